What follows belongs to an exercise in optimizing a design on an open flow for small area; a production flow would make more cautious choices.
Function was checked by simulation only, so behaviour that the tests miss may differ from the original.
Order is by start time. A run may have started before the one above it ended, and the first run may already hold edits.
The series may have gaps, and a smaller design here may also do less where the tests do not look.
In runs 6 to 11 the design's own scripts or RTL, not TritonCTS, make the clock network.
The clock input has no modelled driver; a real chip could not lean on it and would need a root buffer or a full tree.
Power figures rest on the tool's default switching activity, not on a simulated workload.

## flow/run.sh

```bash
#!/bin/bash
# synth_recipe.tcl (not shown) runs the flow's synth.tcl, then flattens the netlist and writes it again
# the make line also repeats each setting of config.mk as NAME=value (left out here)
make -C /OpenROAD-flow-scripts/flow DESIGN_CONFIG=/design/flow/config.mk WORK_HOME=/design/flow/orfs CLKGATE_MAP_FILE= SYNTH_SCRIPT=/design/flow/synth_recipe.tcl finish
```

## flow/config.mk

```make
export PLATFORM = sky130hd
export DESIGN_NAME = top_module
export DESIGN_NICKNAME = top_module
export VERILOG_FILES = /design/flow/design.v
export SDC_FILE = /design/flow/constraint.sdc
export NUM_CORES = 4
export LEC_CHECK = 0
export CAP_MARGIN = 20
export CORE_MARGIN = 2
export CORE_UTILIZATION = 40
export SLEW_MARGIN = 20
```

## flow/constraint.sdc

```tcl
create_clock -name core_clock -period 14.0 [get_ports {clk}]
set_input_delay 2.8000 -clock core_clock [delete_from_list [all_inputs] [get_ports {clk}]]
set_output_delay 2.8000 -clock core_clock [all_outputs]
set_load 0.01 [all_outputs]
```

## flow/design.v

```verilog
module input_manager (
    input logic clk,
    input logic reset,
    input logic [3:0] dip_switch,
    input logic input_ready,
    output logic [11:0] number_out,
    output logic ready
);
    logic [3:0] units;
    logic [3:0] tens;
    logic [3:0] hundreds;
    logic [1:0] state;
    always_ff @(posedge clk or posedge reset) begin
        if (reset) begin
            units <= 4'b0;
            tens <= 4'b0;
            hundreds <= 4'b0;
            state <= 2'b00;
            ready <= 1'b0;  
        end else begin
            case (state)
                2'b00: begin
                    if (input_ready) begin
                        hundreds <= dip_switch;  
                        state <= 2'b01;  
                    end
                end
                2'b01: begin
                    if (input_ready) begin
                        tens <= dip_switch;  
                        state <= 2'b10;  
                    end
                end
                2'b10: begin
                    if (input_ready) begin
                        units <= dip_switch;  
                        state <= 2'b00;  
                        ready <= 1'b1;  
                    end
                end
            endcase
        end
    end
    assign number_out = (hundreds * 100) + (tens * 10) + units;  
endmodule
module adder_submodule (
    input logic clk,              
    input logic reset,           
    input logic [11 : 0] number1,         
    input logic [11 : 0] number2,         
    input logic enable,                   
    output logic [11 : 0] sum_result,     
    output logic sum_state                
);
    logic [11 : 0] sum_reg;           
    logic sum_ready;                     
    always_ff @(posedge clk or posedge reset) begin
        if (reset) begin
            sum_reg <= 12'b0;          
            sum_ready <= 1'b0;         
        end else if (enable) begin
            sum_reg <= number1 + number2;
            sum_ready <= 1'b1; 
        end
    end
    assign sum_result = sum_reg;
    assign sum_state = sum_ready;  
endmodule
module display_multiplexer(
    input logic clk,
    input logic reset,
    input logic [11:0] sum_result,                     
    output logic [6:0] segments,                       
    output logic [3:0] display_select                  
);
    logic [3:0] units, tens, hundreds, thousands;      
    logic [1:0] current_display;                
    logic [19:0] refresh_counter;              
    always_comb begin
        thousands = sum_result / 1000;                 
        hundreds = (sum_result % 1000) / 100;          
        tens = (sum_result % 100) / 10;                
        units = sum_result % 10;                       
    end
    always_ff @(posedge clk or posedge reset) begin    
        if (reset) begin
            refresh_counter <= 0;
            current_display <= 0;
        end else begin
            refresh_counter <= refresh_counter + 1;
            if (refresh_counter == 10000) begin
                refresh_counter <= 0;
                current_display <= current_display + 1;
            end
        end
    end
    always_comb begin
        case(current_display)
            2'b00: display_select = 4'b1110;           
            2'b01: display_select = 4'b1101;           
            2'b10: display_select = 4'b1011;           
            2'b11: display_select = 4'b0111;           
            default: display_select = 4'b1111; 
        endcase
    end
    always_comb begin                                  
        segments = 7'b0000000;
        case(display_select)
            4'b1110: segments = display_to_segments(units);
            4'b1101: segments = display_to_segments(tens);
            4'b1011: segments = display_to_segments(hundreds);
            4'b0111: segments = display_to_segments(thousands);
            default: segments = 7'b0000000;
        endcase
    end
    function [6:0] display_to_segments(input logic [3:0] digit);
        case(digit)
            4'd0: display_to_segments = 7'b1111110;
            4'd1: display_to_segments = 7'b0110000;
            4'd2: display_to_segments = 7'b1101101; 
            4'd3: display_to_segments = 7'b1111001;
            4'd4: display_to_segments = 7'b0110011; 
            4'd5: display_to_segments = 7'b1011011;
            4'd6: display_to_segments = 7'b1011111; 
            4'd7: display_to_segments = 7'b1110000;
            4'd8: display_to_segments = 7'b1111111; 
            4'd9: display_to_segments = 7'b1110011; 
            default: display_to_segments = 7'b0000000;
        endcase
    endfunction
endmodule
module top_module (
    input logic clk,
    input logic reset,
    input logic [3:0] dip_switch,       
    input logic input_ready1,           
    input logic input_ready2,           
    output logic [6:0] segments,        
    output logic [3:0] display_select   
);
    logic [11:0] number1, number2, sum_result;
    logic ready1, ready2, enable_adder,sum_ready;
    logic [1:0] state;
    typedef enum logic [1:0] {
        IM = 2'b00,    
        ADD = 2'b01,     
        DISPLAY = 2'b10  
    } state_t;
    state_t current_state, next_state;
    input_manager input_manager1 (
        .clk(clk),
        .reset(reset),
        .dip_switch(dip_switch),
        .input_ready(input_ready1),
        .number_out(number1),
        .ready(ready1)
    );
    input_manager input_manager2 (
        .clk(clk),
        .reset(reset),
        .dip_switch(dip_switch),
        .input_ready(input_ready2),
        .number_out(number2),
        .ready(ready2)
    );
    adder_submodule adder (
        .clk(clk),
        .reset(reset),
        .number1(number1),
        .number2(number2),
        .enable(enable_adder), 
        .sum_result(sum_result),
        .sum_state(sum_ready)
    );
    display_multiplexer display (
        .clk(clk),
        .reset(reset),
        .sum_result(sum_result),
        .segments(segments),
        .display_select(display_select)
    );
    always_ff @(posedge clk or posedge reset) begin
        if (reset) begin
            current_state <= IM;
        end else begin
            current_state <= next_state;
        end
    end
    always_comb begin
        enable_adder = 1'b0;
        next_state = current_state; 
        case (current_state)
            IM: begin
                if (ready1 & ready2) begin
                    next_state = ADD;
                end
            end
            ADD: begin
                enable_adder = 1'b1;
                if (sum_ready) begin
                    next_state = DISPLAY;
                end
            end
            DISPLAY: begin
                next_state = DISPLAY; 
            end
            default: next_state = IM;
        endcase
    end
endmodule
```

==> results.yml, run 1 <==
timing:
  slew_viol_final: 0
  worst_pin_slew_ns: 0.935
  tns_ns: 0
  setup-violations-final: 0
  fin_crit_sh_pct: 94.6
  post-route-min-period_ns: 13.24
  rsz0062_at_grt: "no"
  fmax_ghz: 0.0755
  report.final.hold_viol_count: 0
  relSlewSlack_pct: 37.4
  skew_ns: 0.00527
worst_setup_path:
  critPathLaunchType: "flip-flop"
  worstPathMaxFanout: 14
  crit_type: "flip-flop to primary output"
  cp.required_ns: 11.20
  reg2regPathDepth: 16
  critPathSlowestCell: "or4b_1"
  arrival_ns: 10.44
  reg2reg_to: "adder.sum_reg[11]"
  r2r_start: "input_manager1.tens[1]"
  path_buf_inv: 2
  critPathCaptureType: "primary output"
  cpPeakStageDelay_ns: 0.76
  cp_top_family: "compound AO/OA/AOI/OAI gates"
  worst-path-stages: 32
  rrSetupSlack_ns: 9.44
floorplanning:
  die_area_um2: 27300
  die_y_um: 165
  start_util_pct: 40.3
  boundaryPins: 19
  row_count: 59
  core-area_um2: 25800
  die_w_um: 165
clock_network:
  insertion_delay_ns: 0.32
  cts_root_buf: "clkbuf_16"
  cts_hold_buf: 0
  cts_num_sinks: 67
  clockBufferDepth: 2
  clk_pin_slew_ns: 0.06
  cts_made_buffers: 9
  cts_tree: "done"
  h-tree-depth: 3
final_layout:
  largest_reg_flops: 20
  drive_above_1_share_pct: 9.19
  regArea_um2: 1680
  fillers: 2606
  n_antenna_cell: 0
  multi_input_area_um2: 8160
  design_area_um2: 11100
  fin_cells: 1619
  post-route-util_pct: 43.1
  area_delta_synth_final_pct: 6.93
  final_nets: 1404
outcome:
  status: "timing/DRC/antenna clean"
placed_design:
  dp_hpwl_mm: 19.8
  place_congestion: 0.887
  place_area_um2: 10800
  port_buffers: 18
  placed_cells: 1603
synthesis:
  yosys_register_bits: 67
  syn_nets: 1424
  synthCells: 1299
  async_reset_ff_share_pct: 100
  synth_area_leaders: "dfrtp_1 16%, ha_1 11%, xnor2_1 4.8%"
  ys_types: 106
  synth_edf_count: 0
  yosys_most_used_dff: "dfrtp_1"
  yosysMostFrequentCell: "nand2_1"
  ys_warn_count: 4
  ys_seq_area_share_pct: 16.1
  syn_area_um2: 10400
  syn_avg_cell_area_um2: 8.02
  synthDominantCellAreaShare_pct: 16.1
  synth_commonest_cells: "117 x nand2_1, 93 x ha_1, 92 x nor2_1"
  yosysTopAreaCell: "dfrtp_1"
hold_path:
  min_to: "input_manager1.ready"
  hold_class: "flip-flop to flip-flop"
  hold_depth: 1
  hold_start: "input_manager1.ready"
routing:
  ant_nets: 0
  vias_per_cell: 5.96
  drc: 0
  routed_wirelength_mm: 26.2
  wl_per_cell_um: 16.2
  drt_iter0_markers: 880
  vias: 9643
  drt_pass1_iterations: 6
job:
  cap_viol_max_count: 0
grt:
  antenna_found_initial: 0
  grt_pass1_wl_mm: 43.9
  grt_pass1_vias: 8966
  overflow: 0
  grt_max_degree: 68
  grtUsageTotal_pct: 19.1
-- metrics by stage --
stage	setup WS [ns]	hold WS, ns
4_1_cts	0.808	0.473
3_3_place_gp	1.41	0.454
6_report	0.759	0.470
5_1_grt	0.0823	0.493
2_1_floorplan	2.66	0.435
3_5_place_dp	1.19	0.459
-- layout by cell type, fill, tap and decap left out, types with 18 or more instances in the layout --
| master | count |
|---|---|
| inv_1 | 68 |
| ha_1 | 93 |
| nor4_1 | 18 |
| nand2_1 | 117 |
| nor2_1 | 91 |
| fa_1 | 24 |
| o21ai_0 | 82 |
| a21o_1 | 21 |
| mux2_2 | 32 |
| clkdlybuf4s50_1 | 18 |
| a21oi_1 | 57 |
| mux2i_1 | 18 |
| o21a_1 | 18 |
| dfrtp_1 | 67 |
| nor3_1 | 36 |
| xnor2_1 | 57 |
| nand3_1 | 41 |
| a31oi_1 | 20 |
| xor2_1 | 21 |
-- per-layer routing --
layer / global-route usage (%) / vias to the layer above / routed length (µm)
met5: 0 / - / 0
met4: 3.76 / 0 / 323
met3: 1.75 / 39 / 1100
met2: 32.3 / 257 / 12300
met1: 26.8 / 4582 / 12400
li1: - / 4765 / -
-- cell families (layout without fill, tap and decap cells) --
family	Yosys count	after routing	synth area share [%]
simple gates	447	447	22.3
compound gates	390	390	27.0
buf+inv	139	124	5.62
fa+ha+maj	124	124	16.5
xor+xnor	79	79	6.72
flops	67	67	16.1
mux	53	53	5.77
-- timing repair --
action | 4_1_cts | 5_1_grt
buffers inserted | 0 | 0
setup endpoints to repair | 0 | 3
gates resized for setup | 0 | 1
-- worst reg2reg max path: cells and delay by family (launching register included) --
family                     cells  cell delay, ns
adders and majority gates      7            2.69
DFF                            1            0.42
AOI/OAI and AO/OA              6            0.88
xor gates and xnor gates       1            0.17
and+or+nand+nor                2            0.24
-- final cells by class --
type	count	share of cell area (%)
clock buffer	10	2.15
multi-input combinational	1093	73.3
timing repair buffer	34	2.70
clock inverter	6	0.573
inverter	74	2.49
tap	335	3.76
sequential	67	15.1
-- how the worst max path moves through the flow --
stage,startpoint,slack [ns],to
6_report,adder.sum_reg[9],0.76,segments[0]
5_1_grt,adder.sum_reg[11],0.08,segments[0]
3_5_place_dp,adder.sum_reg[9],1.19,segments[0]
4_1_cts,adder.sum_reg[9],0.81,segments[0]
2_1_floorplan,adder.sum_reg[7],2.66,segments[0]
3_3_place_gp,adder.sum_reg[9],1.41,segments[0]
Power of run 1 is not shown: default switching activity piles up to over one toggle a cycle in this logic, so the estimate is an artifact.
==> inputs of run 2 (changes only) <==
==> flow/design.v (replaced) <==
module input_manager (
    input  logic       clk,
    input  logic       reset,
    input  logic [3:0] dip_switch,
    input  logic       input_ready,
    input  logic       freeze,           
    output logic [3:0] hundreds,
    output logic [3:0] tens,
    output logic [3:0] units,
    output logic       ready
);
    logic [1:0] pos;
    logic take;
    assign take = input_ready & ~freeze;
    always_ff @(posedge clk or posedge reset) begin
        if (reset) begin
            pos   <= 2'b00;
            ready <= 1'b0;
        end else if (input_ready) begin
            pos   <= {pos[0] & ~pos[1], ~pos[1]};
            if (pos[1]) ready <= 1'b1;
        end
    end
    always_ff @(posedge clk) begin
        if (take & ~pos[0])          hundreds <= dip_switch;
        if (take & pos[0] & ~pos[1]) tens     <= dip_switch;
        if (take & pos[1])           units    <= dip_switch;
    end
endmodule
module adder_submodule (
    input  logic [3:0] h1, t1, u1,
    input  logic [3:0] h2, t2, u2,
    input  logic [1:0] sel,
    output logic [3:0] digit
);
    function automatic logic [5:0] add3(input logic [3:0] a, input logic [3:0] b,
                                        input logic [1:0] c);
        logic [4:0] s;
        logic [5:0] r;
        logic       k;
        k = c[0];
        for (int i = 0; i < 4; i++) begin
            s[i] = a[i] ^ b[i] ^ k;
            k    = (a[i] & b[i]) | (k & (a[i] ^ b[i]));
        end
        s[4] = k;
        r[0] = s[0];
        k    = c[1];
        for (int i = 1; i < 5; i++) begin
            r[i] = s[i] ^ k;
            k    = s[i] & k;
        end
        r[5] = k;
        add3 = r;
    endfunction
    function automatic logic [1:0] dcarry(input logic [5:0] s);
        case (s)
            6'd0, 6'd1, 6'd2, 6'd3, 6'd4, 6'd5, 6'd6, 6'd7, 6'd8, 6'd9: dcarry = 2'd0;
            6'd10, 6'd11, 6'd12, 6'd13, 6'd14, 6'd15, 6'd16, 6'd17, 6'd18, 6'd19: dcarry = 2'd1;
            6'd20, 6'd21, 6'd22, 6'd23, 6'd24, 6'd25, 6'd26, 6'd27, 6'd28, 6'd29: dcarry = 2'd2;
            default: dcarry = 2'd3;
        endcase
    endfunction
    function automatic logic [3:0] dmod(input logic [5:0] s);
        case (s)
            6'd0, 6'd10, 6'd20, 6'd30: dmod = 4'd0;
            6'd1, 6'd11, 6'd21, 6'd31: dmod = 4'd1;
            6'd2, 6'd12, 6'd22, 6'd32: dmod = 4'd2;
            6'd3, 6'd13, 6'd23, 6'd33: dmod = 4'd3;
            6'd4, 6'd14, 6'd24: dmod = 4'd4;
            6'd5, 6'd15, 6'd25: dmod = 4'd5;
            6'd6, 6'd16, 6'd26: dmod = 4'd6;
            6'd7, 6'd17, 6'd27: dmod = 4'd7;
            6'd8, 6'd18, 6'd28: dmod = 4'd8;
            default: dmod = 4'd9;
        endcase
    endfunction
    logic [5:0] su, st, sh, s;
    assign su = add3(u1, u2, 2'd0);
    assign st = add3(t1, t2, dcarry(su));
    assign sh = add3(h1, h2, dcarry(st));
    always_comb begin
        case (sel)
            2'd0: s = su;
            2'd1: s = st;
            2'd2: s = sh;
            default: s = {4'b0000, dcarry(sh)};
        endcase
    end
    assign digit = dmod(s);
endmodule
module display_multiplexer (
    input  logic       clk,
    input  logic       reset,
    input  logic       load,             
    input  logic [3:0] digit,            
    output logic [1:0] next_display,
    output logic [6:0] segments,
    output logic [3:0] display_select
);
    localparam logic [13:0] START = 14'd2188;
    localparam logic [13:0] WRAP  = 14'd9286;
    localparam logic [13:0] WMASK = 14'b01101111111111;
    logic [13:0] refresh;
    logic [1:0]  current_display;
    logic [3:0]  shown;                  
    logic        wrap;
    assign wrap = ((refresh ^ WRAP) & WMASK) == 14'd0;
    assign next_display = {current_display[1] ^ (current_display[0] & wrap),
                           current_display[0] ^ wrap};
    always_ff @(posedge clk or posedge reset) begin
        if (reset) begin
            refresh         <= START;
            current_display <= 2'd0;
            shown           <= 4'd0;
        end else begin
            refresh         <= {refresh[12:0], refresh[13] ^ refresh[12] ^ wrap};
            current_display <= next_display;
            shown           <= load ? digit : 4'd0;
        end
    end
    always_comb begin
        case (current_display)
            2'd0: display_select = 4'b1110;
            2'd1: display_select = 4'b1101;
            2'd2: display_select = 4'b1011;
            default: display_select = 4'b0111;
        endcase
    end
    always_comb begin
        case (shown)
            4'd0: segments = 7'b1111110;
            4'd1: segments = 7'b0110000;
            4'd2: segments = 7'b1101101;
            4'd3: segments = 7'b1111001;
            4'd4: segments = 7'b0110011;
            4'd5: segments = 7'b1011011;
            4'd6: segments = 7'b1011111;
            4'd7: segments = 7'b1110000;
            4'd8: segments = 7'b1111111;
            4'd9: segments = 7'b1110011;
            default: segments = 7'bxxxxxxx;
        endcase
    end
endmodule
module top_module (
    input  logic       clk,
    input  logic       reset,
    input  logic [3:0] dip_switch,
    input  logic       input_ready1,
    input  logic       input_ready2,
    output logic [6:0] segments,
    output logic [3:0] display_select
);
    logic [3:0] h1, t1, u1, h2, t2, u2;
    logic       ready1, ready2;
    logic [1:0] state;                   
    logic [1:0] next_display;
    logic [3:0] digit;
    input_manager input_manager1 (
        .clk(clk), .reset(reset), .dip_switch(dip_switch),
        .input_ready(input_ready1), .freeze(state[1]),
        .hundreds(h1), .tens(t1), .units(u1), .ready(ready1)
    );
    input_manager input_manager2 (
        .clk(clk), .reset(reset), .dip_switch(dip_switch),
        .input_ready(input_ready2), .freeze(state[1]),
        .hundreds(h2), .tens(t2), .units(u2), .ready(ready2)
    );
    adder_submodule adder (
        .h1(h1), .t1(t1), .u1(u1), .h2(h2), .t2(t2), .u2(u2),
        .sel(next_display), .digit(digit)
    );
    display_multiplexer display (
        .clk(clk), .reset(reset), .load(state[0] | state[1]), .digit(digit),
        .next_display(next_display), .segments(segments),
        .display_select(display_select)
    );
    always_ff @(posedge clk or posedge reset) begin
        if (reset) state <= 2'b00;
        else       state <= {state[0] | state[1], ~state[1] & (state[0] | (ready1 & ready2))};
    end
endmodule
--- a/flow/config.mk
+++ b/flow/config.mk
@@ -7,5 +7,6 @@
 export LEC_CHECK = 0
+export ABC_AREA = 1
 export CAP_MARGIN = 20
 export CORE_MARGIN = 2
-export CORE_UTILIZATION = 40
+export CORE_UTILIZATION = 60
 export SLEW_MARGIN = 20
==> run 2 against run 1 <==
Clock skew grew 0.0014 ns. First-iteration DRC count shrank 92%. Routed wire length shrank 83%. Maximum frequency grew 59%. Die area shrank 81%. Global-route usage grew 0.73 points. Design area shrank 72%. Sequential cell count shrank 15. Register-to-register slack lost 3.8 ns. Non-clock buffer count shrank 16. Critical endpoint is now display.shown[3]. Largest cell class is now sequential cells. Highest routed layer unchanged.
==> results.yml, run 2 <==
outcome:
  status: "timing/DRC/antenna clean"
worst_setup_path:
  worstPathMaxFanout: 4
  cpPeakStageDelay_ns: 0.55
  critPathLaunch: "input_manager1.units[0]"
  cp.required_ns: 14.18
  critPathLaunchType: "flip-flop"
  crit_type: "flip-flop to flip-flop"
  arrival_ns: 8.50
  critPathSlowestCell: "fa_1"
  crit_end: "display.shown[3]"
  reg2reg_to: "display.shown[3]"
  rrSetupSlack_ns: 5.69
  reg2regPathDepth: 32
  cpMostUsedCell: "fa_1"
  critPathCaptureType: "flip-flop"
  r2r_start: "input_manager1.units[0]"
synthesis:
  ys_warn_count: 4
  synthCells: 256
  synth_area_leaders: "edfxtp_1 26%, dfrtp_1 22%, fa_1 8.0%"
  yosysMostFrequentCell: "inv_1"
  async_reset_ff_share_pct: 53.8
  yosys_most_used_dff: "edfxtp_1"
  yosysTopAreaCell: "edfxtp_1"
  syn_avg_cell_area_um2: 10.7
  synth_edf_count: 24
  ys_seq_area_share_pct: 52.0
  synth_commonest_cells: "48 x inv_1, 32 x nand2_1, 24 x dfrtp_1, 24 x edfxtp_1, 20 x nand3_1"
  ys_types: 33
  synthDominantCellAreaShare_pct: 26.3
  syn_nets: 292
  syn_area_um2: 2740
  yosys_register_bits: 52
grt:
  grt_max_degree: 29
  grt_pass1_vias: 1703
  overflow: 0
  grtUsageTotal_pct: 19.9
  grt_pass1_wl_mm: 7.69
  antenna_found_initial: 0
final_layout:
  largest_reg_flops: 14
  final_nets: 316
  n_antenna_cell: 0
  fin_cells: 333
  final_cell_mix: "47 x inv_1, 32 x nand2_1, 24 x dfrtp_1, 24 x edfxtp_1, 20 x nand3_1"
  drive_above_1_share_pct: 12.8
  area_delta_synth_final_pct: 12.2
  top_register: "display.refresh"
  layout_commonest_cell: "inv_1"
  fillers: 327
timing:
  slew_viol_final: 0
  rsz0062_at_grt: "no"
  setup-violations-final: 0
  tns_ns: 0
  worst_pin_slew_ns: 0.648
  skew_ns: 0.00669
  finalWorstSetupSlack_ns: 5.69
  post-route-min-period_ns: 8.31
  fmax_ghz: 0.120
  relSlewSlack_pct: 56.5
  report.final.hold_viol_count: 0
  fin_crit_sh_pct: 59.4
clock_network:
  clk_pin_slew_ns: 0.08
  clockBufferDepth: 2
  cts_tree: "done"
  insertion_delay_ns: 0.30
  cts_num_sinks: 52
  cts_made_buffers: 5
  cts_root_buf: "clkbuf_8"
  h-tree-depth: 2
  cts_resized: 0
  cts_hold_buf: 0
  post-cts-setup-buffers: 0
routing:
  drt_iter0_markers: 74
  routed_wirelength_mm: 4.43
  vias_per_cell: 5.28
  ant_nets: 0
  wl_per_cell_um: 13.3
  drt_pass1_iterations: 4
  drc: 0
  vias: 1757
floorplanning:
  core-area_um2: 4380
  start_util_pct: 62.6
  die_area_um2: 5130
  row_count: 24
  boundaryPins: 19
  die_y_um: 71.6
  die_w_um: 71.6
power_and_ir_drop:
  p_per_area_nw_per_um2: 114
  fin_total_pwr_uw: 350
  p_leak_nw: 1.39
  ir_drop_mv: 0.0905
placed_design:
  place_congestion: 0.847
  placed_cells: 325
  dp_hpwl_mm: 3.46
  pre_cts_ws_ns: 5.67
  port_buffers: 18
job:
  cap_viol_max_count: 0
hold_path:
  hold_class: "flip-flop to flip-flop"
## run 2: changes by cell type after synthesis, sizes merged, moves of 21 or more
cell and delta:
xnor2 -57, ha -76, a21oi -48, nor2 -75, o21ai -81, nand2 -78
mux2 -33, clkbuf -44, inv -23, edfxtp +24, nor3 -39, dfrtp -43
a21o -21
## run 2: cell families after synthesis
group,Yosys count,share of synthesized area [%]
compound gates,30,6.75
simple gates,94,18.0
xor+xnor,2,0.639
flops,52,52.0
fa+ha+maj,28,15.8
buf+inv,50,6.84
## run 2: metrics by stage
step | area, µm² | utilization, % | hold WS (ns)
floorplan | 2740 | - | 0.333
global placement | 2990 | 68.1 | 0.335
detailed placement | 2990 | 68.1 | 0.338
CTS | 3080 | 70.2 | 0.368
global route | 3080 | 70.2 | 0.375
finish | 3080 | 70.2 | 0.362
## run 2: worst min path at each step
| stage | startpoint | end | cells past startpoint |
|---|---|---|---|
| 3_5_place_dp | display.refresh[10] | display.refresh[11] | 0 |
| 3_3_place_gp | display.refresh[10] | display.refresh[11] | 0 |
| 4_1_cts | display.refresh[10] | display.refresh[11] | 0 |
| 2_1_floorplan | display.refresh[10] | display.refresh[11] | 0 |
| 6_report | display.refresh[10] | display.refresh[11] | 0 |
| 5_1_grt | display.refresh[2] | display.refresh[3] | 0 |
## run 2: cell type report
class	instances	area, µm²	area share (%)
multi-input combinational	154	1130	36.7
timing repair buffer	18	180	5.85
tap	52	65.1	2.11
clock buffer	6	82.6	2.68
inverter	49	184	5.98
sequential	52	1430	46.3
clock inverter	2	10.0	0.325
## run 2: where the power goes
group	internal (mW)	switching [mW]	leakage [nW]
clock	0.0394	0.0446	0.0510
sequential	0.170	0.00751	0.560
combinational	0.0395	0.0492	0.776
## run 2: metal layers
layer	share of wire [%]	GRT usage [%]	routed length [µm]	up-vias
li1	-	-	-	895
met1	47	27.2	2100	795
met2	45	31.4	2000	55
met3	5.5	4.64	244	12
met4	2.1	7.34	95	0
met5	0	0	0	-
## run 2: critical path, delay by kind of cell, from the launching register on
kind            cells  cell delay, ns
fa+ha+maj          16            6.18
simple gates        8            0.79
compound gates      5            0.69
flops               1            0.39
buf+inv             3            0.19
==> inputs of run 3 (changes only) <==
--- a/flow/config.mk
+++ b/flow/config.mk
@@ -10,3 +10,3 @@
 export CORE_MARGIN = 2
-export CORE_UTILIZATION = 60
+export CORE_UTILIZATION = 85
 export SLEW_MARGIN = 20
==> run 3 against run 2 <==
Area after synthesis unchanged. Synthesized cell count unchanged. The flow now stops in 3_3_place_gp.
==> results.yml, run 3 <==
outcome:
  status: "stopped before the end"
  lastStage: "3_3_place_gp"
  firstError: "[ERROR GPL-0301] Utilization 100.747 % exceeds 100%."
synthesis:
  yosys_most_used_dff: "edfxtp_1"
  synthDominantCellAreaShare_pct: 26.3
  yosysMostFrequentCell: "inv_1"
  synth_commonest_cells: "48 x inv_1, 32 x nand2_1, 24 x dfrtp_1, 24 x edfxtp_1, 20 x nand3_1"
  synth_area_leaders: "edfxtp_1 26%, dfrtp_1 22%, fa_1 8.0%"
  syn_avg_cell_area_um2: 10.7
  yosys_register_bits: 52
  yosysTopAreaCell: "edfxtp_1"
  ys_types: 33
  async_reset_ff_share_pct: 53.8
  ys_warn_count: 4
  synthCells: 256
  ys_seq_area_share_pct: 52.0
  syn_nets: 292
  syn_area_um2: 2740
  synth_edf_count: 24
floorplanning:
  die_w_um: 60.8
  boundaryPins: 19
  die_y_um: 60.8
  start_util_pct: 89.9
  row_count: 20
placed_design:
  port_buffers: 18
-- run 3: cell counts after synthesis --
No cell type changed its count.
-- run 3: logic make-up after synthesis --
group,share of synthesized area [%]
adders and majority gates,15.8
buffers and inverters,6.84
DFF,52.0
xor gates and xnor gates,0.639
and+or+nand+nor,18.0
AOI/OAI and AO/OA,6.75
==> inputs of run 4 (changes only) <==
--- a/flow/design.v
+++ b/flow/design.v
@@ -9,3 +9,3 @@
     output logic [3:0] units,
-    output logic       ready
+    output logic       done              
 );
@@ -14,10 +14,6 @@
     assign take = input_ready & ~freeze;
+    assign done = input_ready & pos[1];
     always_ff @(posedge clk or posedge reset) begin
-        if (reset) begin
-            pos   <= 2'b00;
-            ready <= 1'b0;
-        end else if (input_ready) begin
-            pos   <= {pos[0] & ~pos[1], ~pos[1]};
-            if (pos[1]) ready <= 1'b1;
-        end
+        if (reset)            pos <= 2'b00;
+        else if (input_ready) pos <= {pos[0] & ~pos[1], ~pos[1]};
     end
@@ -155,4 +151,5 @@
     logic [3:0] h1, t1, u1, h2, t2, u2;
-    logic       ready1, ready2;
-    logic [1:0] state;                   
+    logic       done1, done2;
+    logic       ready1, ready2, add;
+    logic       freeze, load;
     logic [1:0] next_display;
@@ -161,4 +158,4 @@
         .clk(clk), .reset(reset), .dip_switch(dip_switch),
-        .input_ready(input_ready1), .freeze(state[1]),
-        .hundreds(h1), .tens(t1), .units(u1), .ready(ready1)
+        .input_ready(input_ready1), .freeze(freeze),
+        .hundreds(h1), .tens(t1), .units(u1), .done(done1)
     );
@@ -166,4 +163,4 @@
         .clk(clk), .reset(reset), .dip_switch(dip_switch),
-        .input_ready(input_ready2), .freeze(state[1]),
-        .hundreds(h2), .tens(t2), .units(u2), .ready(ready2)
+        .input_ready(input_ready2), .freeze(freeze),
+        .hundreds(h2), .tens(t2), .units(u2), .done(done2)
     );
@@ -174,3 +171,3 @@
     display_multiplexer display (
-        .clk(clk), .reset(reset), .load(state[0] | state[1]), .digit(digit),
+        .clk(clk), .reset(reset), .load(load), .digit(digit),
         .next_display(next_display), .segments(segments),
@@ -178,5 +175,14 @@
     );
+    assign load   = add;               
+    assign freeze = add & ~ready1;     
     always_ff @(posedge clk or posedge reset) begin
-        if (reset) state <= 2'b00;
-        else       state <= {state[0] | state[1], ~state[1] & (state[0] | (ready1 & ready2))};
+        if (reset) begin
+            ready1 <= 1'b0;
+            ready2 <= 1'b0;
+            add    <= 1'b0;
+        end else begin
+            ready1 <= ~add & (ready1 | done1);
+            ready2 <= add ? (ready1 & ready2) : (ready2 | done2);
+            add    <= add | (ready1 & ready2);
+        end
     end
==> flow/flow/run.sh (new file) <==
#!/bin/bash
# Standard synthesis, then the combinational logic re-mapped with a stronger
# ABC script (registers untouched), then the standard layout.
set -euo pipefail
W=$PWD
R=$W/orfs/results/$FLOW_PLATFORM/top_module/base
YOSYS=$FLOW_HOME/../tools/install/yosys/bin/yosys
[[ -x $YOSYS ]] || YOSYS=yosys

bash standard.sh synth > $W/synth.log 2>&1

cp $R/1_2_yosys.v $W/std_1_2_yosys.v
export REOPT_LIB=$FLOW_HOME/platforms/$FLOW_PLATFORM/lib/sky130_fd_sc_hd__tt_025C_1v80.lib
export REOPT_IN=$W/std_1_2_yosys.v
export REOPT_OUT=$W/reopt_1_2_yosys.v
export REOPT_TOP=$FLOW_TOP
export REOPT_DIR=$W
export REOPT_SCRIPT=$W/flow/reopt.abc
export REOPT_DONT_USE="$(grep -o -- '-dont_use [A-Za-z0-9_]*' $W/orfs/logs/$FLOW_PLATFORM/top_module/base/1_2_yosys.log | awk '{print $2}' | sort -u | tr '\n' ' ')"
$YOSYS -c $W/flow/reopt.tcl > $W/reopt.log 2>&1

cp $REOPT_OUT $R/1_2_yosys.v
rm -f $R/1_synth.odb $R/1_synth.sdc
# extra make variables for the layout, one per line
EXTRA=()
[[ -f $W/flow/make.args ]] && mapfile -t EXTRA < <(grep -v '^#' $W/flow/make.args | grep -v '^$')
bash standard.sh finish "${EXTRA[@]}" > $W/layout.log 2>&1
==> flow/flow/make.args (new file) <==
# port buffers: the smallest buffer
BUFFER_PORTS_ARGS=-buffer_cell sky130_fd_sc_hd__buf_1
# clock tree: clkbuf_8 only, no dummy loads
CTS_ARGS=-sink_clustering_enable -repair_clock_nets -dont_use_dummy_load -buf_list sky130_fd_sc_hd__clkbuf_8 -root_buf sky130_fd_sc_hd__clkbuf_8
==> flow/flow/reopt.abc (new file) <==
strash
&get -n
&deepsyn -J 20 -T 300
&put
&get -n
&dch -f
&nf -R 1000
&put
topo
==> flow/flow/reopt.tcl (new file) <==
# Re-map the combinational logic of the standard synthesis netlist with a
# stronger ABC script.  Flip-flops (and tie cells) are kept as they are:
# same instances, names and cell types.
set lib $::env(REOPT_LIB)
yosys read_liberty -ignore_miss_func $lib
yosys blackbox sky130_fd_sc_hd__df* sky130_fd_sc_hd__edf* sky130_fd_sc_hd__sdf* sky130_fd_sc_hd__sedf* sky130_fd_sc_hd__dl* sky130_fd_sc_hd__conb*
yosys read_verilog $::env(REOPT_IN)
yosys hierarchy -top $::env(REOPT_TOP)
yosys flatten
yosys rename -hide w:_*_.*
yosys opt_clean -purge
yosys tee -o $::env(REOPT_DIR)/reopt_before.stat stat -liberty $lib
set du {}
foreach c [split $::env(REOPT_DONT_USE)] { if {$c ne ""} { lappend du -dont_use $c } }
yosys abc -liberty $lib -script $::env(REOPT_SCRIPT) {*}$du
yosys setundef -zero
yosys splitnets
yosys opt_clean -purge
yosys hilomap -singleton -hicell sky130_fd_sc_hd__conb_1 HI -locell sky130_fd_sc_hd__conb_1 LO
yosys insbuf -buf sky130_fd_sc_hd__buf_4 A X
yosys tee -o $::env(REOPT_DIR)/reopt_after.stat stat -liberty $lib
yosys read_liberty -lib -ignore_redef $lib
yosys hierarchy -top $::env(REOPT_TOP)
yosys check -assert
yosys write_verilog -noattr -nohex -nodec $::env(REOPT_OUT)
==> flow/standard.sh (new file) <==
#!/bin/bash
# synth_recipe.tcl (not shown) runs the flow's synth.tcl, then flattens the netlist and writes it again
# the make line also repeats each setting of config.mk as NAME=value (left out here)
make -C /OpenROAD-flow-scripts/flow DESIGN_CONFIG=/design/flow/config.mk WORK_HOME=/design/flow/orfs CLKGATE_MAP_FILE= SYNTH_SCRIPT=/design/flow/synth_recipe.tcl "${@:-finish}"
--- a/flow/config.mk
+++ b/flow/config.mk
@@ -10,3 +10,3 @@
 export CORE_MARGIN = 2
-export CORE_UTILIZATION = 85
+export CORE_UTILIZATION = 60
 export SLEW_MARGIN = 20
removed: flow/run.sh
==> run 4 against run 3 <==
Now clean on timing, DRC and antenna. Synthesized cell count shrank 13%. Area after synthesis decreased by 12%.
==> results.yml, run 4 <==
timing:
  finalWorstSetupSlack_ns: 7.53
  skew_ns: 0.0201
  setup-violations-final: 0
  tns_ns: 0
  rsz0062_at_grt: "no"
  worst_pin_slew_ns: 0.904
  fin_crit_sh_pct: 46.2
  report.final.hold_viol_count: 0
  whs_ns: 0.374
  relSlewSlack_pct: 39.4
  slew_viol_final: 0
  fmax_ghz: 0.154
  post-route-min-period_ns: 6.47
synthesis:
  synthCells: 224
  syn_avg_cell_area_um2: 10.8
  syn_area_um2: 2420
  ys_warn_count: 4
  syn_nets: 232
floorplanning:
  core-area_um2: 3940
  row_count: 23
  die_w_um: 67.5
  boundaryPins: 19
  start_util_pct: 61.3
  die_area_um2: 4550
  die_y_um: 67.5
clock_network:
  cts_num_sinks: 51
  clockBufferDepth: 2
  h-tree-depth: 2
  cts_hold_buf: 0
  clk_pin_slew_ns: 0.09
  cts_resized: 0
  insertion_delay_ns: 0.30
  cts_tree: "done"
  cts_root_buf: "clkbuf_8"
  cts_made_buffers: 5
  post-cts-setup-buffers: 0
final_layout:
  design_area_um2: 2620
  top_register: "display.refresh"
  post-route-util_pct: 66.3
  drive_above_1_share_pct: 3.64
  final_cell_mix: "28 x nand2_1, 25 x nor2_1, 24 x edfxtp_1"
  final_nets: 257
  layout_commonest_cell: "nand2_1"
  area_delta_synth_final_pct: 8.23
  largest_reg_flops: 14
  fin_cells: 297
  n_antenna_cell: 0
grt:
  grtUsageTotal_pct: 21.9
  overflow: 0
  grt_max_degree: 28
  grt_pass1_wl_mm: 7.16
  grt_pass1_vias: 1678
  antenna_found_initial: 0
worst_setup_path:
  critPathSlowestCell: "o21ai_0"
  arrival_ns: 6.71
  worstPathMaxFanout: 5
  critPathLaunchType: "flip-flop"
  cpPeakStageDelay_ns: 0.51
  cp.required_ns: 14.23
  reg2regPathDepth: 29
  critPathCaptureType: "flip-flop"
  crit_type: "flip-flop to flip-flop"
  cpMostUsedCell: "nor2_1"
routing:
  vias: 1689
  routed_wirelength_mm: 4.31
  drc: 0
  wl_per_cell_um: 14.5
  vias_per_cell: 5.69
  ant_nets: 0
  drt_iter0_markers: 104
  drt_pass1_iterations: 4
outcome:
  status: "timing/DRC/antenna clean"
power_and_ir_drop:
  fin_total_pwr_uw: 351
  power_switching_uw: 109
  ir_drop_mv: 0.0897
  clock_power_share_pct: 20.9
  power_frac_seq_pct: 52.5
  switching_share_pct: 31.1
  p_leak_nw: 0.986
  p_per_area_nw_per_um2: 134
  pwr-share-comb_pct: 26.7
  p_int_uw: 242
placed_design:
  placed_cells: 292
  place_area_um2: 2550
  port_buffers: 18
  pre_cts_ws_ns: 7.63
  dp_hpwl_mm: 3.34
  place_congestion: 0.943
hold_path:
  hold_class: "flip-flop to flip-flop"
  hold_depth: 0
job:
  cap_viol_max_count: 0
-- run 4: final cells by class --
cell class                      count  area, µm²
Sequential cell                    51       1400
Fill cell                         327       1330
Multi-Input combinational cell    166        988
Clock buffer                        5       68.8
Timing Repair Buffer               18       67.6
Tap cell                           50       62.6
Inverter                            7       26.3
-- run 4: layer usage --
layer  vias to the layer above  global-route usage, %  part of all wire, %  wire, µm
met5                         -                      0                    0         0
li1                        837                      -                    -         -
met4                         0                   10.5                  2.4       104
met1                       801                   24.3                   42      1800
met2                        43                   39.2                   51      2180
met3                         8                   5.67                  5.2       225
-- run 4: final timing paths --
check	start	endpoint	slack, ns
min reg2reg	display.refresh[2]	display.refresh[3]	0.37
min in group asynchronous	reset	display.refresh[13]	2.54
max in group asynchronous	reset	display.refresh[0]	11.03
max reg2reg	input_manager1.units[1]	display.shown[1]	7.53
min	display.refresh[2]	display.refresh[3]	0.37
max	input_manager1.units[1]	display.shown[1]	7.53
-- run 4: power by group through the flow --
| stage | logic (mW) | registers (mW) | clock network, mW |
|---|---|---|---|
| after floorplan | 0.0718 | 0.184 | 0 |
| after global placement | 0.0889 | 0.186 | 0 |
| after detailed placement | 0.0932 | 0.187 | 0 |
| after CTS | 0.0936 | 0.184 | 0.0750 |
| after global routing | 0.106 | 0.187 | 0.0792 |
| final | 0.0937 | 0.184 | 0.0733 |
-- run 4: critical path: cells and delay by family, from the launching register on --
family,cells,cell delay [ns]
adder cells (fa/ha/maj),3,1.23
AND/OR/NAND/NOR,10,1.25
AO/OA/AOI/OAI,15,3.13
flip-flops,1,0.43
XOR/XNOR,1,0.37
==> inputs of run 5 (changes only) <==
--- a/flow/flow/run.sh
+++ b/flow/flow/run.sh
@@ -18,7 +18,14 @@
 export REOPT_SCRIPT=$W/flow/reopt.abc
+export REOPT_FA=-fa
+export REOPT_ADDER_MAP=$FLOW_HOME/platforms/$FLOW_PLATFORM/cells_adders_hd.v
 export REOPT_DONT_USE="$(grep -o -- '-dont_use [A-Za-z0-9_]*' $W/orfs/logs/$FLOW_PLATFORM/top_module/base/1_2_yosys.log | awk '{print $2}' | sort -u | tr '\n' ' ')"
-$YOSYS -c $W/flow/reopt.tcl > $W/reopt.log 2>&1
+$YOSYS -c $W/flow/reopt.tcl > $W/reopt.log 2>&1 || true
 
-cp $REOPT_OUT $R/1_2_yosys.v
-rm -f $R/1_synth.odb $R/1_synth.sdc
+# Use the re-mapped netlist only if it is proven equivalent to the standard one.
+sed -e "s|@LIB@|$REOPT_LIB|" -e "s|@GOLD@|$REOPT_IN|" -e "s|@GATE@|$REOPT_OUT|" -e "s|@TOP@|$FLOW_TOP|g" \
+    $W/flow/equiv.ys.in > $W/equiv.ys
+if $YOSYS -s $W/equiv.ys > $W/equiv.log 2>&1; then
+  cp $REOPT_OUT $R/1_2_yosys.v
+  rm -f $R/1_synth.odb $R/1_synth.sdc
+fi
 # extra make variables for the layout, one per line
==> flow/flow/equiv.ys.in (new file) <==
read_liberty -ignore_miss_func @LIB@
read_verilog @GOLD@
rename @TOP@ gold
read_verilog @GATE@
rename @TOP@ gate
hierarchy -check
flatten gold gate
opt_clean
async2sync
rename -hide w:_*
opt_clean
equiv_make gold gate equiv
hierarchy -top equiv
equiv_simple
equiv_status -assert
--- a/flow/flow/reopt.tcl
+++ b/flow/flow/reopt.tcl
@@ -2,3 +2,4 @@
 # stronger ABC script.  Flip-flops (and tie cells) are kept as they are:
-# same instances, names and cell types.
+# same instances, names and cell types.  Full adders are extracted first and
+# mapped to the full-adder cell, which ABC cannot use itself.
 set lib $::env(REOPT_LIB)
@@ -11,2 +12,8 @@
 yosys opt_clean -purge
+yosys techmap
+yosys opt -fast
+yosys extract_fa $::env(REOPT_FA)
+yosys techmap -map $::env(REOPT_ADDER_MAP)
+yosys techmap
+yosys opt -fast -purge
 yosys tee -o $::env(REOPT_DIR)/reopt_before.stat stat -liberty $lib
==> run 5 against run 4 <==
Still clean on timing, DRC and antenna. Sequential cell count stayed put. Clock skew is 0.00081 ns lower. Sequential share of layout area is 1.7 points higher.
==> results.yml, run 5 <==
clock_network:
  cts_resized: 0
  cts_root_buf: "clkbuf_8"
  cts_tree: "done"
  h-tree-depth: 2
  cts_num_sinks: 51
  cts_made_buffers: 5
  clockBufferDepth: 2
  insertion_delay_ns: 0.29
  clk_pin_slew_ns: 0.09
  post-cts-setup-buffers: 0
  cts_hold_buf: 0
routing:
  wl_per_cell_um: 14.4
  vias: 1501
  drt_pass1_iterations: 4
  drt_iter0_markers: 134
  routed_wirelength_mm: 3.82
  vias_per_cell: 5.66
  drc: 0
  ant_nets: 0
grt:
  grt_max_degree: 28
  overflow: 0
  grt_pass1_wl_mm: 6.69
  grt_pass1_vias: 1524
  grtUsageTotal_pct: 20.8
  antenna_found_initial: 0
placed_design:
  dp_hpwl_mm: 3.04
  place_congestion: 0.902
  port_buffers: 18
timing:
  report.final.hold_viol_count: 0
  fmax_ghz: 0.129
  relSlewSlack_pct: 39.8
  slew_viol_final: 0
  setup-violations-final: 0
  tns_ns: 0
  post-route-min-period_ns: 7.77
  whs_ns: 0.364
  worst_pin_slew_ns: 0.898
  skew_ns: 0.0192
  fin_crit_sh_pct: 55.5
  rsz0062_at_grt: "no"
synthesis:
  ys_warn_count: 4
  synthCells: 194
  syn_avg_cell_area_um2: 12.0
  syn_area_um2: 2340
  syn_nets: 213
final_layout:
  final_cell_mix: "24 x edfxtp_1, 23 x dfrtp_1, 21 x clkinv_1"
  largest_reg_flops: 14
  fillers: 289
  regArea_um2: 1400
  multi_input_area_um2: 857
  drive_above_1_share_pct: 4.15
  final_nets: 238
  n_antenna_cell: 0
  layout_commonest_cell: "edfxtp_1"
  top_register: "display.refresh"
  area_delta_synth_final_pct: 8.40
worst_setup_path:
  reg2reg_to: "display.shown[1]"
  critPathLaunchType: "flip-flop"
  critPathCaptureType: "flip-flop"
  crit_type: "flip-flop to flip-flop"
  cp.required_ns: 14.22
  worstPathMaxFanout: 5
  rrSetupSlack_ns: 6.23
  reg2regPathDepth: 25
  critPathLaunch: "input_manager2.units[0]"
  r2r_start: "input_manager2.units[0]"
  crit_end: "display.shown[1]"
  arrival_ns: 7.99
power_and_ir_drop:
  ir_drop_mv: 0.105
  fin_total_pwr_uw: 349
  p_per_area_nw_per_um2: 138
  p_leak_nw: 0.943
floorplanning:
  core-area_um2: 3720
  row_count: 22
  die_area_um2: 4410
  die_y_um: 66.4
  die_w_um: 66.4
  start_util_pct: 62.9
  boundaryPins: 19
hold_path:
  hold_class: "flip-flop to flip-flop"
  hold_depth: 0
outcome:
  status: "timing/DRC/antenna clean"
job:
  cap_viol_max_count: 0
==> run 5: cell type report <==
| cell class | instances | share of cell area [%] |
|---|---|---|
| Clock buffer | 5 | 2.72 |
| Sequential cell | 51 | 55.3 |
| Multi-Input combinational cell | 122 | 33.8 |
| Inverter | 21 | 3.11 |
| Tap cell | 48 | 2.37 |
| Timing Repair Buffer | 18 | 2.67 |
==> run 5: power breakdown <==
group / switching [mW] / leakage, nW / internal [mW]
Sequential: 0.0113 / 0.560 / 0.173
Combinational: 0.0563 / 0.347 / 0.0373
Clock: 0.0394 / 0.0359 / 0.0322
==> run 5: worst min-delay path by stage <==
stage / startpoint / endpoint / slack (ns)
floorplan: display.refresh[10] / display.refresh[11] / 0.33
global placement: display.refresh[10] / display.refresh[11] / 0.35
detailed placement: display.refresh[10] / display.refresh[11] / 0.35
CTS: display.refresh[2] / display.refresh[3] / 0.37
global route: display.refresh[2] / display.refresh[3] / 0.37
finish: display.refresh[10] / display.refresh[11] / 0.36
==> run 5: worst max-delay path, cell delays in order, from the launching register on <==
cell and delay (ns):
edfxtp_1 0.39, and2_0 0.21, fa_1 0.46, fa_1 0.47
fa_1 0.50, nor2b_1 0.15, o211ai_1 0.10, o21a_1 0.13
fa_1 0.46, fa_1 0.50, fa_1 0.48, fa_1 0.56
nor3_1 0.21, a31oi_1 0.08, fa_1 0.47, fa_1 0.43
clkinv_1 0.07, fa_1 0.20, fa_1 0.45, or3_1 0.42
a221o_1 0.31, nand2_1 0.07, and2_0 0.20, nand3_1 0.13
o211ai_1 0.10, and2_0 0.15
==> run 5: routing by layer <==
layer	vias to the layer above	GRT usage [%]	part of all wire (%)
li1	725	-	-
met1	725	28.2	45
met2	44	33.9	49
met3	7	4.26	4.2
met4	0	6.63	1.5
met5	-	0	0
==> run 5: metrics by stage <==
stage	utilization [%]	cell area [µm²]	cells	worst slack, ns
4_1_cts	68.2	2530	265	6.23
6_report	68.2	2530	265	6.23
3_5_place_dp	66.3	2460	260	6.24
5_1_grt	68.2	2530	265	5.91
2_1_floorplan	-	2340	194	6.72
3_3_place_gp	66.3	2460	260	6.43
==> inputs of run 6 (changes only) <==
--- a/flow/flow/run.sh
+++ b/flow/flow/run.sh
@@ -33,2 +33,4 @@
 [[ -f $W/flow/make.args ]] && mapfile -t EXTRA < <(grep -v '^#' $W/flow/make.args | grep -v '^$')
+# clock distribution: one buffer (flow/pre_cts.tcl)
+EXTRA+=("PRE_CTS_TCL=$W/flow/pre_cts.tcl" "ROOT_CLK_PORT=clk")
 bash standard.sh finish "${EXTRA[@]}" > $W/layout.log 2>&1
==> flow/flow/make.args (replaced) <==
# port buffers: the smallest buffer
BUFFER_PORTS_ARGS=-buffer_cell sky130_fd_sc_hd__buf_1
ROOT_CLK_NBUF=4
ROOT_CLK_BUF=sky130_fd_sc_hd__clkbuf_4
==> flow/flow/pre_cts.tcl (new file) <==
# Clock distribution for a small design: the clock port drives a few clock
# buffers directly (ROOT_CLK_NBUF of them), each placed at the centre of a
# balanced cluster of nearby flip-flops and driving that cluster.  This replaces the
# H-tree that clock_tree_synthesis would build; every register is one buffer
# from the clock port.
set nbuf $::env(ROOT_CLK_NBUF)
set block [ord::get_db_block]
set db [ord::get_db]
set clk_net [[$block findBTerm $::env(ROOT_CLK_PORT)] getNet]
set master [$db findMaster $::env(ROOT_CLK_BUF)]
$clk_net setSigType CLOCK

# sinks and their locations (pin centres)
set sinks {}
foreach it [$clk_net getITerms] {
  set bb [[$it getInst] getBBox]
  lappend sinks [list $it [expr {([$bb xMin] + [$bb xMax]) / 2.0}] [expr {([$bb yMin] + [$bb yMax]) / 2.0}]]
}

# balanced clusters by recursive bisection: split the larger coordinate span
# at the median (sizes in proportion to the buffers each side gets)
proc bisect {sinks nbuf} {
  if {$nbuf <= 1} { return [list $sinks] }
  set xs [lmap s $sinks {lindex $s 1}]
  set ys [lmap s $sinks {lindex $s 2}]
  set spanx [expr {[tcl::mathfunc::max {*}$xs] - [tcl::mathfunc::min {*}$xs]}]
  set spany [expr {[tcl::mathfunc::max {*}$ys] - [tcl::mathfunc::min {*}$ys]}]
  set idx [expr {$spanx >= $spany ? 1 : 2}]
  set sorted [lsort -real -index $idx $sinks]
  set nl [expr {$nbuf / 2}]
  set cut [expr {int(round([llength $sorted] * double($nl) / $nbuf))}]
  return [concat [bisect [lrange $sorted 0 [expr {$cut - 1}]] $nl] \
                 [bisect [lrange $sorted $cut end] [expr {$nbuf - $nl}]]]
}
set groups [bisect $sinks $nbuf]
set cx {}
set cy {}
foreach g $groups {
  set sx 0.0; set sy 0.0
  foreach s $g { set sx [expr {$sx + [lindex $s 1]}]; set sy [expr {$sy + [lindex $s 2]}] }
  lappend cx [expr {$sx / [llength $g]}]
  lappend cy [expr {$sy / [llength $g]}]
}

for {set k 0} {$k < $nbuf} {incr k} {
  set members [lmap s [lindex $groups $k] {lindex $s 0}]
  if {[llength $members] == 0} { continue }
  set buf [odb::dbInst_create $block $master clkbuf_leaf_$k]
  set net [odb::dbNet_create $block clknet_leaf_$k]
  $net setSigType CLOCK
  foreach it $members { $it disconnect; $it connect $net }
  [$buf findITerm A] connect $clk_net
  [$buf findITerm X] connect $net
  $buf setLocation [expr {int([lindex $cx $k])}] [expr {int([lindex $cy $k])}]
  $buf setPlacementStatus PLACED
  puts "pre_cts: clkbuf_leaf_$k ($::env(ROOT_CLK_BUF)) drives [llength $members] clock sinks"
}

# The clock is buffered; make the tree builder a no-op for this run.
rename clock_tree_synthesis orfs_clock_tree_synthesis
proc clock_tree_synthesis {args} {
  puts "clock_tree_synthesis skipped: clock already buffered"
}
==> run 6 against run 5 <==
Still clean on timing, DRC and antenna. Register-to-register slack got worse by 0.04 ns. Power decreased by 6.9%. Sequential cell count unchanged. Via count increased by 0.40%. Critical path type unchanged.
==> results.yml, run 6 <==
timing:
  post-route-min-period_ns: 7.81
  fin_crit_sh_pct: 55.8
  fmax_ghz: 0.128
  slew_viol_final: 0
  worst_pin_slew_ns: 0.900
  tns_ns: 0
  whs_ns: 0.371
  rsz0062_at_grt: "no"
  report.final.hold_viol_count: 0
  skew_ns: 0.0114
  relSlewSlack_pct: 39.6
  setup-violations-final: 0
floorplanning:
  die_w_um: 66.4
  core-area_um2: 3720
  row_count: 22
  boundaryPins: 19
  die_y_um: 66.4
  die_area_um2: 4410
  start_util_pct: 62.9
clock_network:
  insertion_delay_ns: 0.18
  post-cts-setup-buffers: 0
  cts_hold_buf: 0
  clk_pin_slew_ns: 0.12
  cts_resized: 0
final_layout:
  final_cell_mix: "24 x edfxtp_1, 23 x dfrtp_1, 21 x clkinv_1"
  fin_cells: 264
  fillers: 292
  n_antenna_cell: 0
  multi_input_area_um2: 857
  regArea_um2: 1400
  drive_above_1_share_pct: 3.70
  largest_reg_flops: 14
  layout_commonest_cell: "edfxtp_1"
  area_delta_synth_final_pct: 6.75
  post-route-util_pct: 67.1
  final_nets: 237
  top_register: "display.refresh"
worst_setup_path:
  cpMostUsedCell: "fa_1"
  critPathSlowestCell: "fa_1"
  cpPeakStageDelay_ns: 0.57
  critPathCaptureType: "flip-flop"
  critPathLaunchType: "flip-flop"
  crit_type: "flip-flop to flip-flop"
  crit_chain: "and2_0 -> fa_1 -> fa_1 -> fa_1 -> nor2b_1 -> o211ai_1 -> o21a_1 -> fa_1 -> fa_1 -> fa_1 -> fa_1 -> nor3_1 -> a31oi_1 -> fa_1 -> fa_1 -> clkinv_1 -> fa_1 -> fa_1 -> and3_1 -> o311ai_0 -> and2_0 -> nand3_1 -> o211ai_1 -> and2_0"
  worstPathMaxFanout: 5
  cp.required_ns: 14.13
  arrival_ns: 7.93
placed_design:
  place_congestion: 0.902
  dp_hpwl_mm: 3.04
  port_buffers: 18
  placed_cells: 260
grt:
  grt_max_degree: 28
  grtUsageMet1_pct: 28.2
  antenna_found_initial: 0
  grt_use_met3_pct: 1.70
  grt_pass1_vias: 1512
  grt_pass1_wl_mm: 6.71
  busiest_layer: "met2"
  grtUsageTotal_pct: 19.7
  gr-usage-met2_pct: 34.1
  overflow: 0
routing:
  drt_pass1_iterations: 4
  ant_nets: 0
  drc: 0
  vias: 1507
  wl_per_cell_um: 14.6
  vias_per_cell: 5.71
  drt_iter0_markers: 132
  routed_wirelength_mm: 3.86
synthesis:
  synthCells: 194
  syn_avg_cell_area_um2: 12.0
  syn_nets: 213
  syn_area_um2: 2340
  ys_warn_count: 4
power_and_ir_drop:
  p_leak_nw: 0.925
  p_per_area_nw_per_um2: 130
  ir_drop_mv: 0.0901
hold_path:
  hold_class: "flip-flop to flip-flop"
outcome:
  status: "timing/DRC/antenna clean"
job:
  cap_viol_max_count: 0
## run 6: path summary, 6_finish.rpt
path | from | to | slack (ns) | cells after the start
max | input_manager2.units[0] | display.shown[1] | 6.19 | 24
max in group asynchronous | reset | add | 10.92 | 2
min reg2reg | display.refresh[10] | display.refresh[11] | 0.37 | 0
min in group asynchronous | reset | display.shown[3] | 2.65 | 2
max reg2reg | input_manager2.units[0] | display.shown[1] | 6.19 | 24
min | display.refresh[10] | display.refresh[11] | 0.37 | 0
## run 6: layout make-up
cell class	instances	area share (%)
plain buffers	4	1.20
inverters	21	3.16
multi-input cells	122	34.4
flip-flops and latches	51	56.2
well taps	48	2.41
repair buffers	18	2.71
## run 6: layer usage
| metal | vias to the layer above | routed length (µm) |
|---|---|---|
| met1 | 721 | 1760 |
| met2 | 50 | 1840 |
| li1 | 728 | - |
| met3 | 8 | 186 |
| met5 | - | 0 |
| met4 | 0 | 68 |
## run 6: worst max-delay path: cells and delay by family, from the launching register on
| kind | cells | cell delay (ns) |
|---|---|---|
| buffers and inverters | 1 | 0.07 |
| AO/OA/AOI/OAI | 5 | 0.92 |
| flip-flops | 1 | 0.41 |
| adder cells (fa/ha/maj) | 11 | 4.99 |
| AND/OR/NAND/NOR | 7 | 1.36 |
## run 6: metrics by stage
step	setup slack (ns)	total power [mW]	instance area (µm²)
2_1_floorplan	6.72	0.255	2340
3_3_place_gp	6.43	0.276	2460
3_5_place_dp	6.24	0.281	2460
4_1_cts	6.25	0.317	2490
5_1_grt	5.92	0.347	2490
6_report	6.19	0.325	2490
## run 6: where the power goes
group          switching (mW)  leakage, nW  internal, mW
clock network          0.0333       0.0184        0.0138
registers              0.0113        0.560         0.172
logic                  0.0568        0.347        0.0374
total                   0.101        0.925         0.224
==> inputs of run 7 (changes only) <==
==> flow/flow/make.args (replaced) <==
# port buffers: the smallest buffer
BUFFER_PORTS_ARGS=-buffer_cell sky130_fd_sc_hd__buf_1
# clock: the port drives 3 clkbuf_8, each driving a balanced cluster of flip-flops
ROOT_CLK_NBUF=3
ROOT_CLK_BUF=sky130_fd_sc_hd__clkbuf_8
==> run 7 against run 6 <==
Still clean on timing, DRC and antenna. Combinational power about the same. Utilization up 0.30 points. Critical path depth up 1. Worst setup slack better by 0.038 ns. Cell count fell by 0.38%. Design area increased by 0.45%. Largest power group unchanged.
==> results.yml, run 7 <==
timing:
  fin_crit_sh_pct: 55.5
  report.final.hold_viol_count: 0
  slew_viol_final: 0
  post-route-min-period_ns: 7.77
  skew_ns: 0.0129
  tns_ns: 0
  worst_pin_slew_ns: 0.904
  fmax_ghz: 0.129
  rsz0062_at_grt: "no"
  whs_ns: 0.367
  relSlewSlack_pct: 39.3
  setup-violations-final: 0
  finalWorstSetupSlack_ns: 6.23
worst_setup_path:
  critPathLaunchType: "flip-flop"
  arrival_ns: 7.86
  reg2regPathDepth: 25
  crit_type: "flip-flop to flip-flop"
  rrSetupSlack_ns: 6.23
  cp.required_ns: 14.09
  worstPathMaxFanout: 5
  critPathCaptureType: "flip-flop"
final_layout:
  largest_reg_flops: 14
  area_delta_synth_final_pct: 7.23
  multi_input_area_um2: 857
  drive_above_1_share_pct: 3.26
  final_nets: 236
  fillers: 286
  final_cell_mix: "24 x edfxtp_1, 23 x dfrtp_1, 21 x clkinv_1"
  design_area_um2: 2510
  n_antenna_cell: 0
  regArea_um2: 1400
  layout_commonest_cell: "edfxtp_1"
  top_register: "display.refresh"
outcome:
  status: "timing/DRC/antenna clean"
grt:
  antenna_found_initial: 0
  overflow: 0
  grtUsageTotal_pct: 20.0
  grt_pass1_vias: 1532
  grt_pass1_wl_mm: 6.80
  grt_max_degree: 28
clock_network:
  cts_resized: 0
  cts_hold_buf: 0
  clk_pin_slew_ns: 0.09
  insertion_delay_ns: 0.16
  post-cts-setup-buffers: 0
synthesis:
  syn_avg_cell_area_um2: 12.0
  synthCells: 194
  ys_warn_count: 4
  syn_area_um2: 2340
  syn_nets: 213
floorplanning:
  die_w_um: 66.4
  row_count: 22
  die_area_um2: 4410
  start_util_pct: 62.9
  die_y_um: 66.4
  boundaryPins: 19
  core-area_um2: 3720
placed_design:
  place_congestion: 0.902
  place_area_um2: 2460
  pre_cts_ws_ns: 6.24
  dp_hpwl_mm: 3.04
  port_buffers: 18
routing:
  vias: 1503
  vias_per_cell: 5.71
  routed_wirelength_mm: 3.93
  drc: 0
  ant_nets: 0
  drt_pass1_iterations: 4
  wl_per_cell_um: 14.9
  drt_iter0_markers: 104
hold_path:
  hold_depth: 0
  hold_class: "flip-flop to flip-flop"
power_and_ir_drop:
  ir_drop_mv: 0.0816
  p_leak_nw: 0.929
  fin_total_pwr_uw: 333
  p_per_area_nw_per_um2: 133
job:
  cap_viol_max_count: 0
[run 7: layout make-up]
type / instances / share of cell area [%]
Buffer: 3 / 1.65
Inverter: 21 / 3.15
Multi-Input combinational cell: 122 / 34.2
Sequential cell: 51 / 55.9
Tap cell: 48 / 2.40
Timing Repair Buffer: 18 / 2.70
[run 7: worst max-delay path, stage by stage (launching register included)]
cell and delay, ns:
edfxtp_1 0.40, and2_0 0.21, fa_1 0.46, fa_1 0.47, fa_1 0.50, nor2b_1 0.15
o211ai_1 0.10, o21a_1 0.13, fa_1 0.46, fa_1 0.50, fa_1 0.48, fa_1 0.56
nor3_1 0.22, a31oi_1 0.09, fa_1 0.47, fa_1 0.43, clkinv_1 0.07, fa_1 0.20
fa_1 0.45, or3_1 0.41, a221o_1 0.31, nand2_1 0.07, and2_0 0.20, nand3_1 0.12
o211ai_1 0.10, and2_0 0.15
[run 7: worst paths after layout]
| kind | startpoint | to |
|---|---|---|
| setup / recovery | input_manager2.units[0] | display.shown[1] |
| hold / removal | display.refresh[10] | display.refresh[11] |
| setup reg to reg | input_manager2.units[0] | display.shown[1] |
| hold reg to reg | display.refresh[10] | display.refresh[11] |
| max in group asynchronous | reset | input_manager2.pos[1] |
| min in group asynchronous | reset | display.current_display[0] |
[run 7: per-stage QoR]
stage                     std cells  utilization (%)
final                           263             67.4
after global routing            263             67.4
after CTS                       263             67.4
after detailed placement        260             66.3
after global placement          260             66.3
after floorplan                 194                -
[run 7: metal layers]
metal	track usage, %	part of all wire [%]	vias up
met2	35.1	48	41
met5	0	0	-
li1	-	-	725
met4	3.32	1.8	0
met1	28.1	46	726
met3	1.53	4.1	11
[run 7: power by group]
group / switching (mW) / internal [mW]
combinational: 0.0571 / 0.0374
clock: 0.0352 / 0.0199
sequential: 0.0113 / 0.173
total: 0.104 / 0.230
==> inputs of run 8 (changes only) <==
==> flow/flow/run.sh (replaced) <==
#!/bin/bash
# Standard synthesis; then its combinational logic re-mapped with a stronger
# ABC script (flip-flops untouched, full adders mapped to the full-adder cell,
# result proven equivalent); then the standard layout, with the smallest
# port buffers and a clock distributed by a few buffers (flow/pre_cts.tcl).
# Each tool's output goes to a log file here.
set -euo pipefail
W=$PWD
R=$W/orfs/results/$FLOW_PLATFORM/top_module/base
YOSYS=$FLOW_HOME/../tools/install/yosys/bin/yosys
[[ -x $YOSYS ]] || YOSYS=yosys

bash standard.sh synth > $W/synth.log 2>&1

cp $R/1_2_yosys.v $W/std_1_2_yosys.v
export REOPT_LIB=$FLOW_HOME/platforms/$FLOW_PLATFORM/lib/sky130_fd_sc_hd__tt_025C_1v80.lib
export REOPT_IN=$W/std_1_2_yosys.v
export REOPT_TOP=$FLOW_TOP
export REOPT_FA=-fa
export REOPT_ADDER_MAP=$FLOW_HOME/platforms/$FLOW_PLATFORM/cells_adders_hd.v
export REOPT_DONT_USE="$(grep -o -- '-dont_use [A-Za-z0-9_]*' $W/orfs/logs/$FLOW_PLATFORM/top_module/base/1_2_yosys.log | awk '{print $2}' | sort -u | tr '\n' ' ')"

# ABC's search depends on its random seed: map with several seeds (in
# parallel) and keep the smallest netlist that is proven equivalent to the
# standard one.
SEEDS="1 2 3 4 5 6 7 8"
for s in $SEEDS; do
  mkdir -p $W/reopt_$s
  sed "s/@SEED@/$s/" $W/flow/reopt.abc.in > $W/reopt_$s/reopt.abc
  ( export REOPT_DIR=$W/reopt_$s REOPT_OUT=$W/reopt_$s/netlist.v REOPT_SCRIPT=$W/reopt_$s/reopt.abc
    $YOSYS -c $W/flow/reopt.tcl > $W/reopt_$s/reopt.log 2>&1 || true ) &
  while (( $(jobs -rp | wc -l) >= ${NUM_CORES:-4} )); do sleep 0.2; done
done
wait
BEST=""
BEST_AREA=""
for s in $SEEDS; do
  A=$(grep -i 'chip area' $W/reopt_$s/reopt_after.stat 2>/dev/null | awk '{print $NF}' || true)
  [[ -n $A && -f $W/reopt_$s/netlist.v ]] || continue
  sed -e "s|@LIB@|$REOPT_LIB|" -e "s|@GOLD@|$REOPT_IN|" -e "s|@GATE@|$W/reopt_$s/netlist.v|" -e "s|@TOP@|$FLOW_TOP|g" \
      $W/flow/equiv.ys.in > $W/reopt_$s/equiv.ys
  $YOSYS -s $W/reopt_$s/equiv.ys > $W/reopt_$s/equiv.log 2>&1 || continue
  echo "seed $s: area $A, equivalent" >> $W/reopt_summary.log
  if [[ -z $BEST ]] || awk "BEGIN{exit !($A < $BEST_AREA)}"; then BEST=$s; BEST_AREA=$A; fi
done
echo "chosen seed: ${BEST:-none} ($BEST_AREA)" >> $W/reopt_summary.log
if [[ -n $BEST ]]; then
  cp $W/reopt_$BEST/netlist.v $R/1_2_yosys.v
  rm -f $R/1_synth.odb $R/1_synth.sdc
fi

# extra make variables for the layout, one per line
EXTRA=()
[[ -f $W/flow/make.args ]] && mapfile -t EXTRA < <(grep -v '^#' $W/flow/make.args | grep -v '^$')
# clock distribution: a few buffers driven by the clock port (flow/pre_cts.tcl)
EXTRA+=("PRE_CTS_TCL=$W/flow/pre_cts.tcl" "ROOT_CLK_PORT=clk")
bash standard.sh finish "${EXTRA[@]}" > $W/layout.log 2>&1
==> flow/flow/reopt.abc.in (new file) <==
strash
&get -n
&deepsyn -J 50 -S @SEED@ -T 300
&put
&get -n
&dch -f
&nf -R 1000
&put
topo
removed: flow/flow/reopt.abc
==> run 8 against run 7 <==
First-iteration DRC count fell by 6.7%. Worst setup slack improved by 0.17 ns. Sequential share of layout area rose by 0.56 points. Largest cell class unchanged. Highest routed layer unchanged. Critical path type unchanged. Global-route usage fell by 1.9 points. Cell count fell by 4.2%. Area after synthesis fell by 1.1%.
==> results.yml, run 8 <==
grt:
  grtUsageTotal_pct: 18.2
  grt_pass1_vias: 1399
  overflow: 0
  antenna_found_initial: 0
  grt_max_degree: 28
  grt_pass1_wl_mm: 6.20
power_and_ir_drop:
  fin_total_pwr_uw: 355
  ir_drop_mv: 0.0923
  p_leak_nw: 0.930
  p_per_area_nw_per_um2: 143
placed_design:
  pre_cts_ws_ns: 6.40
  place_congestion: 0.961
  place_area_um2: 2440
  dp_hpwl_mm: 2.95
  port_buffers: 18
synthesis:
  synthCells: 183
  syn_nets: 202
  syn_area_um2: 2310
  syn_avg_cell_area_um2: 12.6
  ys_warn_count: 4
timing:
  post-route-min-period_ns: 7.60
  whs_ns: 0.369
  setup-violations-final: 0
  report.final.hold_viol_count: 0
  relSlewSlack_pct: 39.0
  slew_viol_final: 0
  skew_ns: 0.00716
  finalWorstSetupSlack_ns: 6.40
  fmax_ghz: 0.132
  worst_pin_slew_ns: 0.910
  tns_ns: 0
  fin_crit_sh_pct: 54.3
  rsz0062_at_grt: "no"
routing:
  wl_per_cell_um: 14.8
  drt_pass1_iterations: 4
  wl_met1_mm: 1.59
  drt_iter0_markers: 97
  routed_wirelength_mm: 3.73
  dr_wl_met2_mm: 1.93
  top_layer: "met4"
  drc: 0
  met3_length_um: 138
  ant_nets: 0
  vias_per_cell: 5.72
  vias: 1441
clock_network:
  insertion_delay_ns: 0.16
  post-cts-setup-buffers: 0
  clk_pin_slew_ns: 0.10
  cts_resized: 0
  cts_hold_buf: 0
floorplanning:
  core-area_um2: 3690
  die_y_um: 66.1
  row_count: 22
  start_util_pct: 62.7
  die_w_um: 66.1
  die_area_um2: 4370
  boundaryPins: 19
final_layout:
  final_cell_mix: "24 x edfxtp_1, 23 x dfrtp_1, 18 x clkinv_1, 18 x buf_1"
  multi_input_area_um2: 843
  layout_commonest_cell: "edfxtp_1"
  drive_above_1_share_pct: 3.43
  design_area_um2: 2480
  area_delta_synth_final_pct: 7.31
  largest_reg_flops: 14
  top_register: "display.refresh"
  regArea_um2: 1400
  n_antenna_cell: 0
  final_nets: 225
  fillers: 295
worst_setup_path:
  crit_chain: "and2_0 -> fa_1 -> fa_1 -> fa_1 -> o211ai_1 -> o21a_1 -> fa_1 -> fa_1 -> fa_1 -> fa_1 -> and3_1 -> a21oi_1 -> fa_1 -> fa_1 -> clkinv_1 -> fa_1 -> fa_1 -> o311ai_0 -> o211ai_1 -> nor2_1 -> nor2_1 -> o31a_1"
  cpPeakStageDelay_ns: 0.62
  critPathCaptureType: "flip-flop"
  critPathSlowestCell: "fa_1"
  crit_type: "flip-flop to flip-flop"
  critPathLaunchType: "flip-flop"
  cp.required_ns: 14.05
  rrSetupSlack_ns: 6.40
  worstPathMaxFanout: 5
  arrival_ns: 7.65
  cpMostUsedCell: "fa_1"
outcome:
  status: "timing/DRC/antenna clean"
hold_path:
  hold_class: "flip-flop to flip-flop"
job:
  cap_viol_max_count: 0
[run 8: power breakdown]
part	internal (mW)	switching (mW)
sequential	0.176	0.0141
combinational	0.0448	0.0667
clock	0.0199	0.0339
total	0.240	0.115
[run 8: final timing paths]
kind,startpoint,to,depth (start not counted)
worst min register to register,display.refresh[10],display.refresh[11],0
worst max-delay path,input_manager2.units[0],display.shown[1],22
worst max register to register,input_manager2.units[0],display.shown[1],22
worst min-delay path,display.refresh[10],display.refresh[11],0
max in group asynchronous,reset,input_manager2.pos[0],2
min in group asynchronous,reset,display.shown[1],2
[run 8: critical path: cells and delay by family (launching register included)]
kind	cells	cell delay, ns
simple gates	4	0.62
buf+inv	1	0.07
flops	1	0.41
compound gates	6	1.33
fa+ha+maj	11	5.04
[run 8: final cells by class]
type	count	share of cell area, %
multi-input cells	114	34.0
flip-flops and latches	51	56.5
plain buffers	3	1.66
repair buffers	18	2.72
well taps	48	2.42
inverters	18	2.72
[run 8: through the flow]
stage | util [%] | instances
detailed placement | 66.1 | 249
CTS | 67.3 | 252
global route | 67.3 | 252
global placement | 66.1 | 249
finish | 67.3 | 252
floorplan | - | 183
[run 8: layer usage]
| metal | up-vias | track usage, % |
|---|---|---|
| li1 | 698 | - |
| met5 | - | 0 |
| met2 | 26 | 32.5 |
| met4 | 0 | 3.32 |
| met3 | 8 | 1.02 |
| met1 | 709 | 25.0 |
==> inputs of run 9 (changes only) <==
--- a/flow/design.v
+++ b/flow/design.v
@@ -12,2 +12,6 @@
     logic [1:0] pos;
+    localparam logic [3:0] HUNDREDS_INV = 4'b0011;
+    localparam logic [3:0] TENS_INV     = 4'b1111;
+    localparam logic [3:0] UNITS_INV    = 4'b0001;
+    logic [3:0] hundreds_q, tens_q, units_q;
     logic take;
@@ -20,6 +24,9 @@
     always_ff @(posedge clk) begin
-        if (take & ~pos[0])          hundreds <= dip_switch;
-        if (take & pos[0] & ~pos[1]) tens     <= dip_switch;
-        if (take & pos[1])           units    <= dip_switch;
+        if (take & ~pos[0])          hundreds_q <= dip_switch ^ HUNDREDS_INV;
+        if (take & pos[0] & ~pos[1]) tens_q     <= dip_switch ^ TENS_INV;
+        if (take & pos[1])           units_q    <= dip_switch ^ UNITS_INV;
     end
+    assign hundreds = hundreds_q ^ HUNDREDS_INV;
+    assign tens     = tens_q ^ TENS_INV;
+    assign units    = units_q ^ UNITS_INV;
 endmodule
==> run 9 against run 8 <==
Utilization decreased by 0.35 points. Synthesized cell count shrank 2.7%. Area after synthesis decreased by 1.4%. Design area down 1.3%. Die area shrank 1.3%. Clock power barely moved. Critical endpoint unchanged. Power up 0.85%. Critical path type unchanged. Routed wire length rose by 2.0%. Cell count fell by 2.0%.
==> results.yml, run 9 <==
final_layout:
  final_nets: 220
  layout_commonest_cell: "edfxtp_1"
  top_register: "display.refresh"
  final_cell_mix: "24 x edfxtp_1, 23 x dfrtp_1, 18 x buf_1"
  multi_input_area_um2: 842
  drive_above_1_share_pct: 3.52
  largest_reg_flops: 14
  n_antenna_cell: 0
  fillers: 268
  area_delta_synth_final_pct: 7.41
  regArea_um2: 1400
clock_network:
  cts_hold_buf: 0
  clk_pin_slew_ns: 0.10
  cts_resized: 0
  post-cts-setup-buffers: 0
  insertion_delay_ns: 0.16
hold_path:
  hold_class: "flip-flop to flip-flop"
  hold_start: "display.refresh[10]"
power_and_ir_drop:
  p_leak_nw: 0.924
  pwr-share-comb_pct: 31.7
  p_int_uw: 242
  switching_share_pct: 32.3
  p_per_area_nw_per_um2: 146
  ir_drop_mv: 0.116
  clock_power_share_pct: 15.0
  power_switching_uw: 116
  power_frac_seq_pct: 53.3
synthesis:
  synthCells: 178
  syn_area_um2: 2280
  syn_avg_cell_area_um2: 12.8
  syn_nets: 197
  ys_warn_count: 4
timing:
  post-route-min-period_ns: 7.72
  rsz0062_at_grt: "no"
  skew_ns: 0.00892
  finalWorstSetupSlack_ns: 6.28
  fin_crit_sh_pct: 55.2
  setup-violations-final: 0
  slew_viol_final: 0
  worst_pin_slew_ns: 0.914
  fmax_ghz: 0.129
  relSlewSlack_pct: 38.7
  whs_ns: 0.362
  tns_ns: 0
  report.final.hold_viol_count: 0
placed_design:
  dp_hpwl_mm: 2.95
  pre_cts_ws_ns: 6.33
  port_buffers: 18
  place_congestion: 0.895
routing:
  vias: 1421
  drt_pass1_iterations: 4
  ant_nets: 0
  drc: 0
  vias_per_cell: 5.75
  wl_per_cell_um: 15.4
  drt_iter0_markers: 86
  routed_wirelength_mm: 3.81
worst_setup_path:
  r2r_start: "input_manager1.units_q[0]"
  cpPeakStageDelay_ns: 0.64
  critPathLaunchType: "flip-flop"
  critPathLaunch: "input_manager1.units_q[0]"
  cpMostUsedCell: "fa_1"
  arrival_ns: 7.78
  cp.required_ns: 14.06
  critPathCaptureType: "flip-flop"
  critPathSlowestCell: "fa_1"
  crit_type: "flip-flop to flip-flop"
  worstPathMaxFanout: 4
job:
  cap_viol_max_count: 0
outcome:
  status: "timing/DRC/antenna clean"
floorplanning:
  die_area_um2: 4310
  die_w_um: 65.7
  core-area_um2: 3660
  row_count: 22
  start_util_pct: 62.3
  die_y_um: 65.7
  boundaryPins: 19
grt:
  overflow: 0
  grtUsageTotal_pct: 18.8
  antenna_found_initial: 0
  grt_pass1_vias: 1369
  grt_pass1_wl_mm: 6.24
  grt_max_degree: 28
[run 9: stage by stage]
step	util [%]	cells	instance area, µm²	power (mW)
2_1_floorplan	-	178	2280	0.277
3_3_place_gp	65.8	244	2410	0.300
3_5_place_dp	65.8	244	2410	0.306
4_1_cts	66.9	247	2450	0.349
5_1_grt	66.9	247	2450	0.381
6_report	66.9	247	2450	0.358
[run 9: critical path, delay by kind of cell (launching register included)]
kind            cells  cell delay [ns]
mux                 1             0.27
fa+ha+maj          11             4.94
simple gates        7             1.10
xor+xnor            1             0.09
flops               1             0.35
buf+inv             1             0.07
compound gates      5             0.78
[run 9: cell type report]
cell class | instances | area share [%]
buffer | 3 | 1.69
tap | 48 | 2.45
timing repair buffer | 18 | 2.76
sequential | 51 | 57.2
inverter | 10 | 1.53
multi-input combinational | 117 | 34.4
[run 9: metal layers]
layer	vias to the layer above	track usage (%)	wire length [µm]
met5	-	0	0
met4	0	2.60	59
met3	6	1.03	128
met2	32	32.3	1910
met1	705	27.4	1710
li1	678	-	-
[run 9: path summary, 6_finish.rpt]
kind / end / slack (ns) / depth (start not counted)
worst max-delay path: display.shown[1] / 6.28 / 26
worst min-delay path: display.refresh[11] / 0.36 / 0
worst max register to register: display.shown[1] / 6.28 / 26
worst min register to register: display.refresh[11] / 0.36 / 0
max in group asynchronous: input_manager1.pos[1] / 10.88 / 2
min in group asynchronous: display.shown[1] / 2.69 / 2
[run 9: power by group through the flow]
stage / Clock, mW / Combinational [mW] / Sequential (mW)
after floorplan: 0 / 0.0874 / 0.190
after global placement: 0 / 0.108 / 0.192
after detailed placement: 0 / 0.113 / 0.194
after CTS: 0.0414 / 0.113 / 0.194
after global routing: 0.0595 / 0.127 / 0.194
final: 0.0538 / 0.114 / 0.191
==> inputs of run 10 (changes only) <==
--- a/flow/design.v
+++ b/flow/design.v
@@ -14,3 +14,3 @@
     localparam logic [3:0] TENS_INV     = 4'b1111;
-    localparam logic [3:0] UNITS_INV    = 4'b0001;
+    localparam logic [3:0] UNITS_INV    = 4'b0011;
     logic [3:0] hundreds_q, tens_q, units_q;
--- a/flow/flow/run.sh
+++ b/flow/flow/run.sh
@@ -22,9 +22,10 @@
 
-# ABC's search depends on its random seed: map with several seeds (in
-# parallel) and keep the smallest netlist that is proven equivalent to the
-# standard one.
-SEEDS="1 2 3 4 5 6 7 8"
+# ABC's search depends on its random seed: map with two scripts and several
+# seeds each (in parallel) and keep the smallest netlist that is proven
+# equivalent to the standard one.
+SEEDS=""
+for k in 1 2 3 4 5 6 7 8; do SEEDS="$SEEDS a$k b$k"; done
 for s in $SEEDS; do
   mkdir -p $W/reopt_$s
-  sed "s/@SEED@/$s/" $W/flow/reopt.abc.in > $W/reopt_$s/reopt.abc
+  sed "s/@SEED@/${s:1}/" $W/flow/reopt_${s:0:1}.abc.in > $W/reopt_$s/reopt.abc
   ( export REOPT_DIR=$W/reopt_$s REOPT_OUT=$W/reopt_$s/netlist.v REOPT_SCRIPT=$W/reopt_$s/reopt.abc
==> flow/flow/reopt_a.abc.in (new file) <==
strash
&get -n
&deepsyn -J 50 -S @SEED@ -T 300
&put
&get -n
&dch -f
&nf -R 1000
&put
topo
==> flow/flow/reopt_b.abc.in (new file) <==
strash
&get -n
&deepsyn -J 100 -S @SEED@ -T 300
&put
dc2
&get -n
&dch -f
&nf -R 1000 -p
&put
topo
removed: flow/flow/reopt.abc.in
==> run 10 against run 9 <==
Critical path depth shrank 1. Still clean on timing, DRC and antenna. Die area shrank 0.52%. Utilization shrank 0.34 points. Area after synthesis shrank 0.55%. Sequential power grew 2%. Combinational power grew 19%. Critical path type unchanged. Largest cell class unchanged.
==> results.yml, run 10 <==
worst_setup_path:
  critPathLaunchType: "flip-flop"
  critPathCaptureType: "flip-flop"
  crit_type: "flip-flop to flip-flop"
  cp.required_ns: 14.06
  arrival_ns: 7.56
  worstPathMaxFanout: 5
  reg2regPathDepth: 25
routing:
  drc: 0
  drt_iter0_markers: 106
  vias_per_cell: 5.73
  drt_pass1_iterations: 4
  wl_per_cell_um: 15.4
  ant_nets: 0
  vias: 1426
  routed_wirelength_mm: 3.85
final_layout:
  largest_reg_flops: 14
  final_cell_mix: "24 x edfxtp_1, 23 x dfrtp_1, 18 x buf_1"
  layout_commonest_cell: "edfxtp_1"
  final_nets: 222
  top_register: "display.refresh"
  design_area_um2: 2440
  area_delta_synth_final_pct: 7.45
  n_antenna_cell: 0
  drive_above_1_share_pct: 3.48
placed_design:
  port_buffers: 18
  dp_hpwl_mm: 3.08
  place_congestion: 0.861
  place_area_um2: 2400
synthesis:
  syn_avg_cell_area_um2: 12.6
  syn_area_um2: 2270
  ys_warn_count: 4
  syn_nets: 199
  synthCells: 180
floorplanning:
  die_y_um: 65.5
  boundaryPins: 19
  row_count: 22
  core-area_um2: 3660
  die_w_um: 65.5
  start_util_pct: 62.0
  die_area_um2: 4290
clock_network:
  cts_resized: 0
  post-cts-setup-buffers: 0
  insertion_delay_ns: 0.16
  clk_pin_slew_ns: 0.10
  cts_hold_buf: 0
timing:
  relSlewSlack_pct: 40.5
  tns_ns: 0
  setup-violations-final: 0
  rsz0062_at_grt: "no"
  report.final.hold_viol_count: 0
  post-route-min-period_ns: 7.50
  skew_ns: 0.00795
  fmax_ghz: 0.133
  fin_crit_sh_pct: 53.5
  slew_viol_final: 0
  worst_pin_slew_ns: 0.887
hold_path:
  hold_depth: 0
  hold_class: "flip-flop to flip-flop"
grt:
  grt_pass1_wl_mm: 6.48
  grt_max_degree: 28
  grt_pass1_vias: 1398
  antenna_found_initial: 0
  grtUsageTotal_pct: 19.6
  overflow: 0
job:
  cap_viol_max_count: 0
power_and_ir_drop:
  p_per_area_nw_per_um2: 157
  p_leak_nw: 0.906
  ir_drop_mv: 0.0872
outcome:
  status: "timing/DRC/antenna clean"
-- run 10: power breakdown --
group	internal, mW	switching, mW
Clock	0.0198	0.0327
Combinational	0.0517	0.0838
Sequential	0.180	0.0145
Total	0.252	0.131
-- run 10: final cells by class --
cell class                 instances  area (µm²)
multi-input combinational        114         811
tap                               48        60.1
timing repair buffer              18        67.6
buffer                             3        41.3
inverter                          15        56.3
sequential                        51        1400
fill                             287        1220
-- run 10: per-stage QoR --
| stage | setup WS, ns | std cells | util (%) | total power, mW | hold slack, ns |
|---|---|---|---|---|---|
| after CTS | 6.50 | 249 | 66.6 | 0.375 | 0.342 |
| after detailed placement | 6.53 | 246 | 65.4 | 0.332 | 0.346 |
| after floorplan | 7.12 | 180 | - | 0.294 | 0.333 |
| final | 6.50 | 249 | 66.6 | 0.383 | 0.363 |
| after global routing | 5.99 | 249 | 66.6 | 0.411 | 0.368 |
| after global placement | 6.81 | 246 | 65.4 | 0.323 | 0.340 |
-- run 10: path summary, 6_finish.rpt --
kind,from,end,slack [ns]
setup / recovery,input_manager1.units_q[0],display.shown[1],6.50
hold / removal,display.refresh[10],display.refresh[11],0.36
setup reg to reg,input_manager1.units_q[0],display.shown[1],6.50
hold reg to reg,display.refresh[10],display.refresh[11],0.36
max in group asynchronous,reset,input_manager1.pos[0],10.90
min in group asynchronous,reset,display.shown[0],2.68
-- run 10: worst max-delay path: stages (launching register included) --
cell      delay, ns
edfxtp_1       0.39
nor2_1         0.08
fa_1           0.44
fa_1           0.46
fa_1           0.51
nand2b_1       0.13
o211ai_1       0.09
o21a_1         0.13
fa_1           0.45
fa_1           0.47
fa_1           0.47
fa_1           0.51
nor2_1         0.15
and3_1         0.21
nor2_1         0.07
fa_1           0.44
fa_1           0.43
clkinv_1       0.07
fa_1           0.20
fa_1           0.43
o311ai_0       0.45
nand2b_1       0.18
a21oi_1        0.09
nor2_1         0.20
o21ai_0        0.13
a31oi_1        0.20
-- run 10: metal layers --
| metal | part of all wire [%] | track usage [%] | wire [µm] |
|---|---|---|---|
| met4 | 0.94 | 1.82 | 36 |
| met3 | 4.5 | 1.20 | 175 |
| met1 | 42 | 27.0 | 1630 |
| met5 | 0 | 0 | 0 |
| met2 | 52 | 36.1 | 2000 |
==> inputs of run 11 (changes only) <==
--- a/flow/design.v
+++ b/flow/design.v
@@ -14,3 +14,3 @@
     localparam logic [3:0] TENS_INV     = 4'b1111;
-    localparam logic [3:0] UNITS_INV    = 4'b0011;
+    localparam logic [3:0] UNITS_INV    = 4'b0001;
     logic [3:0] hundreds_q, tens_q, units_q;
@@ -144,3 +144,8 @@
             4'd9: segments = 7'b1110011;
-            default: segments = 7'bxxxxxxx;
+            4'd10: segments = 7'b1111111;
+            4'd11: segments = 7'b1111001;
+            4'd12: segments = 7'b1110111;
+            4'd13: segments = 7'b1011011;
+            4'd14: segments = 7'b1011111;
+            4'd15: segments = 7'b1110000;
         endcase
==> run 11 against run 10 <==
Still clean on timing, DRC and antenna. Critical path depth is the same. Synthesized cell count shrank 0.56%. Design area shrank 0.15%. Sequential cell count is the same. Sequential power shrank 3%. Critical path type unchanged. Critical endpoint unchanged. Highest routed layer unchanged.
==> results.yml, run 11 <==
synthesis:
  ys_warn_count: 4
  syn_nets: 198
  syn_avg_cell_area_um2: 12.7
  syn_area_um2: 2260
  synthCells: 179
power_and_ir_drop:
  p_leak_nw: 0.913
  fin_total_pwr_uw: 356
  p_per_area_nw_per_um2: 146
  ir_drop_mv: 0.0877
timing:
  rsz0062_at_grt: "no"
  post-route-min-period_ns: 7.93
  setup-violations-final: 0
  slew_viol_final: 0
  fmax_ghz: 0.126
  fin_crit_sh_pct: 56.6
  tns_ns: 0
  relSlewSlack_pct: 39.6
  worst_pin_slew_ns: 0.900
  report.final.hold_viol_count: 0
  whs_ns: 0.361
  skew_ns: 0.0125
final_layout:
  largest_reg_flops: 14
  fillers: 296
  top_register: "display.refresh"
  area_delta_synth_final_pct: 7.46
  final_cell_mix: "24 x edfxtp_1, 23 x dfrtp_1, 21 x nand2_1"
  fin_cells: 248
  design_area_um2: 2430
  final_nets: 221
  drive_above_1_share_pct: 3.50
  layout_commonest_cell: "edfxtp_1"
  n_antenna_cell: 0
worst_setup_path:
  r2r_start: "input_manager2.units_q[0]"
  crit_type: "flip-flop to flip-flop"
  critPathLaunch: "input_manager2.units_q[0]"
  arrival_ns: 8.00
  worstPathMaxFanout: 4
  cp.required_ns: 14.08
  critPathCaptureType: "flip-flop"
  critPathLaunchType: "flip-flop"
outcome:
  status: "timing/DRC/antenna clean"
placed_design:
  placed_cells: 245
  port_buffers: 18
  place_congestion: 0.833
  dp_hpwl_mm: 3.21
  place_area_um2: 2390
grt:
  grt_pass1_wl_mm: 6.84
  antenna_found_initial: 0
  grt_max_degree: 28
  grtUsageTotal_pct: 20.9
  overflow: 0
  grt_pass1_vias: 1512
clock_network:
  clk_pin_slew_ns: 0.10
  insertion_delay_ns: 0.16
  post-cts-setup-buffers: 0
  cts_resized: 0
  cts_hold_buf: 0
floorplanning:
  die_w_um: 65.4
  die_y_um: 65.4
  row_count: 22
  die_area_um2: 4280
  boundaryPins: 19
  core-area_um2: 3630
  start_util_pct: 62.3
routing:
  drc: 0
  routed_wirelength_mm: 4.03
  vias: 1462
  drt_pass1_iterations: 8
  ant_nets: 0
  wl_per_cell_um: 16.3
  vias_per_cell: 5.90
  drt_iter0_markers: 158
hold_path:
  hold_class: "flip-flop to flip-flop"
  hold_start: "display.refresh[10]"
job:
  cap_viol_max_count: 0
[run 11: cell count changes in the layout (fill, tap and decap cells not counted), moves of 3 or more]
cell	change
clkinv_1	-6
a21oi_1	-5
nand2_1	+4
nor2b_1	+4
and3_1	-3
nand3_1	+3
nor2_1	+3
[run 11: cell type report]
cell class | count | area, µm² | area share [%]
tap | 48 | 60.1 | 2.47
multi-input combinational | 119 | 830 | 34.1
sequential | 51 | 1400 | 57.6
buffer | 3 | 41.3 | 1.70
timing repair buffer | 18 | 67.6 | 2.78
inverter | 9 | 33.8 | 1.39
[run 11: worst paths after layout]
kind | slack [ns] | end | cells past startpoint
worst max-delay path | 6.07 | display.shown[1] | 25
worst min-delay path | 0.36 | display.refresh[11] | 0
worst max register to register | 6.07 | display.shown[1] | 25
worst min register to register | 0.36 | display.refresh[11] | 0
max in group asynchronous | 10.87 | input_manager1.pos[0] | 2
min in group asynchronous | 2.69 | display.shown[3] | 2
[run 11: worst max-delay path, cell delays in order, from the launching register on]
cell and delay, ns:
edfxtp_1 0.35, nor2_1 0.07, fa_1 0.45, fa_1 0.47, fa_1 0.51, nor2b_1 0.16
o211ai_1 0.11, o21a_1 0.14, fa_1 0.46, fa_1 0.46, fa_1 0.46, fa_1 0.63
nand3_1 0.12, o32a_1 0.21, fa_1 0.46, fa_1 0.44, clkinv_1 0.07, fa_1 0.19
fa_1 0.44, a222oi_1 0.49, nor2_1 0.11, a211oi_1 0.33, a21oi_1 0.12, nor3_1 0.26
nand2_1 0.12, a31oi_1 0.20
[run 11: routing by layer]
layer / global-route usage [%] / vias to the layer above / wire, µm
met3: 1.03 / 4 / 134
met5: 0 / - / 0
met4: 1.82 / 0 / 36
met1: 28.4 / 745 / 1780
li1: - / 676 / -
met2: 39.0 / 37 / 2080
[run 11: power by group]
| part | internal, mW | switching (mW) | leakage (nW) |
|---|---|---|---|
| Sequential | 0.176 | 0.0133 | 0.560 |
| Clock | 0.0199 | 0.0340 | 0.0216 |
| Combinational | 0.0444 | 0.0684 | 0.331 |
[run 11: metrics by stage]
stage                     util, %  setup WS (ns)
final                        67.0           6.07
after global routing         67.0           5.72
after CTS                    67.0           6.11
after detailed placement     65.8           6.12
after global placement       65.8           6.44
after floorplan                 -           6.75

## afterwards: timing with drivers on the ports
The results above use ideal ports. As a check the final layouts listed here were re-extracted and re-timed, cells and wires unchanged. Step 1 assumes that a clkbuf_16 drives the clock port and a buf_2 every other input. Step 2, shift: input delay + t, output delay - t, t = (earliest + latest rising clock arrival at the registers) / 2. This alone moves slack from input paths to output paths. Slacks: ideal / step 1 / step 2; pairs: ideal / step 1.
run	shift t [ns]	setup WS [ns]	worst setup path at the end
run 1	0.356	0.759 / 0.722 / 1.079	register to output
run 2	0.323	5.686 / 5.686 / 5.686	register to register
run 4	0.323	7.525 / 7.525 / 7.525	register to register
run 5	0.307	6.234 / 6.234 / 6.234	register to register
run 6	0.216	6.193 / 6.193 / 6.193	register to register
run 7	0.203	6.231 / 6.231 / 6.231	register to register
run 8	0.198	6.399 / 6.399 / 6.399	register to register
run 9	0.199	6.277 / 6.277 / 6.277	register to register
run 10	0.193	6.504 / 6.504 / 6.504	register to register
run 11	0.197	6.071 / 6.071 / 6.071	register to register
After both steps setup and hold are still met in every run listed.
